From an optimization exercise on the open Yosys and OpenROAD flow, aimed at small area; shortcuts taken in it are not production practice. RTL that was checked went through simulation tests only; none was proved equivalent to the original. Order is by start time. A run may have started before the one above it ended, and the first run may already hold edits. Some runs may be left out. An edit can pass the tests and still lose a function that they never use. Function not checked in runs 1 to 3: the RTL went through the layout flow alone.

<file path="design/flow/config.mk">
export PLATFORM = sky130hd
export DESIGN_NAME = top_module
export DESIGN_NICKNAME = top_module
export VERILOG_FILES = /design/flow/design.v
export SDC_FILE = /design/flow/constraint.sdc
export NUM_CORES = 4
export LEC_CHECK = 0
export CAP_MARGIN = 20
export CORE_MARGIN = 2
export CORE_UTILIZATION = 40
export SLEW_MARGIN = 20
</file>
<file path="design/flow/design.v">
module top_module(
    input clk,
    input load,
    input [255:0] data,
    output logic [255:0] q ); 
    logic [15:0][15:0] q_next, q_2d; 
    logic [255:0]q_1d;
    always @(posedge clk)begin
        if(load)begin
            q <= data;
        end
        else if(~load)begin
            q <= q_1d;
        end
    end
    always_comb begin  
    for(int k=0; k<16; k=k+1)begin
        for(int m=0; m<16; m=m+1)begin
            q_2d[k][m] = q[k*16 + m];
        end
    end
        for(int i=0; i<16; i=i+1)begin
            for(int j=0; j<16; j++)begin
                int j_left, j_right, i_down, i_up;
                int count;
                j_left = (j + 4'b1111) & 4'b1111;
                j_right = (j + 4'b0001) & 4'b1111;
                i_down = (i + 4'b0001) & 4'b1111;
                i_up = (i + 4'b1111) & 4'b1111;
                count = q_2d[i_up][j] + q_2d[i_up][j_right] + q_2d[i][j_right] + q_2d[i_down][j_right] +
                        q_2d[i_down][j] + q_2d[i_down][j_left] + q_2d[i][j_left] + q_2d[i_up][j_left];
                case(count)
                    0: q_next[i][j] = 0;
                    1: q_next[i][j] = 0;
                    2: q_next[i][j] = q_2d[i][j];
                    3: q_next[i][j] = 1;
                    default: q_next[i][j] = 0;
                endcase 
            end 
        end
        for(int i=0; i<16; i=i+1)begin
            for(int j=0; j<16; j=j+1)begin
                q_1d[i*16 + j] = q_next[i][j];
            end
        end
    end
endmodule
</file>
<file path="design/flow/run.sh">
#!/bin/bash
# synth_recipe.tcl (not shown) runs the flow's synth.tcl, then flattens the netlist and writes it again
# the make line also repeats each setting of config.mk as NAME=value (left out here)
make -C /OpenROAD-flow-scripts/flow DESIGN_CONFIG=/design/flow/config.mk WORK_HOME=/design/flow/orfs CLKGATE_MAP_FILE= SYNTH_SCRIPT=/design/flow/synth_recipe.tcl finish
</file>
<file path="design/flow/constraint.sdc">
create_clock -name core_clock -period 5.0 [get_ports {clk}]
set_input_delay 1.0000 -clock core_clock [delete_from_list [all_inputs] [get_ports {clk}]]
set_output_delay 1.0000 -clock core_clock [all_outputs]
set_load 0.01 [all_outputs]
</file>
==> impl_summary.txt, run 1 <==
----------------------------------------------------
[Clock network]
  Post-cts hold buffer count ... 0
  CTS tree ... built
  Worst-skew pair later-pin latency ... 620 ps
  Count of instances resized after the clock tree is built ... 0
  Worst-case clock buffer depth ... 3
  Maximum level of the CTS H-tree ... 2
  Post-CTS repair timing setup buffer count ... 0
  Clock tree sinks ... 256
  Clock root buffer master ... clkbuf_16
  TritonCTS Buffers ... 45
  Clk pin slew, worst setup/hold paths ... 60 ps

[Place]
  Number of input and output port buffers inserted ... 513
  Weighted congestion at the end of routability-driven global placement ... 0.862
  DPL Wire Length ... 134000 µm
  Pre-CTS worst setup slack ... 829 ps
  Total instance count after detailed placement ... 7706
  Placed Area ... 0.0620 mm²

[Detailed routing]
  Total via count after detailed routing ... 39725
  Routed length per instance ... 20.3 µm
  Drt first pass iters ... 5
  Average vias per placed instance ... 5.11
  DRC errors left ... 0
  Antenna Nets Post-Route ... 0
  WL final ... 158000 µm
  Initial DRC Count ... 2178

[Status]
  Run status ... complete, no violations

[STA]
  RSZ-0062 raised after global routing ... false
  Setup TNS Final ... 0 ps
  Upper clock frequency limit ... 243 MHz
  Final critical path time including I/O delays and setup ... 4110 ps
  Share of the clock period used by the worst path after layout ... 0.823
  Normalized max-slew margin ... 0.423
  Number of endpoints with negative hold slack in the final report ... 0
  Setup violation total in the final timing report ... 0
  Final count of pins violating max slew ... 0
  Final Worst Setup Slack ... 886 ps
  Clock skew after layout ... 10.9 ps
  Least-Margin Pin Slew ... 865 ps

[Floorplan]
  Y dimension of the die ... 375 µm
  Starting utilization of the core area ... 0.401
  Die width ... 375 µm
  Number of rows in the core area ... 136
  Area of the die ... 0.140 mm²
  Boundary Pins ... 514
  Total core area ... 0.137 mm²

[Logic synthesis]
  Cell type with the largest total area after synthesis ... fa_1
  Synthesized area divided by synthesized cell count ... 10.1 µm²
  Number of standard cells after synthesis ... 5457
  Flop and latch count out of synthesis ... 256
  Fraction of registers with async set or reset after synthesis ... 0
  Count of distinct cell types in the synthesized netlist ... 22
  Number of flops mapped to enable cells by yosys ... 256
  Most instantiated flip-flop cell in the synthesis netlist ... edfxtp_1
  Synthesized area ... 0.0550 mm²
  Synth warnings ... 1
  Leading cell type by number of instances after synthesis ... inv_1
  Ranking of synthesized cells by instance count ... inv_1 (1279), fa_1 (1023), ha_1 (768)
  Synth Net Count ... 7506
  Share of the synthesized area in the top cell type ... 0.373
  Ranking of synthesized cells by area ... fa_1 (37%), ha_1 (17%), edfxtp_1 (14%)
  Part of the Yosys area used for sequential elements ... 0.140

[GRT]
  Initial antenna violation count ... 1
  Largest net degree at the start of global routing ... 130
  Number of global-route vias before repair ... 41869
  Total grt overflow ... 0
  Total routing resource utilization after global routing ... 0.230
  Wire length of the first global-routing pass ... 245000 µm

[Critical path]
  Crit Path Class ... flip-flop to flip-flop
  Crit path required time ... 5340 ps
  Source of the worst register-to-register timing path ... q[65]$_DFFE_PP_
  Critical-path maximum fanout ... 8
  Crit path arrival time ... 4460 ps
  Launching element of the worst setup path ... q[65]$_DFFE_PP_
  R2R Setup Slk ... 890 ps
  Crit start category ... flip-flop
  Setup crit end kind ... flip-flop

[Final layout]
  Largest regs ... q: 256 flops
  Number of filler instances in the final layout ... 13029
  Max FFs per register ... 256
  Synth-to-layout area growth ... 15.0%
  Final net count ... 8008
  Non-filler instance count after layout ... 7781
  Proportion of layout cells with a drive suffix above 1 ... 0.0214
  Final design instance area without fill ... 0.0632 mm²
  Largest reg by FF count ... q

[Min path]
  Hold path startpoint ... q[212]$_DFFE_PP_
  Worst Hold Class ... flip-flop to flip-flop

[Job]
  Max-capacitance violation count ... 0

----------------------------------------------------
-- area by class of cell --
type | count | area [µm²] | area share
diodes | 1 | 2.50 | 0.0000396
clock buffers | 61 | 1190 | 0.0188
clock inverters | 13 | 51.3 | 0.000811
inverters | 1279 | 4800 | 0.0759
multi-input cells | 3837 | 41900 | 0.662
flip-flops and latches | 256 | 7690 | 0.122
well taps | 1794 | 2240 | 0.0355
repair buffers | 540 | 5380 | 0.0851
-- kinds of logic (layout without fill, tap and decap cells) --
| logic type | after synthesis | in the layout | share of synthesized area |
|---|---|---|---|
| fa+ha+maj | 1791 | 1791 | 0.547 |
| buf+inv | 1364 | 1893 | 0.0984 |
| simple gates | 1278 | 1278 | 0.128 |
| flops | 256 | 256 | 0.140 |
| other cells | 0 | 1 | 0 |
| compound gates | 768 | 768 | 0.0864 |
-- worst paths after layout --
kind / endpoint / cells past startpoint
worst max-delay path: q[66]$_DFFE_PP_ / 10
worst max register to register: q[66]$_DFFE_PP_ / 10
worst min-delay path: q[227]$_DFFE_PP_ / 2
worst min register to register: q[227]$_DFFE_PP_ / 2
-- layout by cell type (no fill, tap or decap), drive strengths merged, types with 4 or more instances in the layout --
| cell | netlist | routed |
|---|---|---|
| a21oi | 506 | 506 |
| nor2 | 254 | 254 |
| or4b | 253 | 253 |
| fa | 1023 | 1023 |
| clkdlybuf4s50 | 0 | 512 |
| edfxtp | 256 | 256 |
| o31ai | 252 | 252 |
| and2 | 253 | 253 |
| nand2 | 508 | 508 |
| inv | 1279 | 1279 |
| clkinv | 0 | 13 |
| clkbuf | 13 | 61 |
| o21ai | 4 | 4 |
| ha | 768 | 768 |
| buf | 72 | 28 |
-- critical path, cell delays in order (launching register included) --
cell and delay, ps:
edfxtp_1 460, inv_1 540, fa_1 550, fa_1 460, fa_1 510, inv_1 50
ha_1 200, fa_1 380, nor2_1 90, a21oi_1 60, or4b_1 530
-- through the flow --
stage          hold slack (ps)   util
6_report                   779  0.462
2_1_floorplan              776      -
3_3_place_gp               761  0.453
4_1_cts                    773  0.462
5_1_grt                    815  0.462
3_5_place_dp               756  0.453
-- per-layer routing --
metal | track usage | vias up | part of all wire
met5 | 0 | - | 0
met1 | 0.303 | 19966 | 0.43
met2 | 0.385 | 855 | 0.48
li1 | - | 18680 | -
met4 | 0.0769 | 0 | 0.037
met3 | 0.0372 | 224 | 0.053
Power of run 1 is not shown: default switching activity piles up to over one toggle a cycle in this logic, so the estimate is an artifact.
==> run 2, diff against run 1 <==
==> design/flow/design.v (replaced) <==
module fa3(input a, input b, input c, output s, output co);
    assign s = a ^ b ^ c;
    assign co = (a & b) | (a & c) | (b & c);
endmodule
module ha2(input a, input b, output s, output co);
    assign s = a ^ b;
    assign co = a & b;
endmodule
module pairsum(input x0, input x1, input y0, input y1, output a0, output a1, output a2);
    wire c;
    ha2 h(.a(x0), .b(y0), .s(a0), .co(c));
    fa3 f(.a(x1), .b(y1), .c(c), .s(a1), .co(a2));
endmodule
module life_rule(input a0, input a1, input a2, input v0, input v1,
                 input self, input load, input d, output nq);
    wire t0, c, u1, u2;
    ha2 h(.a(a0), .b(v0), .s(t0), .co(c));
    fa3 f(.a(a1), .b(v1), .c(c), .s(u1), .co(u2));
    wire alive = (t0 & u1 & ~u2 & ~a2) | (self & ~t0 & ~u1 & (u2 ^ a2));
    assign nq = load ? d : alive;
endmodule
module top_module(
    input clk,
    input load,
    input [255:0] data,
    output reg [255:0] q );
    wire [255:0] v0, v1, nxt;
    wire [127:0] a0, a1, a2;
    genvar i, j;
    generate
        for (i = 0; i < 16; i = i + 1) begin : row
            for (j = 0; j < 16; j = j + 1) begin : col
                fa3 vs(.a(q[((i+15)%16)*16 + j]), .b(q[i*16 + j]), .c(q[((i+1)%16)*16 + j]),
                       .s(v0[i*16+j]), .co(v1[i*16+j]));
            end
            for (j = 0; j < 16; j = j + 2) begin : pr
                pairsum ps(.x0(v0[i*16+j]), .x1(v1[i*16+j]), .y0(v0[i*16+j+1]), .y1(v1[i*16+j+1]),
                           .a0(a0[i*8+j/2]), .a1(a1[i*8+j/2]), .a2(a2[i*8+j/2]));
                life_rule re(.a0(a0[i*8+j/2]), .a1(a1[i*8+j/2]), .a2(a2[i*8+j/2]),
                             .v0(v0[i*16+(j+15)%16]), .v1(v1[i*16+(j+15)%16]),
                             .self(q[i*16+j]), .load(load), .d(data[i*16+j]), .nq(nxt[i*16+j]));
                life_rule ro(.a0(a0[i*8+j/2]), .a1(a1[i*8+j/2]), .a2(a2[i*8+j/2]),
                             .v0(v0[i*16+(j+2)%16]), .v1(v1[i*16+(j+2)%16]),
                             .self(q[i*16+j+1]), .load(load), .d(data[i*16+j+1]), .nq(nxt[i*16+j+1]));
            end
        end
    endgenerate
    always @(posedge clk)
        q <= nxt;
endmodule
--- a/design/flow/config.mk
+++ b/design/flow/config.mk
@@ -10,2 +10,3 @@
 export CORE_UTILIZATION = 40
 export SLEW_MARGIN = 20
+export SYNTH_HIERARCHICAL = 1
==> impl_summary.txt, run 2 <==
----------------------------------------------------
[Status]
  Run status ... complete, no violations (unchanged)

[GRT]
  Total grt overflow ... 0 (unchanged)
  Total routing resource utilization after global routing ... 0.248 (was 0.230)
  Initial antenna violation count ... 6 (was 1)
  Number of global-route vias before repair ... 26630 (was 41869)
  Wire length of the first global-routing pass ... 158000 µm (was 245000 µm)
  Largest net degree at the start of global routing ... 153 (was 130)

[Logic synthesis]
  Synth Net Count ... 4354 (was 7506)
  Ranking of synthesized cells by area ... fa_1 (39%), dfxtp_1 (16%), ha_1 (15%) (was fa_1 (37%), ha_1 (17%), edfxtp_1 (14%))
  Flop and latch count out of synthesis ... 256 (unchanged)
  Number of flops mapped to enable cells by yosys ... 0 (was 256)
  Leading cell type by number of instances after synthesis ... fa_1 (was inv_1)
  Number of standard cells after synthesis ... 3072 (was 5457)
  Part of the Yosys area used for sequential elements ... 0.157 (was 0.140)
  Synthesized area divided by synthesized cell count ... 10.6 µm² (was 10.1 µm²)
  Most instantiated flip-flop cell in the synthesis netlist ... dfxtp_1 (was edfxtp_1)
  Fraction of registers with async set or reset after synthesis ... 0 (unchanged)
  Cell type with the largest total area after synthesis ... fa_1 (unchanged)
  Ranking of synthesized cells by instance count ... fa_1 (640), nor2_1 (512), ha_1 (384) (was inv_1 (1279), fa_1 (1023), ha_1 (768))
  Share of the synthesized area in the top cell type ... 0.392 (was 0.373)
  Synthesized area ... 0.0327 mm² (was 0.0550 mm²)
  Count of distinct cell types in the synthesized netlist ... 9 (was 22)
  Synth warnings ... 7 (was 1)

[STA]
  Normalized max-slew margin ... 0.436 (was 0.423)
  Setup violation total in the final timing report ... 0 (unchanged)
  RSZ-0062 raised after global routing ... false (unchanged)
  Clock skew after layout ... 14.5 ps (was 10.9 ps)
  Setup TNS Final ... 0 ps (unchanged)
  Share of the clock period used by the worst path after layout ... 0.587 (was 0.823)
  Number of endpoints with negative hold slack in the final report ... 0 (unchanged)
  Final count of pins violating max slew ... 0 (unchanged)
  Least-Margin Pin Slew ... 846 ps (was 865 ps)
  Upper clock frequency limit ... 341 MHz (was 243 MHz)
  Final critical path time including I/O delays and setup ... 2940 ps (was 4110 ps)

[Floorplan]
  Die width ... 290 µm (was 375 µm)
  Number of rows in the core area ... 104 (was 136)
  Total core area ... 0.0807 mm² (was 0.137 mm²)
  Boundary Pins ... 514 (unchanged)
  Starting utilization of the core area ... 0.405 (was 0.401)
  Y dimension of the die ... 290 µm (was 375 µm)
  Area of the die ... 0.0840 mm² (was 0.140 mm²)

[Final layout]
  Final design instance area without fill ... 0.0405 mm² (was 0.0632 mm²)
  Final net count ... 4914 (was 8008)
  Largest reg by FF count ... q (unchanged)
  Proportion of layout cells with a drive suffix above 1 ... 0.0178 (was 0.0214)
  Leading cell type in the layout, fill and taps excluded ... fa_1 (was inv_1)
  Max FFs per register ... 256 (unchanged)
  Number of filler instances in the final layout ... 7327 (was 13029)
  Most frequent cells in the layout ... fa_1 (640), nor2_1 (512), clkdlybuf4s50_1 (512), ha_1 (384) (was inv_1 (1279), fa_1 (1023), ha_1 (768), clkdlybuf4s50_1 (512), nand2_1 (508))
  Non-filler instance count after layout ... 4722 (was 7781)
  Synth-to-layout area growth ... 24.0% (was 15.0%)
  Largest regs ... q: 256 flops (unchanged)

[Detailed routing]
  Drt first pass iters ... 5 (unchanged)
  Initial DRC Count ... 1448 (was 2178)
  Routed length per instance ... 21.8 µm (was 20.3 µm)
  WL final ... 103000 µm (was 158000 µm)
  WL met1 ... 44500 µm (was 67800 µm)
  Total via count after detailed routing ... 25456 (was 39725)
  Antenna Nets Post-Route ... 0 (unchanged)
  Met2 wire length ... 49000 µm (was 75700 µm)
  Highest routed layer ... met5 (was met4)
  Met3 routed wirelength ... 6330 µm (was 8360 µm)
  DRC errors left ... 0 (unchanged)
  Average vias per placed instance ... 5.39 (was 5.11)

[Place]
  Placed Area ... 0.0392 mm² (was 0.0620 mm²)
  Number of input and output port buffers inserted ... 513 (unchanged)
  DPL Wire Length ... 87900 µm (was 134000 µm)
  Weighted congestion at the end of routability-driven global placement ... 0.905 (was 0.862)
  Total instance count after detailed placement ... 4652 (was 7706)

[Min path]
  Hold-critical path endpoint ... q[18]$_DFF_P_ (was q[227]$_DFFE_PP_)
  Number of stages on the worst hold path ... 2 (unchanged)
  Hold path startpoint ... q[18]$_DFF_P_ (was q[212]$_DFFE_PP_)
  Worst Hold Class ... flip-flop to flip-flop (unchanged)

[Critical path]
  Crit start category ... flip-flop (unchanged)
  R2R Setup Slk ... 2060 ps (was 890 ps)
  Crit path arrival time ... 3420 ps (was 4460 ps)
  Number of cells on the worst reg-to-reg path ... 7 (was 10)
  Crit path required time ... 5490 ps (was 5340 ps)
  Reg2Reg Capture Point ... q[88]$_DFF_P_ (was q[66]$_DFFE_PP_)
  Source of the worst register-to-register timing path ... q[105]$_DFF_P_ (was q[65]$_DFFE_PP_)
  Setup crit end kind ... flip-flop (unchanged)
  Crit Path Class ... flip-flop to flip-flop (unchanged)
  Launching element of the worst setup path ... q[105]$_DFF_P_ (was q[65]$_DFFE_PP_)
  Critical-path maximum fanout ... 5 (was 8)

[Clock network]
  Post-cts hold buffer count ... 0 (unchanged)
  Maximum level of the CTS H-tree ... 2 (unchanged)
  Clock root buffer master ... clkbuf_16 (unchanged)
  TritonCTS Buffers ... 38 (was 45)
  Clock tree sinks ... 256 (unchanged)
  Post-CTS repair timing setup buffer count ... 0 (unchanged)
  CTS tree ... built (unchanged)
  Worst-skew pair later-pin latency ... 560 ps (was 620 ps)
  Clk pin slew, worst setup/hold paths ... 60 ps (about the same)
  Count of instances resized after the clock tree is built ... 0 (unchanged)
  Worst-case clock buffer depth ... 3 (unchanged)

[Job]
  Max-capacitance violation count ... 0 (unchanged)

----------------------------------------------------
## run 2: cell types whose count changed after synthesis, sizes merged, moves of 255 or more
cell,before,now
inv,1279,0
nand2,508,0
a31oi,0,256
nand3,1,256
nor2,254,512
xor2,0,256
ha,768,384
dfxtp,0,256
edfxtp,256,0
fa,1023,640
## run 2: metrics by stage
step                 util  hold WS (ps)  setup slack [ps]
finish              0.502           606              2060
global route        0.502           639              1910
CTS                 0.502           615              2080
detailed placement  0.486           604              2110
global placement    0.486           596              2110
floorplan               -           576              2460
## run 2: cells by family (layout without fill, tap and decap cells)
| group | after synthesis | count (layout) | share of synthesized area |
|---|---|---|---|
| simple gates | 1024 | 1024 | 0.147 |
| compound gates | 512 | 512 | 0.0882 |
| other cells | 0 | 4 | 0 |
| flops | 256 | 256 | 0.157 |
| buf+inv | 0 | 586 | 0 |
| xor+xnor | 256 | 256 | 0.0686 |
| fa+ha+maj | 1024 | 1024 | 0.539 |
## run 2: worst max-delay path by stage
stage | end | slack [ps] | depth (start not counted)
global placement | q[96]$_DFF_P_ | 2110 | 7
global route | q[88]$_DFF_P_ | 1910 | 7
floorplan | q[0]$_DFF_P_ | 2460 | 7
finish | q[88]$_DFF_P_ | 2060 | 7
CTS | q[88]$_DFF_P_ | 2080 | 7
detailed placement | q[88]$_DFF_P_ | 2110 | 7
## run 2: Yosys stat by module (local to each module, per instance), a selection
module	area [µm²]	times used	cells inside
top_module	5120	1	256
life_rule	38.8	256	7
fa3	20.0	640	1
ha2	12.5	384	1
## run 2: layer usage
| layer | up-vias | GRT usage |
|---|---|---|
| met4 | 4 | 0.0713 |
| met1 | 12650 | 0.333 |
| met2 | 721 | 0.410 |
| li1 | 11949 | - |
| met5 | - | 0 |
| met3 | 132 | 0.0464 |
## run 2: worst max-delay path, stage by stage (launching register included)
cell and delay [ps]:
dfxtp_1 650, fa_1 560, ha_1 220, fa_1 510
fa_1 530, nor2_1 120, nand3_1 80, a21oi_1 180
## run 2: layout make-up
cell class	count	area [µm²]	area share
multi-input combinational	2816	27500	0.680
timing repair buffer	520	5230	0.129
sequential	256	5120	0.127
tap	1060	1330	0.0328
clock buffer	60	1170	0.0290
clock inverter	6	83.8	0.00207
antenna	4	10.0	0.000247
Power of run 2 is left out for the same reason.
==> run 3, diff against run 2 <==
==> design/flow/flow/run.sh (new file) <==
#!/bin/bash
# Standard layout, but the port buffers use the smallest buffer cell.
export BUFFER_PORTS_ARGS="-buffer_cell sky130_fd_sc_hd__buf_1"
bash standard.sh > standard.log 2>&1
==> design/flow/standard.sh (new file) <==
#!/bin/bash
# synth_recipe.tcl (not shown) runs the flow's synth.tcl, then flattens the netlist and writes it again
# the make line also repeats each setting of config.mk as NAME=value (left out here)
make -C /OpenROAD-flow-scripts/flow DESIGN_CONFIG=/design/flow/config.mk WORK_HOME=/design/flow/orfs CLKGATE_MAP_FILE= SYNTH_SCRIPT=/design/flow/synth_recipe.tcl "${@:-finish}"
--- a/design/flow/config.mk
+++ b/design/flow/config.mk
@@ -9,4 +9,5 @@
 export CORE_MARGIN = 2
 export CORE_UTILIZATION = 40
+export CTS_BUF_LIST = sky130_fd_sc_hd__clkbuf_4
 export SLEW_MARGIN = 20
 export SYNTH_HIERARCHICAL = 1
removed: design/flow/run.sh
==> impl_summary.txt, run 3 <==
----------------------------------------------------
[Status]
  Run status ... complete, no violations (unchanged)

[Logic synthesis]
  Number of flops mapped to enable cells by yosys ... 0 (unchanged)
  Share of the synthesized area in the top cell type ... 0.392 (unchanged)
  Part of the Yosys area used for sequential elements ... 0.157 (unchanged)
  Ranking of synthesized cells by instance count ... fa_1 (640), nor2_1 (512), ha_1 (384) (unchanged)
  Flop and latch count out of synthesis ... 256 (unchanged)
  Post-Synth Adder-Cell Area ... 0.539 (unchanged)
  Cell type with the largest total area after synthesis ... fa_1 (unchanged)
  Count of distinct cell types in the synthesized netlist ... 9 (unchanged)
  Ranking of synthesized cells by area ... fa_1 (39%), dfxtp_1 (16%), ha_1 (15%) (unchanged)
  Number of standard cells after synthesis ... 3072 (unchanged)
  Leading cell type by number of instances after synthesis ... fa_1 (unchanged)
  Area fraction in compound gates after synthesis ... 0.0882 (unchanged)
  Most instantiated flip-flop cell in the synthesis netlist ... dfxtp_1 (unchanged)
  Synth Net Count ... 4354 (unchanged)
  Synthesized area divided by synthesized cell count ... 10.6 µm² (unchanged)
  Synthesized area ... 0.0327 mm² (unchanged)
  Main combinational cell family by area after synthesis ... adder cells (unchanged)
  Synth warnings ... 7 (unchanged)
  Multiplexer area fraction after synthesis ... 0 (unchanged)
  Simple-gate share of the synthesized area ... 0.147 (unchanged)
  Fraction of registers with async set or reset after synthesis ... 0 (unchanged)
  Post-synthesis xor/xnor area fraction ... 0.0686 (unchanged)

[Min path]
  Number of stages on the worst hold path ... 3 (was 2)
  Worst Hold Class ... primary input to flip-flop (was flip-flop to flip-flop)
  Hold-critical path endpoint ... q[195]$_DFF_P_ (was q[18]$_DFF_P_)
  Hold path startpoint ... data[195] (was q[18]$_DFF_P_)

[STA]
  Final critical path time including I/O delays and setup ... 2930 ps (was 2940 ps)
  Least-Margin Pin Slew ... 660 ps (was 846 ps)
  Normalized max-slew margin ... 0.560 (was 0.436)
  Worst hold-check slack ... 339 ps (was 606 ps)
  Setup violation total in the final timing report ... 0 (unchanged)
  RSZ-0062 raised after global routing ... false (unchanged)
  Share of the clock period used by the worst path after layout ... 0.587 (about the same)
  Upper clock frequency limit ... 341 MHz (about the same)
  Final count of pins violating max slew ... 0 (unchanged)
  Setup TNS Final ... 0 ps (unchanged)
  Final Worst Setup Slack ... 2070 ps (was 2060 ps)
  Number of endpoints with negative hold slack in the final report ... 0 (unchanged)
  Clock skew after layout ... 33.7 ps (was 14.5 ps)

[GRT]
  Wire length of the first global-routing pass ... 156000 µm (was 158000 µm)
  Most Used Layer, Global Route ... met2 (unchanged)
  Total routing resource utilization after global routing ... 0.245 (was 0.248)
  Number of global-route vias before repair ... 26871 (was 26630)
  Met2 track utilization from global routing ... 0.399 (was 0.410)
  Largest net degree at the start of global routing ... 106 (was 153)
  Total grt overflow ... 0 (unchanged)
  Initial antenna violation count ... 11 (was 6)
  Met1 track demand over resource ... 0.319 (was 0.333)
  Global-route track usage on met3 ... 0.0549 (was 0.0464)

[Floorplan]
  Total core area ... 0.0807 mm² (unchanged)
  Number of rows in the core area ... 104 (unchanged)
  Boundary Pins ... 514 (unchanged)
  Starting utilization of the core area ... 0.405 (unchanged)
  Die width ... 290 µm (unchanged)
  Area of the die ... 0.0840 mm² (unchanged)
  Y dimension of the die ... 290 µm (unchanged)

[Critical path]
  Number of cells on the worst reg-to-reg path ... 7 (unchanged)
  Crit path arrival time ... 3720 ps (was 3420 ps)
  Crit Path Class ... flip-flop to flip-flop (unchanged)
  Reg2Reg Capture Point ... q[97]$_DFF_P_ (was q[88]$_DFF_P_)
  R2R Setup Slk ... 2070 ps (was 2060 ps)
  Setup crit end kind ... flip-flop (unchanged)
  Crit path required time ... 5790 ps (was 5490 ps)
  Critical-path maximum fanout ... 5 (unchanged)
  Source of the worst register-to-register timing path ... q[112]$_DFF_P_ (was q[105]$_DFF_P_)
  Crit start category ... flip-flop (unchanged)

[Clock network]
  Worst-skew pair later-pin latency ... 890 ps (was 560 ps)
  Clock tree sinks ... 256 (unchanged)
  Post-CTS repair timing setup buffer count ... 0 (unchanged)
  Worst-case clock buffer depth ... 3 (unchanged)
  Post-cts hold buffer count ... 0 (unchanged)
  Clk pin slew, worst setup/hold paths ... 70 ps (was 60 ps)
  Count of instances resized after the clock tree is built ... 0 (unchanged)
  CTS tree ... built (unchanged)
  TritonCTS Buffers ... 90 (was 38)
  Clock root buffer master ... clkbuf_4 (was clkbuf_16)
  Maximum level of the CTS H-tree ... 3 (was 2)

[Final layout]
  Largest regs ... q: 256 flops (unchanged)
  Leading cell type in the layout, fill and taps excluded ... fa_1 (unchanged)
  Final net count ... 4972 (was 4914)
  Most frequent cells in the layout ... fa_1 (640), nor2_1 (512), buf_1 (512), ha_1 (384) (was fa_1 (640), nor2_1 (512), clkdlybuf4s50_1 (512), ha_1 (384))
  Final design instance area without fill ... 0.0372 mm² (was 0.0405 mm²)
  Largest reg by FF count ... q (unchanged)
  Proportion of layout cells with a drive suffix above 1 ... 0.0413 (was 0.0178)
  Number of filler instances in the final layout ... 7865 (was 7327)
  Synth-to-layout area growth ... 13.9% (was 24.0%)
  Max FFs per register ... 256 (unchanged)

[Detailed routing]
  Total via count after detailed routing ... 26224 (was 25456)
  DRC errors left ... 0 (unchanged)
  Initial DRC Count ... 1402 (was 1448)
  WL final ... 102000 µm (was 103000 µm)
  Average vias per placed instance ... 5.43 (was 5.39)
  Drt first pass iters ... 8 (was 5)
  Routed length per instance ... 21.2 µm (was 21.8 µm)
  Antenna Nets Post-Route ... 0 (unchanged)

[Place]
  Placed Area ... 0.0361 mm² (was 0.0392 mm²)
  Pre-CTS worst setup slack ... 2100 ps (was 2110 ps)
  Weighted congestion at the end of routability-driven global placement ... 0.911 (was 0.905)
  DPL Wire Length ... 87500 µm (was 87900 µm)
  Number of input and output port buffers inserted ... 513 (unchanged)

[Job]
  Max-capacitance violation count ... 0 (unchanged)

----------------------------------------------------
==> run 3: critical path, cell delays in order (launching register included) <==
cell and delay, ps:
dfxtp_1 640, fa_1 580, ha_1 240, fa_1 510, fa_1 540, nor2_1 120, nand3_1 80, a21oi_1 150
==> run 3: through the flow <==
stage	utilization	cells
6_report	0.461	4826
4_1_cts	0.461	4814
5_1_grt	0.461	4824
2_1_floorplan	-	3072
3_3_place_gp	0.447	4658
3_5_place_dp	0.447	4658
==> run 3: worst max-delay path by stage <==
stage	start	cells past startpoint	end
after floorplan	q[16]$_DFF_P_	7	q[0]$_DFF_P_
after global placement	q[104]$_DFF_P_	7	q[88]$_DFF_P_
final	q[112]$_DFF_P_	7	q[97]$_DFF_P_
after CTS	q[112]$_DFF_P_	7	q[97]$_DFF_P_
after global routing	q[112]$_DFF_P_	7	q[112]$_DFF_P_
after detailed placement	q[48]$_DFF_P_	7	q[49]$_DFF_P_
==> run 3: area by class of cell <==
class / count / area (µm²) / area share
Antenna cell: 12 / 30.0 / 0.000807
Clock buffer: 138 / 1040 / 0.0278
Clock inverter: 18 / 68.8 / 0.00185
Multi-Input combinational cell: 2816 / 27500 / 0.740
Sequential cell: 256 / 5120 / 0.138
Tap cell: 1060 / 1330 / 0.0356
Timing Repair Buffer: 526 / 2080 / 0.0558
==> run 3: cell families (layout without fill, tap and decap cells) <==
group	Yosys count	after routing
compound gates	512	512
xor+xnor	256	256
fa+ha+maj	1024	1024
buf+inv	0	682
flops	256	256
other cells	0	12
simple gates	1024	1024
==> run 3: modules after synthesis (local to each module, per instance), a selection <==
module / area, µm² / flops+latches
ha2: 12.5 / 0
top_module: 5120 / 256
life_rule: 38.8 / 0
fa3: 20.0 / 0
==> run 3: per-layer routing <==
metal / vias to the layer above / wire length, µm
li1: 12120 / -
met1: 13038 / 42500
met2: 877 / 48400
met3: 185 / 7760
met4: 4 / 3440
met5: - / 26
Power of run 3 is left out for the same reason.
==> run 4, diff against run 3 <==
==> design/flow/design.v (replaced) <==
module g_a211oi_1(input A1, input A2, input B1, input C1, output Y);
    assign Y = (~A1&~B1&~C1) | (~A2&~B1&~C1);
endmodule
module g_a21oi_1(input A1, input A2, input B1, output Y);
    assign Y = (~A1&~B1) | (~A2&~B1);
endmodule
module g_clkinv_1(input A, output Y);
    assign Y = (~A);
endmodule
module g_nand2_1(input A, input B, output Y);
    assign Y = (~A) | (~B);
endmodule
module g_nor2_1(input A, input B, output Y);
    assign Y = (~A&~B);
endmodule
module g_o211ai_1(input A1, input A2, input B1, input C1, output Y);
    assign Y = (~A1&~A2) | (~B1) | (~C1);
endmodule
module g_o21ai_0(input A1, input A2, input B1, output Y);
    assign Y = (~A1&~A2) | (~B1);
endmodule
module life_rule(input a0, input a1, input a2, input pL, input mL, input s0, input load, input d0, output nq0);
    wire new_n10, new_n11, new_n12, new_n13, new_n14, new_n15, new_n16, new_n17, new_n18;
    g_clkinv_1 g0(.A(d0), .Y(new_n10));
    g_a21oi_1 g1(.A1(a1), .A2(mL), .B1(a2), .Y(new_n11));
    g_o21ai_0 g2(.A1(a1), .A2(mL), .B1(a2), .Y(new_n12));
    g_nor2_1 g3(.A(a0), .B(pL), .Y(new_n13));
    g_nand2_1 g4(.A(new_n12), .B(new_n13), .Y(new_n14));
    g_o211ai_1 g5(.A1(a1), .A2(mL), .B1(new_n11), .C1(new_n14), .Y(new_n15));
    g_o21ai_0 g6(.A1(new_n11), .A2(new_n14), .B1(new_n15), .Y(new_n16));
    g_a21oi_1 g7(.A1(a0), .A2(pL), .B1(new_n15), .Y(new_n17));
    g_a211oi_1 g8(.A1(new_n16), .A2(s0), .B1(load), .C1(new_n17), .Y(new_n18));
    g_a21oi_1 g9(.A1(load), .A2(new_n10), .B1(new_n18), .Y(nq0));
endmodule
module fa3(input a, input b, input c, output s, output co);
    assign s = a ^ b ^ c;
    assign co = (a & b) | (a & c) | (b & c);
endmodule
module ha2(input a, input b, output s, output co);
    assign s = a ^ b;
    assign co = a & b;
endmodule
module pairsum(input x0, input x1, input y0, input y1, output a0, output a1, output a2);
    wire c;
    ha2 h(.a(x0), .b(y0), .s(a0), .co(c));
    fa3 f(.a(x1), .b(y1), .c(c), .s(a1), .co(a2));
endmodule
module top_module(
    input clk,
    input load,
    input [255:0] data,
    output reg [255:0] q );
    wire [255:0] vp, vm, nxt;
    wire [127:0] a0, a1, a2;
    genvar i, j;
    generate
        for (i = 0; i < 16; i = i + 1) begin : row
            for (j = 0; j < 16; j = j + 1) begin : col
                fa3 vs(.a(q[((i+15)%16)*16 + j]), .b(q[i*16 + j]), .c(q[((i+1)%16)*16 + j]),
                       .s(vp[i*16+j]), .co(vm[i*16+j]));
            end
            for (j = 0; j < 16; j = j + 2) begin : pr
                pairsum ps(.x0(vp[i*16+j]), .x1(vm[i*16+j]), .y0(vp[i*16+j+1]), .y1(vm[i*16+j+1]),
                           .a0(a0[i*8+j/2]), .a1(a1[i*8+j/2]), .a2(a2[i*8+j/2]));
                life_rule re(.a0(a0[i*8+j/2]), .a1(a1[i*8+j/2]), .a2(a2[i*8+j/2]),
                             .pL(vp[i*16+(j+15)%16]), .mL(vm[i*16+(j+15)%16]),
                             .s0(q[i*16+j]), .load(load), .d0(data[i*16+j]), .nq0(nxt[i*16+j]));
                life_rule ro(.a0(a0[i*8+j/2]), .a1(a1[i*8+j/2]), .a2(a2[i*8+j/2]),
                             .pL(vp[i*16+(j+2)%16]), .mL(vm[i*16+(j+2)%16]),
                             .s0(q[i*16+j+1]), .load(load), .d0(data[i*16+j+1]), .nq0(nxt[i*16+j+1]));
            end
        end
    endgenerate
    always @(posedge clk)
        q <= nxt;
endmodule
==> design/flow/flow/run.sh (replaced) <==
#!/bin/bash
# The standard layout (standard.sh) with two changes:
#  - after synthesis every logic cell is given the smallest drive strength of
#    its family (flow/downsize.tcl); the resizer upsizes later where needed;
#  - the port buffers that global placement inserts use buf_1.
# Each tool's output goes to the ORFS logs; make's output to standard.log.
set -e
export POST_SYNTH_TCL=$PWD/flow/downsize.tcl
export BUFFER_PORTS_ARGS="-buffer_cell sky130_fd_sc_hd__buf_1"
bash standard.sh > standard.log 2>&1
==> design/flow/flow/downsize.tcl (new file) <==
# After synthesis: give every logic cell the smallest drive strength of its
# family (same function, e.g. a21oi_2 -> a21oi_1).  Flip-flops are left alone.
# Later resizer steps still upsize wherever timing, slew or capacitance needs it.
set db [ord::get_db]
set block [[$db getChip] getBlock]
set swapped 0
foreach inst [$block getInsts] {
  set m [$inst getMaster]
  set name [$m getName]
  if {![regexp {^(sky130_fd_sc_hd__[a-z0-9]+)_([0-9]+)$} $name -> base size]} { continue }
  if {[regexp {__(df|sdf|edf|dl|conb|tap|fill|decap|clk)} $base]} { continue }
  set best $m
  set barea [expr {[$m getWidth] * [$m getHeight]}]
  foreach s {0 1 2} {
    set c [$db findMaster "${base}_$s"]
    if {$c eq "NULL" || $c eq ""} { continue }
    set a [expr {[$c getWidth] * [$c getHeight]}]
    if {$a < $barea} { set best $c; set barea $a }
  }
  if {$best ne $m} {
    $inst swapMaster $best
    incr swapped
  }
}
puts "downsize: swapped $swapped instances to smaller drive strengths"
--- a/design/flow/config.mk
+++ b/design/flow/config.mk
@@ -8,6 +8,8 @@
 export CAP_MARGIN = 20
 export CORE_MARGIN = 2
-export CORE_UTILIZATION = 40
-export CTS_BUF_LIST = sky130_fd_sc_hd__clkbuf_4
+export CORE_UTILIZATION = 60
+export CTS_BUF_LIST = sky130_fd_sc_hd__clkbuf_4 sky130_fd_sc_hd__clkbuf_8
+export CTS_CLUSTER_DIAMETER = 50
+export CTS_CLUSTER_SIZE = 10
 export SLEW_MARGIN = 20
 export SYNTH_HIERARCHICAL = 1
==> impl_summary.txt, run 4 <==
----------------------------------------------------
[Status]
  Run status ... complete, no violations (unchanged)

[Clock network]
  Worst-case clock buffer depth ... 3 (unchanged)
  Clock root buffer master ... clkbuf_8 (was clkbuf_4)
  Post-CTS repair timing setup buffer count ... 0 (unchanged)
  Clock tree sinks ... 256 (unchanged)
  TritonCTS Buffers ... 45 (was 90)
  Worst-skew pair later-pin latency ... 670 ps (was 890 ps)
  Maximum level of the CTS H-tree ... 2 (was 3)
  CTS tree ... built (unchanged)
  Post-cts hold buffer count ... 0 (unchanged)
  Count of instances resized after the clock tree is built ... 0 (unchanged)
  Clk pin slew, worst setup/hold paths ... 70 ps (about the same)

[STA]
  Final count of pins violating max slew ... 0 (unchanged)
  Clock skew after layout ... 34.1 ps (was 33.7 ps)
  Setup violation total in the final timing report ... 0 (unchanged)
  Worst hold-check slack ... 536 ps (was 339 ps)
  Normalized max-slew margin ... 0.437 (was 0.560)
  Share of the clock period used by the worst path after layout ... 0.608 (was 0.587)
  Number of endpoints with negative hold slack in the final report ... 0 (unchanged)
  Upper clock frequency limit ... 329 MHz (was 341 MHz)
  Setup TNS Final ... 0 ps (unchanged)
  Final Worst Setup Slack ... 1960 ps (was 2070 ps)
  RSZ-0062 raised after global routing ... false (unchanged)
  Least-Margin Pin Slew ... 844 ps (was 660 ps)
  Final critical path time including I/O delays and setup ... 3040 ps (was 2930 ps)

[Place]
  Weighted congestion at the end of routability-driven global placement ... 0.976 (was 0.911)
  Number of input and output port buffers inserted ... 513 (unchanged)
  Total instance count after detailed placement ... 4445 (was 4658)
  Pre-CTS worst setup slack ... 2060 ps (was 2100 ps)
  DPL Wire Length ... 78600 µm (was 87500 µm)

[Final layout]
  Leading cell type in the layout, fill and taps excluded ... a21oi_1 (was fa_1)
  Area used by multi-input combinational logic ... 0.0215 mm² (was 0.0275 mm²)
  Max FFs per register ... 256 (unchanged)
  Number of filler instances in the final layout ... 3830 (was 7865)
  Proportion of layout cells with a drive suffix above 1 ... 0.0209 (was 0.0413)
  Synth-to-layout area growth ... 13.9% (about the same)
  Non-filler instance count after layout ... 4532 (was 4826)
  Largest reg by FF count ... q (unchanged)
  Largest regs ... q: 256 flops (unchanged)
  Final net count ... 4662 (was 4972)
  Most frequent cells in the layout ... a21oi_1 (768), o21ai_1 (512), buf_1 (512), fa_1 (384) (was fa_1 (640), nor2_1 (512), buf_1 (512), ha_1 (384))
  Area taken by flip-flops and latches ... 0.00512 mm² (unchanged)

[Critical path]
  Crit path required time ... 5500 ps (was 5790 ps)
  Peak per-stage delay on the critical path ... 640 ps (about the same)
  Critical-path cell with the highest stage delay ... dfxtp_1 (unchanged)
  Crit Path Class ... flip-flop to flip-flop (unchanged)
  Critical path, cell by cell ... fa_1 -> ha_1 -> fa_1 -> o21ai_1 -> nand2_1 -> o211ai_1 -> o21ai_1 -> a211oi_1 -> a21oi_1 (was fa_1 -> ha_1 -> fa_1 -> fa_1 -> nor2_1 -> nand3_1 -> a21oi_1)
  Critical-path maximum fanout ... 6 (was 5)
  Crit start category ... flip-flop (unchanged)
  Crit path arrival time ... 3540 ps (was 3720 ps)
  Setup crit end kind ... flip-flop (unchanged)

[GRT]
  Total routing resource utilization after global routing ... 0.403 (was 0.245)
  Number of global-route vias before repair ... 28309 (was 26871)
  Total grt overflow ... 0 (unchanged)
  Wire length of the first global-routing pass ... 150000 µm (was 156000 µm)
  Initial antenna violation count ... 13 (was 11)
  Largest net degree at the start of global routing ... 150 (was 106)

[Detailed routing]
  Drt first pass iters ... 8 (unchanged)
  DRC errors left ... 0 (unchanged)
  Antenna Nets Post-Route ... 0 (unchanged)
  WL final ... 98600 µm (was 102000 µm)
  Total via count after detailed routing ... 29938 (was 26224)
  Initial DRC Count ... 3234 (was 1402)
  Average vias per placed instance ... 6.61 (was 5.43)
  Routed length per instance ... 21.8 µm (was 21.2 µm)

[Logic synthesis]
  Number of standard cells after synthesis ... 3328 (was 3072)
  Synthesized area divided by synthesized cell count ... 8.28 µm² (was 10.6 µm²)
  Synth warnings ... 7 (unchanged)
  Synth Net Count ... 4098 (was 4354)
  Synthesized area ... 0.0275 mm² (was 0.0327 mm²)

[Job]
  Max-capacitance violation count ... 0 (unchanged)

[Floorplan]
  Y dimension of the die ... 218 µm (was 290 µm)
  Area of the die ... 0.0476 mm² (was 0.0840 mm²)
  Total core area ... 0.0454 mm² (was 0.0807 mm²)
  Boundary Pins ... 514 (unchanged)
  Starting utilization of the core area ... 0.607 (was 0.405)
  Die width ... 218 µm (was 290 µm)
  Number of rows in the core area ... 78 (was 104)

[Min path]
  Worst Hold Class ... primary input to flip-flop (unchanged)

----------------------------------------------------
==> run 4: worst paths after layout <==
| check | startpoint | endpoint | slack (ps) | depth (start not counted) |
|---|---|---|---|---|
| hold / removal | data[238] | q[238]$_DFF_P_ | 540 | 3 |
| setup reg to reg | q[102]$_DFF_P_ | q[102]$_DFF_P_ | 1960 | 9 |
| setup / recovery | q[102]$_DFF_P_ | q[102]$_DFF_P_ | 1960 | 9 |
| hold reg to reg | q[214]$_DFF_P_ | q[214]$_DFF_P_ | 750 | 2 |
==> run 4: per-layer routing <==
layer	vias to the layer above	wire, µm	global-route usage
met5	-	41	0
met3	347	10400	0.0862
met1	14269	37900	0.516
met2	1739	44800	0.637
li1	13577	-	-
met4	6	5480	0.224
==> run 4: layout make-up <==
| cell class | count | share of cell area |
|---|---|---|
| Multi-Input combinational cell | 2816 | 0.684 |
| Inverter | 256 | 0.0306 |
| Timing Repair Buffer | 517 | 0.0641 |
| Clock inverter | 23 | 0.00977 |
| Tap cell | 600 | 0.0239 |
| Clock buffer | 54 | 0.0231 |
| Sequential cell | 256 | 0.163 |
| Antenna cell | 10 | 0.000798 |
==> run 4: critical path, delay by kind of cell (launching register included) <==
family,cells,cell delay [ps]
fa+ha+maj,3,1340
compound gates,5,840
flops,1,640
simple gates,1,80
==> run 4: stage by stage <==
step / utilization / instance area [µm²]
finish: 0.691 / 31400
global route: 0.691 / 31400
CTS: 0.691 / 31300
detailed placement: 0.668 / 30300
global placement: 0.668 / 30300
floorplan: - / 27500
Power of run 4 is left out for the same reason.
==> run 5, diff against run 4 <==
==> design/flow/config.mk (replaced) <==
export PLATFORM = sky130hd
export DESIGN_NAME = top_module
export DESIGN_NICKNAME = top_module
export VERILOG_FILES = /design/flow/design.v
export SDC_FILE = /design/flow/constraint.sdc
export NUM_CORES = 4
export LEC_CHECK = 0
export CAP_MARGIN = 20
export CORE_MARGIN = 2
export CORE_UTILIZATION = 40
export CTS_BUF_LIST = sky130_fd_sc_hd__clkbuf_8
export CTS_CLUSTER_DIAMETER = 60
export CTS_CLUSTER_SIZE = 12
export SLEW_MARGIN = 20
export SYNTH_HIERARCHICAL = 1
==> impl_summary.txt, run 5 <==
----------------------------------------------------
[Status]
  Run status ... complete, no violations (unchanged)

[Final layout]
  Proportion of layout cells with a drive suffix above 1 ... 0.0231 (was 0.0209)
  Most frequent cells in the layout ... a21oi_1 (768), o21ai_1 (512), buf_1 (512), fa_1 (384), inv_1 (258) (was a21oi_1 (768), o21ai_1 (512), buf_1 (512), fa_1 (384))
  Synth-to-layout area growth ... 15.5% (was 13.9%)
  Number of filler instances in the final layout ... 6978 (was 3830)
  Max FFs per register ... 256 (unchanged)
  Area taken by flip-flops and latches ... 0.00512 mm² (unchanged)
  Final net count ... 4666 (was 4662)
  Leading cell type in the layout, fill and taps excluded ... a21oi_1 (unchanged)
  Area used by multi-input combinational logic ... 0.0215 mm² (unchanged)
  Largest regs ... q: 256 flops (unchanged)
  Largest reg by FF count ... q (unchanged)

[STA]
  Worst hold-check slack ... 544 ps (was 536 ps)
  Clock skew after layout ... 21.6 ps (was 34.1 ps)
  RSZ-0062 raised after global routing ... false (unchanged)
  Least-Margin Pin Slew ... 1010 ps (was 844 ps)
  Final critical path time including I/O delays and setup ... 2910 ps (was 3040 ps)
  Share of the clock period used by the worst path after layout ... 0.582 (was 0.608)
  Normalized max-slew margin ... 0.325 (was 0.437)
  Setup TNS Final ... 0 ps (unchanged)
  Upper clock frequency limit ... 344 MHz (was 329 MHz)
  Number of endpoints with negative hold slack in the final report ... 0 (unchanged)
  Setup violation total in the final timing report ... 0 (unchanged)
  Final count of pins violating max slew ... 0 (unchanged)
  Final Worst Setup Slack ... 2090 ps (was 1960 ps)

[Clock network]
  Maximum level of the CTS H-tree ... 2 (unchanged)
  Worst-case clock buffer depth ... 3 (unchanged)
  CTS tree ... built (unchanged)
  TritonCTS Buffers ... 46 (was 45)
  Worst-skew pair later-pin latency ... 650 ps (was 670 ps)
  Clock tree sinks ... 256 (unchanged)
  Count of instances resized after the clock tree is built ... 0 (unchanged)
  Clk pin slew, worst setup/hold paths ... 80 ps (was 70 ps)
  Post-cts hold buffer count ... 0 (unchanged)
  Clock root buffer master ... clkbuf_8 (unchanged)
  Post-CTS repair timing setup buffer count ... 0 (unchanged)

[Detailed routing]
  WL final ... 98100 µm (was 98600 µm)
  Antenna Nets Post-Route ... 0 (unchanged)
  Initial DRC Count ... 2186 (was 3234)
  Routed length per instance ... 20.4 µm (was 21.8 µm)
  Drt first pass iters ... 6 (was 8)
  Average vias per placed instance ... 5.85 (was 6.61)
  DRC errors left ... 0 (unchanged)
  Total via count after detailed routing ... 28184 (was 29938)

[Critical path]
  Critical-path maximum fanout ... 6 (unchanged)
  Crit path arrival time ... 3410 ps (was 3540 ps)
  Crit path required time ... 5500 ps (about the same)
  Reg2Reg Capture Point ... q[196]$_DFF_P_ (was q[102]$_DFF_P_)
  Capture point of the critical path ... q[196]$_DFF_P_ (was q[102]$_DFF_P_)
  Setup crit end kind ... flip-flop (unchanged)
  Crit Path Class ... flip-flop to flip-flop (unchanged)
  R2R Setup Slk ... 2090 ps (was 1960 ps)
  Crit start category ... flip-flop (unchanged)
  Launching element of the worst setup path ... q[196]$_DFF_P_ (was q[102]$_DFF_P_)
  Number of cells on the worst reg-to-reg path ... 9 (unchanged)
  Source of the worst register-to-register timing path ... q[196]$_DFF_P_ (was q[102]$_DFF_P_)

[GRT]
  Global-route track usage on met3 ... 0.0568 (was 0.0862)
  Met1 track demand over resource ... 0.363 (was 0.516)
  Most Used Layer, Global Route ... met2 (unchanged)
  Largest net degree at the start of global routing ... 134 (was 150)
  Initial antenna violation count ... 6 (was 13)
  Met2 track utilization from global routing ... 0.439 (was 0.637)
  Number of global-route vias before repair ... 25556 (was 28309)
  Total grt overflow ... 0 (unchanged)
  Wire length of the first global-routing pass ... 148000 µm (was 150000 µm)
  Total routing resource utilization after global routing ... 0.271 (was 0.403)

[Floorplan]
  Area of the die ... 0.0710 mm² (was 0.0476 mm²)
  Number of rows in the core area ... 96 (was 78)
  Y dimension of the die ... 266 µm (was 218 µm)
  Boundary Pins ... 514 (unchanged)
  Die width ... 266 µm (was 218 µm)
  Starting utilization of the core area ... 0.403 (was 0.607)
  Total core area ... 0.0683 mm² (was 0.0454 mm²)

[Place]
  Pre-CTS worst setup slack ... 2140 ps (was 2060 ps)
  Weighted congestion at the end of routability-driven global placement ... 0.923 (was 0.976)
  DPL Wire Length ... 79900 µm (was 78600 µm)
  Number of input and output port buffers inserted ... 513 (unchanged)

[Logic synthesis]
  Synth Net Count ... 4098 (unchanged)
  Synth warnings ... 7 (unchanged)
  Number of standard cells after synthesis ... 3328 (unchanged)
  Synthesized area divided by synthesized cell count ... 8.28 µm² (unchanged)
  Synthesized area ... 0.0275 mm² (unchanged)

[Job]
  Max-capacitance violation count ... 0 (unchanged)

[Min path]
  Worst Hold Class ... primary input to flip-flop (unchanged)

----------------------------------------------------
[run 5: how the worst min path moves through the flow]
stage | startpoint | to | slack [ps] | cells after the start
after floorplan | q[0]$_DFF_P_ | q[0]$_DFF_P_ | 700 | 2
after global placement | q[70]$_DFF_P_ | q[70]$_DFF_P_ | 700 | 2
after detailed placement | q[70]$_DFF_P_ | q[70]$_DFF_P_ | 730 | 2
after CTS | data[79] | q[79]$_DFF_P_ | 480 | 3
after global routing | data[81] | q[81]$_DFF_P_ | 510 | 3
final | data[79] | q[79]$_DFF_P_ | 540 | 3
[run 5: critical path: stages, from the launching register on]
cell      delay [ps]
dfxtp_1          610
fa_1             540
ha_1             240
fa_1             530
o21ai_1          160
nand2_1           90
o211ai_1         120
o21ai_1          100
a211oi_1         310
a21oi_1           70
[run 5: routing by layer]
metal | vias up | part of all wire
met4 | 8 | 0.029
met3 | 161 | 0.082
met2 | 1000 | 0.46
met1 | 13431 | 0.43
met5 | - | 0.00047
li1 | 13584 | -
[run 5: metrics by stage]
step                      area [µm²]  std cells  utilization
after global routing           31800       4816        0.465
after detailed placement       30700       4730        0.449
final                          31800       4816        0.465
after global placement         30700       4730        0.449
after floorplan                27500       3328            -
after CTS                      31800       4815        0.465
[run 5: layout make-up]
class	count	share of cell area
Multi-Input combinational cell	2816	0.675
Sequential cell	256	0.161
Timing Repair Buffer	520	0.0639
Tap cell	882	0.0347
Inverter	256	0.0302
Clock buffer	53	0.0229
Clock inverter	32	0.0126
Antenna cell	1	0.0000787
Power of run 5 is left out for the same reason.
==> run 6, diff against run 5 <==
--- a/design/flow/design.v
+++ b/design/flow/design.v
@@ -1,10 +1,10 @@
-module g_a211oi_1(input A1, input A2, input B1, input C1, output Y);
-    assign Y = (~A1&~B1&~C1) | (~A2&~B1&~C1);
+module g_a2111oi_0(input A1, input A2, input B1, input C1, input D1, output Y);
+    assign Y = (~A1&~B1&~C1&~D1) | (~A2&~B1&~C1&~D1);
+endmodule
+module g_a21o_1(input A1, input A2, input B1, output X);
+    assign X = (A1&A2) | (B1);
 endmodule
 module g_a21oi_1(input A1, input A2, input B1, output Y);
     assign Y = (~A1&~B1) | (~A2&~B1);
-endmodule
-module g_clkinv_1(input A, output Y);
-    assign Y = (~A);
 endmodule
 module g_nand2_1(input A, input B, output Y);
@@ -14,22 +14,21 @@
     assign Y = (~A&~B);
 endmodule
-module g_o211ai_1(input A1, input A2, input B1, input C1, output Y);
-    assign Y = (~A1&~A2) | (~B1) | (~C1);
-endmodule
 module g_o21ai_0(input A1, input A2, input B1, output Y);
     assign Y = (~A1&~A2) | (~B1);
 endmodule
+module g_o22ai_1(input A1, input A2, input B1, input B2, output Y);
+    assign Y = (~B1&~B2) | (~A1&~A2);
+endmodule
 module life_rule(input a0, input a1, input a2, input pL, input mL, input s0, input load, input d0, output nq0);
-    wire new_n10, new_n11, new_n12, new_n13, new_n14, new_n15, new_n16, new_n17, new_n18;
-    g_clkinv_1 g0(.A(d0), .Y(new_n10));
-    g_a21oi_1 g1(.A1(a1), .A2(mL), .B1(a2), .Y(new_n11));
-    g_o21ai_0 g2(.A1(a1), .A2(mL), .B1(a2), .Y(new_n12));
-    g_nor2_1 g3(.A(a0), .B(pL), .Y(new_n13));
-    g_nand2_1 g4(.A(new_n12), .B(new_n13), .Y(new_n14));
-    g_o211ai_1 g5(.A1(a1), .A2(mL), .B1(new_n11), .C1(new_n14), .Y(new_n15));
-    g_o21ai_0 g6(.A1(new_n11), .A2(new_n14), .B1(new_n15), .Y(new_n16));
-    g_a21oi_1 g7(.A1(a0), .A2(pL), .B1(new_n15), .Y(new_n17));
-    g_a211oi_1 g8(.A1(new_n16), .A2(s0), .B1(load), .C1(new_n17), .Y(new_n18));
-    g_a21oi_1 g9(.A1(load), .A2(new_n10), .B1(new_n18), .Y(nq0));
+    wire new_n8, new_n9, new_n10, new_n11, new_n12, new_n13, new_n14, alive_nl;
+    g_a21oi_1 g0(.A1(a1), .A2(mL), .B1(a2), .Y(new_n8));
+    g_o22ai_1 g1(.A1(a0), .A2(pL), .B1(a1), .B2(mL), .Y(new_n9));
+    g_nand2_1 g2(.A(a0), .B(pL), .Y(new_n10));
+    g_o21ai_0 g3(.A1(a1), .A2(mL), .B1(a2), .Y(new_n11));
+    g_o21ai_0 g4(.A1(s0), .A2(new_n10), .B1(new_n11), .Y(new_n12));
+    g_nor2_1 g5(.A(a0), .B(pL), .Y(new_n13));
+    g_a21oi_1 g6(.A1(new_n13), .A2(s0), .B1(new_n8), .Y(new_n14));
+    g_a2111oi_0 g7(.A1(new_n8), .A2(new_n9), .B1(new_n12), .C1(new_n14), .D1(load), .Y(alive_nl));
+    g_a21o_1 g8(.A1(load), .A2(d0), .B1(alive_nl), .X(nq0));
 endmodule
 module fa3(input a, input b, input c, output s, output co);
--- a/design/flow/flow/run.sh
+++ b/design/flow/flow/run.sh
@@ -8,3 +8,4 @@
 export POST_SYNTH_TCL=$PWD/flow/downsize.tcl
 export BUFFER_PORTS_ARGS="-buffer_cell sky130_fd_sc_hd__buf_1"
+export CTS_ARGS="-sink_clustering_enable -repair_clock_nets -sink_clustering_size 20 -sink_clustering_max_diameter 60 -buf_list {sky130_fd_sc_hd__clkbuf_8 sky130_fd_sc_hd__clkbuf_16} -root_buf sky130_fd_sc_hd__clkbuf_16 -tree_buf sky130_fd_sc_hd__clkbuf_16 -sink_clustering_buffer sky130_fd_sc_hd__clkbuf_8"
 bash standard.sh > standard.log 2>&1
--- a/design/flow/config.mk
+++ b/design/flow/config.mk
@@ -8,8 +8,5 @@
 export CAP_MARGIN = 20
 export CORE_MARGIN = 2
-export CORE_UTILIZATION = 40
-export CTS_BUF_LIST = sky130_fd_sc_hd__clkbuf_8
-export CTS_CLUSTER_DIAMETER = 60
-export CTS_CLUSTER_SIZE = 12
+export CORE_UTILIZATION = 55
 export SLEW_MARGIN = 20
 export SYNTH_HIERARCHICAL = 1
==> impl_summary.txt, run 6 <==
----------------------------------------------------
[Detailed routing]
  Total via count after detailed routing ... 29666 (was 28184)
  Drt first pass iters ... 8 (was 6)
  Initial DRC Count ... 3233 (was 2186)
  WL final ... 101000 µm (was 98100 µm)
  Average vias per placed instance ... 6.84 (was 5.85)
  DRC errors left ... 0 (unchanged)
  Routed length per instance ... 23.4 µm (was 20.4 µm)
  Antenna Nets Post-Route ... 0 (unchanged)

[GRT]
  Total routing resource utilization after global routing ... 0.384 (was 0.271)
  Wire length of the first global-routing pass ... 152000 µm (was 148000 µm)
  Initial antenna violation count ... 27 (was 6)
  Largest net degree at the start of global routing ... 155 (was 134)
  Total grt overflow ... 0 (unchanged)
  Number of global-route vias before repair ... 27653 (was 25556)

[STA]
  Least-Margin Pin Slew ... 760 ps (was 1010 ps)
  Number of endpoints with negative hold slack in the final report ... 0 (unchanged)
  Clock skew after layout ... 20.7 ps (was 21.6 ps)
  RSZ-0062 raised after global routing ... false (unchanged)
  Final critical path time including I/O delays and setup ... 3110 ps (was 2910 ps)
  Setup violation total in the final timing report ... 0 (unchanged)
  Final count of pins violating max slew ... 0 (unchanged)
  Final Worst Setup Slack ... 1890 ps (was 2090 ps)
  Normalized max-slew margin ... 0.480 (was 0.325)
  Setup TNS Final ... 0 ps (unchanged)
  Share of the clock period used by the worst path after layout ... 0.622 (was 0.582)
  Upper clock frequency limit ... 321 MHz (was 344 MHz)

[Critical path]
  Crit start category ... flip-flop (unchanged)
  R2R Setup Slk ... 1890 ps (was 2090 ps)
  Setup crit end kind ... flip-flop (unchanged)
  Critical-path cell with the highest stage delay ... a2111oi_0 (was dfxtp_1)
  Kind of cell with the highest combined delay on the critical path ... adder cells (unchanged)
  Source of the worst register-to-register timing path ... q[56]$_DFF_P_ (was q[196]$_DFF_P_)
  Reg2Reg Capture Point ... q[56]$_DFF_P_ (was q[196]$_DFF_P_)
  Critical path, cell by cell ... fa_1 -> ha_1 -> fa_1 -> a21oi_1 -> a21oi_1 -> a2111oi_0 -> a21o_1 (was fa_1 -> ha_1 -> fa_1 -> o21ai_1 -> nand2_1 -> o211ai_1 -> o21ai_1 -> a211oi_1 -> a21oi_1)
  Crit path arrival time ... 3610 ps (was 3410 ps)
  Cell count along the critical path ... 7 (was 9)
  Crit Path Class ... flip-flop to flip-flop (unchanged)
  Crit path required time ... 5500 ps (about the same)
  Critical-path maximum fanout ... 6 (unchanged)
  Number of cells on the worst reg-to-reg path ... 7 (was 9)
  Capture point of the critical path ... q[56]$_DFF_P_ (was q[196]$_DFF_P_)
  Critical path buffers and inverters ... 0 (unchanged)
  Peak per-stage delay on the critical path ... 670 ps (was 610 ps)
  Launching element of the worst setup path ... q[56]$_DFF_P_ (was q[196]$_DFF_P_)

[Floorplan]
  Y dimension of the die ... 226 µm (was 266 µm)
  Number of rows in the core area ... 81 (was 96)
  Boundary Pins ... 514 (unchanged)
  Total core area ... 0.0490 mm² (was 0.0683 mm²)
  Starting utilization of the core area ... 0.556 (was 0.403)
  Die width ... 226 µm (was 266 µm)
  Area of the die ... 0.0513 mm² (was 0.0710 mm²)

[Clock network]
  CTS tree ... built (unchanged)
  Clock tree sinks ... 256 (unchanged)
  Worst-skew pair later-pin latency ... 550 ps (was 650 ps)
  Worst-case clock buffer depth ... 3 (unchanged)
  Clock root buffer master ... clkbuf_16 (was clkbuf_8)
  Count of instances resized after the clock tree is built ... 0 (unchanged)
  Post-CTS repair timing setup buffer count ... 0 (unchanged)
  Clk pin slew, worst setup/hold paths ... 80 ps (about the same)
  Post-cts hold buffer count ... 0 (unchanged)
  TritonCTS Buffers ... 38 (was 46)
  Maximum level of the CTS H-tree ... 2 (unchanged)

[Status]
  Run status ... complete, no violations (unchanged)

[Logic synthesis]
  Synth Net Count ... 3842 (was 4098)
  Number of standard cells after synthesis ... 3072 (was 3328)
  Synthesized area divided by synthesized cell count ... 8.86 µm² (was 8.28 µm²)
  Synthesized area ... 0.0272 mm² (was 0.0275 mm²)
  Synth warnings ... 7 (unchanged)

[Min path]
  Worst Hold Class ... primary input to flip-flop (unchanged)

[Final layout]
  Synth-to-layout area growth ... 14.0% (was 15.5%)
  Most frequent cells in the layout ... a21oi_1 (512), o21ai_1 (512), buf_1 (512), fa_1 (384) (was a21oi_1 (768), o21ai_1 (512), buf_1 (512), fa_1 (384), inv_1 (258))
  Proportion of layout cells with a drive suffix above 1 ... 0.0186 (was 0.0231)
  Largest regs ... q: 256 flops (unchanged)
  Max FFs per register ... 256 (unchanged)
  Largest reg by FF count ... q (unchanged)
  Final net count ... 4399 (was 4666)
  Number of filler instances in the final layout ... 4379 (was 6978)

[Job]
  Max-capacitance violation count ... 0 (unchanged)

[Place]
  Weighted congestion at the end of routability-driven global placement ... 0.957 (was 0.923)
  Pre-CTS worst setup slack ... 1970 ps (was 2140 ps)
  Number of input and output port buffers inserted ... 513 (unchanged)
  DPL Wire Length ... 80500 µm (was 79900 µm)

----------------------------------------------------
## run 6: worst min path at each step
stage                     slack (ps)        endpoint  cells past startpoint           from
after detailed placement         780   q[74]$_DFF_P_                      3  q[74]$_DFF_P_
after global placement           750   q[90]$_DFF_P_                      3  q[90]$_DFF_P_
after CTS                        610   q[35]$_DFF_P_                      2       data[35]
final                            630  q[187]$_DFF_P_                      2      data[187]
after global routing             620   q[76]$_DFF_P_                      2       data[76]
after floorplan                  760    q[0]$_DFF_P_                      3   q[0]$_DFF_P_
## run 6: area by class of cell
type	count	area, µm²	share of cell area
Multi-Input combinational cell	2816	22100	0.712
Tap cell	664	831	0.0268
Clock buffer	45	676	0.0218
Antenna cell	15	37.5	0.00121
Sequential cell	256	5120	0.165
Clock inverter	22	275	0.00887
Timing Repair Buffer	517	2000	0.0643
## run 6: layer usage
metal / routed length [µm] / GRT usage
met5: 133 / 0
met4: 5490 / 0.204
met2: 46000 / 0.598
met1: 38800 / 0.489
met3: 10900 / 0.102
## run 6: per-stage QoR
step	instances	hold WS, ps	util	instance area [µm²]
4_1_cts	4320	611	0.633	31000
5_1_grt	4330	622	0.634	31000
3_3_place_gp	4253	753	0.614	30100
3_5_place_dp	4253	785	0.614	30100
2_1_floorplan	3072	763	-	27200
6_report	4335	626	0.634	31000
Power of run 6 is left out for the same reason.
==> run 7, diff against run 6 <==
==> design/flow/flow/run.sh (replaced) <==
#!/bin/bash
# The standard layout (standard.sh) with two changes:
#  - after synthesis every logic cell is given the smallest drive strength of
#    its family (flow/downsize.tcl); the resizer upsizes later where needed;
#  - the port buffers that global placement inserts use buf_1.
# Each tool's output goes to the ORFS logs; make's output to standard.log.
set -e
export POST_SYNTH_TCL=$PWD/flow/downsize.tcl
export BUFFER_PORTS_ARGS="-buffer_cell sky130_fd_sc_hd__buf_1"
export CTS_ARGS="-sink_clustering_enable -repair_clock_nets -sink_clustering_size 40 -sink_clustering_max_diameter 80 -buf_list {sky130_fd_sc_hd__clkbuf_16} -root_buf sky130_fd_sc_hd__clkbuf_16 -tree_buf sky130_fd_sc_hd__clkbuf_16 -sink_clustering_buffer sky130_fd_sc_hd__clkbuf_16"
bash standard.sh > standard.log 2>&1
==> impl_summary.txt, run 7 <==
----------------------------------------------------
[Floorplan]
  Boundary Pins ... 514 (unchanged)
  Y dimension of the die ... 226 µm (unchanged)
  Starting utilization of the core area ... 0.556 (unchanged)
  Area of the die ... 0.0513 mm² (unchanged)
  Die width ... 226 µm (unchanged)
  Total core area ... 0.0490 mm² (unchanged)
  Number of rows in the core area ... 81 (unchanged)

[Final layout]
  Largest regs ... q: 256 flops (unchanged)
  Area used by multi-input combinational logic ... 0.0221 mm² (unchanged)
  Synth-to-layout area growth ... 14.3% (was 14.0%)
  Area taken by flip-flops and latches ... 0.00512 mm² (unchanged)
  Most frequent cells in the layout ... a21oi_1 (512), o21ai_1 (512), buf_1 (512), fa_1 (384) (unchanged)
  Proportion of layout cells with a drive suffix above 1 ... 0.0157 (was 0.0186)
  Final net count ... 4389 (was 4399)
  Largest reg by FF count ... q (unchanged)
  Number of filler instances in the final layout ... 4367 (was 4379)
  Max FFs per register ... 256 (unchanged)

[Detailed routing]
  WL final ... 101000 µm (about the same)
  Routed length per instance ... 23.4 µm (about the same)
  DRC errors left ... 0 (unchanged)
  Antenna Nets Post-Route ... 0 (unchanged)
  Average vias per placed instance ... 6.89 (was 6.84)
  Total via count after detailed routing ... 29755 (was 29666)
  Drt first pass iters ... 6 (was 8)
  Initial DRC Count ... 3121 (was 3233)

[GRT]
  Largest net degree at the start of global routing ... 155 (unchanged)
  Initial antenna violation count ... 24 (was 27)
  Total routing resource utilization after global routing ... 0.381 (was 0.384)
  Number of global-route vias before repair ... 27651 (was 27653)
  Wire length of the first global-routing pass ... 152000 µm (about the same)
  Total grt overflow ... 0 (unchanged)

[Critical path]
  Setup crit end kind ... flip-flop (unchanged)
  Crit path required time ... 5540 ps (was 5500 ps)
  Critical path buffers and inverters ... 0 (unchanged)
  Kind of cell with the highest combined delay on the critical path ... adder cells (unchanged)
  Crit path arrival time ... 3710 ps (was 3610 ps)
  Critical-path cell with the highest stage delay ... a2111oi_0 (unchanged)
  Critical-path maximum fanout ... 6 (unchanged)
  Crit start category ... flip-flop (unchanged)
  Crit Path Class ... flip-flop to flip-flop (unchanged)
  Peak per-stage delay on the critical path ... 690 ps (was 670 ps)
  Critical path, cell by cell ... fa_1 -> ha_1 -> fa_1 -> a21oi_1 -> a21oi_1 -> a2111oi_0 -> a21o_1 (unchanged)

[Clock network]
  Worst-case clock buffer depth ... 3 (unchanged)
  Worst-skew pair later-pin latency ... 600 ps (was 550 ps)
  Count of instances resized after the clock tree is built ... 0 (unchanged)
  Post-CTS repair timing setup buffer count ... 0 (unchanged)
  CTS tree ... built (unchanged)
  TritonCTS Buffers ... 28 (was 38)
  Clock root buffer master ... clkbuf_16 (unchanged)
  Clk pin slew, worst setup/hold paths ... 80 ps (about the same)
  Maximum level of the CTS H-tree ... 1 (was 2)
  Clock tree sinks ... 256 (unchanged)
  Post-cts hold buffer count ... 0 (unchanged)

[Place]
  Weighted congestion at the end of routability-driven global placement ... 0.957 (unchanged)
  Number of input and output port buffers inserted ... 513 (unchanged)
  DPL Wire Length ... 80500 µm (unchanged)

[STA]
  Final critical path time including I/O delays and setup ... 3170 ps (was 3110 ps)
  Clock skew after layout ... 19.4 ps (was 20.7 ps)
  Setup TNS Final ... 0 ps (unchanged)
  Final count of pins violating max slew ... 0 (unchanged)
  Setup violation total in the final timing report ... 0 (unchanged)
  Least-Margin Pin Slew ... 811 ps (was 760 ps)
  Share of the clock period used by the worst path after layout ... 0.634 (was 0.622)
  RSZ-0062 raised after global routing ... false (unchanged)
  Normalized max-slew margin ... 0.445 (was 0.480)
  Worst hold-check slack ... 581 ps (was 626 ps)
  Upper clock frequency limit ... 315 MHz (was 321 MHz)
  Number of endpoints with negative hold slack in the final report ... 0 (unchanged)

[Status]
  Run status ... complete, no violations (unchanged)

[Logic synthesis]
  Synth Net Count ... 3842 (unchanged)
  Synthesized area divided by synthesized cell count ... 8.86 µm² (unchanged)
  Synthesized area ... 0.0272 mm² (unchanged)
  Synth warnings ... 7 (unchanged)
  Number of standard cells after synthesis ... 3072 (unchanged)

[Min path]
  Worst Hold Class ... primary input to flip-flop (unchanged)

[Job]
  Max-capacitance violation count ... 0 (unchanged)

----------------------------------------------------
==> run 7: changes by cell type in the layout (fill, tap and decap cells not counted), sizes merged <==
cell	delta
bufinv	-2
clkbuf	-16
clkinv	-2
clkinvlp	+1
inv	+4
==> run 7: cell type report <==
| class | instances | share of cell area |
|---|---|---|
| Antenna cell | 15 | 0.00121 |
| Clock buffer | 29 | 0.0233 |
| Clock inverter | 23 | 0.00969 |
| Multi-Input combinational cell | 2816 | 0.710 |
| Sequential cell | 256 | 0.165 |
| Tap cell | 664 | 0.0267 |
| Timing Repair Buffer | 517 | 0.0642 |
==> run 7: metrics by stage <==
stage	util	setup slack (ps)	std cells	area, µm²
after floorplan	-	2520	3072	27200
after global placement	0.614	2000	4253	30100
after detailed placement	0.614	1970	4253	30100
after CTS	0.635	1940	4305	31100
after global routing	0.635	1710	4314	31100
final	0.636	1830	4320	31100
==> run 7: per-layer routing <==
layer,part of all wire,global-route usage,wire [µm],vias up
li1,-,-,-,13312
met1,0.38,0.489,38500,14389
met2,0.45,0.595,45500,1712
met3,0.11,0.0932,10800,322
met4,0.059,0.205,5940,20
met5,0.0012,0,125,-
==> run 7: final timing paths <==
check / slack, ps / startpoint / endpoint / cells after the start
worst max-delay path: 1830 / q[56]$_DFF_P_ / q[56]$_DFF_P_ / 7
worst min-delay path: 580 / data[119] / q[119]$_DFF_P_ / 2
worst max register to register: 1830 / q[56]$_DFF_P_ / q[56]$_DFF_P_ / 7
worst min register to register: 790 / q[21]$_DFF_P_ / q[21]$_DFF_P_ / 3
==> run 7: worst reg2reg max path, stage by stage (launching register included) <==
cell       delay (ps)
dfxtp_1           620
fa_1              570
ha_1              270
fa_1              550
a21oi_1           220
a21oi_1            60
a2111oi_0         690
a21o_1            130
Power of run 7 is left out for the same reason.
==> run 8, diff against run 7 <==
--- a/design/flow/flow/run.sh
+++ b/design/flow/flow/run.sh
@@ -8,4 +8,4 @@
 export POST_SYNTH_TCL=$PWD/flow/downsize.tcl
 export BUFFER_PORTS_ARGS="-buffer_cell sky130_fd_sc_hd__buf_1"
-export CTS_ARGS="-sink_clustering_enable -repair_clock_nets -sink_clustering_size 40 -sink_clustering_max_diameter 80 -buf_list {sky130_fd_sc_hd__clkbuf_16} -root_buf sky130_fd_sc_hd__clkbuf_16 -tree_buf sky130_fd_sc_hd__clkbuf_16 -sink_clustering_buffer sky130_fd_sc_hd__clkbuf_16"
+export CTS_ARGS="-sink_clustering_enable -repair_clock_nets -sink_clustering_size 20 -sink_clustering_max_diameter 100 -buf_list {sky130_fd_sc_hd__clkbuf_16} -root_buf sky130_fd_sc_hd__clkbuf_16 -tree_buf sky130_fd_sc_hd__clkbuf_16 -sink_clustering_buffer sky130_fd_sc_hd__clkbuf_16"
 bash standard.sh > standard.log 2>&1
==> impl_summary.txt, run 8 <==
----------------------------------------------------
[GRT]
  Most Used Layer, Global Route ... met2 (unchanged)
  Met2 track utilization from global routing ... 0.596 (was 0.595)
  Wire length of the first global-routing pass ... 151000 µm (was 152000 µm)
  Global-route track usage on met3 ... 0.0882 (was 0.0932)
  Number of global-route vias before repair ... 27429 (was 27651)
  Total routing resource utilization after global routing ... 0.380 (was 0.381)
  Largest net degree at the start of global routing ... 155 (unchanged)
  Initial antenna violation count ... 25 (was 24)
  Total grt overflow ... 0 (unchanged)
  Met1 track demand over resource ... 0.491 (was 0.489)

[Final layout]
  Number of filler instances in the final layout ... 4443 (was 4367)
  Largest reg by FF count ... q (unchanged)
  Most frequent cells in the layout ... a21oi_1 (512), o21ai_1 (512), buf_1 (512), fa_1 (384) (unchanged)
  Largest regs ... q: 256 flops (unchanged)
  Max FFs per register ... 256 (unchanged)
  Proportion of layout cells with a drive suffix above 1 ... 0.00939 (was 0.0157)
  Synth-to-layout area growth ... 12.7% (was 14.3%)
  Final net count ... 4380 (was 4389)

[Detailed routing]
  Routed length per instance ... 23.4 µm (about the same)
  Antenna Nets Post-Route ... 0 (unchanged)
  WL final ... 101000 µm (about the same)
  DRC errors left ... 0 (unchanged)
  Initial DRC Count ... 3254 (was 3121)
  Total via count after detailed routing ... 29393 (was 29755)
  Average vias per placed instance ... 6.84 (was 6.89)
  Drt first pass iters ... 8 (was 6)

[Logic synthesis]
  Number of standard cells after synthesis ... 3072 (unchanged)
  Synthesized area divided by synthesized cell count ... 8.86 µm² (unchanged)
  Synthesized area ... 0.0272 mm² (unchanged)
  Synth warnings ... 7 (unchanged)
  Synth Net Count ... 3842 (unchanged)

[Critical path]
  Launching element of the worst setup path ... q[161]$_DFF_P_ (was q[56]$_DFF_P_)
  Source of the worst register-to-register timing path ... q[161]$_DFF_P_ (was q[56]$_DFF_P_)
  Setup crit end kind ... flip-flop (unchanged)
  Crit start category ... flip-flop (unchanged)
  Peak per-stage delay on the critical path ... 730 ps (was 690 ps)
  Critical path, cell by cell ... fa_1 -> ha_1 -> fa_1 -> a21oi_1 -> a21oi_1 -> a2111oi_0 -> a21o_1 (unchanged)
  Number of cells on the worst reg-to-reg path ... 7 (unchanged)
  Critical-path cell with the highest stage delay ... a2111oi_0 (unchanged)
  Crit Path Class ... flip-flop to flip-flop (unchanged)
  R2R Setup Slk ... 1870 ps (was 1830 ps)
  Crit path arrival time ... 3630 ps (was 3710 ps)
  Reg2Reg Capture Point ... q[160]$_DFF_P_ (was q[56]$_DFF_P_)
  Capture point of the critical path ... q[160]$_DFF_P_ (was q[56]$_DFF_P_)
  Crit path required time ... 5510 ps (was 5540 ps)
  Critical-path maximum fanout ... 6 (unchanged)

[Floorplan]
  Y dimension of the die ... 226 µm (unchanged)
  Total core area ... 0.0490 mm² (unchanged)
  Starting utilization of the core area ... 0.556 (unchanged)
  Area of the die ... 0.0513 mm² (unchanged)
  Boundary Pins ... 514 (unchanged)
  Number of rows in the core area ... 81 (unchanged)
  Die width ... 226 µm (unchanged)

[Clock network]
  Post-cts hold buffer count ... 0 (unchanged)
  Worst-skew pair later-pin latency ... 570 ps (was 600 ps)
  TritonCTS Buffers ... 19 (was 28)
  Post-CTS repair timing setup buffer count ... 0 (unchanged)
  Count of instances resized after the clock tree is built ... 0 (unchanged)
  Clock root buffer master ... clkbuf_16 (unchanged)
  Clk pin slew, worst setup/hold paths ... 100 ps (was 80 ps)
  CTS tree ... built (unchanged)
  Worst-case clock buffer depth ... 3 (unchanged)
  Maximum level of the CTS H-tree ... 1 (unchanged)
  Clock tree sinks ... 256 (unchanged)

[STA]
  Least-Margin Pin Slew ... 796 ps (was 811 ps)
  Setup TNS Final ... 0 ps (unchanged)
  Clock skew after layout ... 19.8 ps (was 19.4 ps)
  Upper clock frequency limit ... 320 MHz (was 315 MHz)
  Normalized max-slew margin ... 0.455 (was 0.445)
  Final critical path time including I/O delays and setup ... 3130 ps (was 3170 ps)
  RSZ-0062 raised after global routing ... false (unchanged)
  Share of the clock period used by the worst path after layout ... 0.625 (was 0.634)
  Final count of pins violating max slew ... 0 (unchanged)
  Number of endpoints with negative hold slack in the final report ... 0 (unchanged)
  Setup violation total in the final timing report ... 0 (unchanged)

[Status]
  Run status ... complete, no violations (unchanged)

[Place]
  Number of input and output port buffers inserted ... 513 (unchanged)
  Weighted congestion at the end of routability-driven global placement ... 0.957 (unchanged)
  DPL Wire Length ... 80500 µm (unchanged)

[Min path]
  Worst Hold Class ... primary input to flip-flop (unchanged)

[Job]
  Max-capacitance violation count ... 0 (unchanged)

----------------------------------------------------
## run 8: cell type report
| class | instances | area, µm² | area share |
|---|---|---|---|
| Tap cell | 664 | 831 | 0.0271 |
| Multi-Input combinational cell | 2816 | 22100 | 0.720 |
| Clock inverter | 13 | 124 | 0.00404 |
| Sequential cell | 256 | 5120 | 0.167 |
| Timing Repair Buffer | 517 | 2000 | 0.0651 |
| Antenna cell | 15 | 37.5 | 0.00122 |
| Clock buffer | 19 | 475 | 0.0155 |
## run 8: worst max-delay path: cells and delay by family (launching register included)
family                     cells  cell delay, ps
AOI/OAI and AO/OA              4            1120
adders and majority gates      3            1340
DFF                            1             600
## run 8: metrics by stage
| step | hold WS (ps) | instances | util | setup WS, ps | cell area (µm²) |
|---|---|---|---|---|---|
| 2_1_floorplan | 763 | 3072 | - | 2520 | 27200 |
| 3_3_place_gp | 753 | 4253 | 0.614 | 2000 | 30100 |
| 3_5_place_dp | 785 | 4253 | 0.614 | 1970 | 30100 |
| 4_1_cts | 598 | 4285 | 0.626 | 1930 | 30700 |
| 5_1_grt | 613 | 4294 | 0.627 | 1720 | 30700 |
| 6_report | 613 | 4300 | 0.627 | 1870 | 30700 |
## run 8: routing by layer
metal	wire length, µm	part of all wire
met1	39100	0.39
met2	46100	0.46
met3	10300	0.10
met4	5190	0.052
met5	115	0.0011
## run 8: worst min-delay path by stage
stage | endpoint | from | slack [ps] | cells after the start
5_1_grt | q[25]$_DFF_P_ | data[25] | 610 | 2
4_1_cts | q[240]$_DFF_P_ | data[240] | 600 | 2
6_report | q[34]$_DFF_P_ | data[34] | 610 | 2
3_3_place_gp | q[90]$_DFF_P_ | q[90]$_DFF_P_ | 750 | 3
2_1_floorplan | q[0]$_DFF_P_ | q[0]$_DFF_P_ | 760 | 3
3_5_place_dp | q[74]$_DFF_P_ | q[74]$_DFF_P_ | 780 | 3
Power of run 8 is left out for the same reason.
==> run 9, diff against run 8 <==
--- a/design/flow/config.mk
+++ b/design/flow/config.mk
@@ -6,7 +6,7 @@
 export NUM_CORES = 4
 export LEC_CHECK = 0
-export CAP_MARGIN = 20
+export CAP_MARGIN = 0
 export CORE_MARGIN = 2
 export CORE_UTILIZATION = 55
-export SLEW_MARGIN = 20
+export SLEW_MARGIN = 0
 export SYNTH_HIERARCHICAL = 1
==> impl_summary.txt, run 9 <==
----------------------------------------------------
[STA]
  Number of endpoints with negative hold slack in the final report ... 0 (unchanged)
  Clock skew after layout ... 19.8 ps (unchanged)
  Share of the clock period used by the worst path after layout ... 0.625 (unchanged)
  Upper clock frequency limit ... 320 MHz (unchanged)
  Normalized max-slew margin ... 0.455 (unchanged)
  Final count of pins violating max slew ... 0 (unchanged)
  Worst hold-check slack ... 613 ps (unchanged)
  Least-Margin Pin Slew ... 796 ps (unchanged)
  Setup TNS Final ... 0 ps (unchanged)
  Final critical path time including I/O delays and setup ... 3130 ps (unchanged)
  Setup violation total in the final timing report ... 0 (unchanged)
  RSZ-0062 raised after global routing ... false (unchanged)

[Critical path]
  Crit Path Class ... flip-flop to flip-flop (unchanged)
  Peak per-stage delay on the critical path ... 730 ps (about the same)
  Kind of cell with the highest combined delay on the critical path ... adder cells (unchanged)
  Setup crit end kind ... flip-flop (unchanged)
  Launching element of the worst setup path ... q[161]$_DFF_P_ (unchanged)
  Crit start category ... flip-flop (unchanged)
  Reg2Reg Capture Point ... q[160]$_DFF_P_ (unchanged)
  Critical-path maximum fanout ... 6 (unchanged)
  Cell count along the critical path ... 7 (unchanged)
  Critical path, cell by cell ... fa_1 -> ha_1 -> fa_1 -> a21oi_1 -> a21oi_1 -> a2111oi_0 -> a21o_1 (unchanged)
  Critical-path cell with the highest stage delay ... a2111oi_0 (unchanged)
  Critical path buffers and inverters ... 0 (unchanged)
  Number of cells on the worst reg-to-reg path ... 7 (unchanged)
  Crit path arrival time ... 3630 ps (about the same)
  Source of the worst register-to-register timing path ... q[161]$_DFF_P_ (unchanged)
  Crit path required time ... 5510 ps (about the same)
  R2R Setup Slk ... 1870 ps (about the same)

[Logic synthesis]
  Number of standard cells after synthesis ... 3072 (unchanged)
  Synth warnings ... 7 (unchanged)
  Synthesized area divided by synthesized cell count ... 8.86 µm² (unchanged)
  Synthesized area ... 0.0272 mm² (unchanged)
  Synth Net Count ... 3842 (unchanged)

[Floorplan]
  Boundary Pins ... 514 (unchanged)
  Y dimension of the die ... 226 µm (unchanged)
  Starting utilization of the core area ... 0.556 (unchanged)
  Die width ... 226 µm (unchanged)
  Number of rows in the core area ... 81 (unchanged)
  Total core area ... 0.0490 mm² (unchanged)
  Area of the die ... 0.0513 mm² (unchanged)

[Clock network]
  Post-cts hold buffer count ... 0 (unchanged)
  TritonCTS Buffers ... 19 (unchanged)
  Clock root buffer master ... clkbuf_16 (unchanged)
  CTS tree ... built (unchanged)
  Clk pin slew, worst setup/hold paths ... 100 ps (about the same)
  Maximum level of the CTS H-tree ... 1 (unchanged)
  Post-CTS repair timing setup buffer count ... 0 (unchanged)
  Count of instances resized after the clock tree is built ... 0 (unchanged)
  Worst-skew pair later-pin latency ... 570 ps (about the same)
  Worst-case clock buffer depth ... 3 (unchanged)
  Clock tree sinks ... 256 (unchanged)

[Final layout]
  Synth-to-layout area growth ... 12.7% (unchanged)
  Final net count ... 4380 (unchanged)
  Largest reg by FF count ... q (unchanged)
  Max FFs per register ... 256 (unchanged)
  Largest regs ... q: 256 flops (unchanged)
  Number of filler instances in the final layout ... 4443 (unchanged)
  Most frequent cells in the layout ... a21oi_1 (512), o21ai_1 (512), buf_1 (512), fa_1 (384) (unchanged)
  Proportion of layout cells with a drive suffix above 1 ... 0.00939 (unchanged)

[GRT]
  Total grt overflow ... 0 (unchanged)
  Total routing resource utilization after global routing ... 0.380 (unchanged)
  Initial antenna violation count ... 25 (unchanged)
  Wire length of the first global-routing pass ... 151000 µm (unchanged)
  Number of global-route vias before repair ... 27429 (unchanged)
  Largest net degree at the start of global routing ... 155 (unchanged)

[Detailed routing]
  Initial DRC Count ... 3254 (unchanged)
  Average vias per placed instance ... 6.84 (unchanged)
  Routed length per instance ... 23.4 µm (unchanged)
  Drt first pass iters ... 8 (unchanged)
  Total via count after detailed routing ... 29393 (unchanged)
  WL final ... 101000 µm (unchanged)
  DRC errors left ... 0 (unchanged)
  Antenna Nets Post-Route ... 0 (unchanged)

[Min path]
  Worst Hold Class ... primary input to flip-flop (unchanged)
  Number of stages on the worst hold path ... 2 (unchanged)
  Hold-critical path endpoint ... q[34]$_DFF_P_ (unchanged)
  Hold path startpoint ... data[34] (unchanged)

[Job]
  Max-capacitance violation count ... 0 (unchanged)

[Place]
  Number of input and output port buffers inserted ... 513 (unchanged)
  DPL Wire Length ... 80500 µm (unchanged)
  Weighted congestion at the end of routability-driven global placement ... 0.957 (unchanged)

[Status]
  Run status ... complete, no violations (unchanged)

----------------------------------------------------
[run 9: cell counts in the layout (fill, tap and decap cells not counted)]
No cell type changed its count.
[run 9: metrics by stage]
step,util,setup WS [ps],cell area (µm²),instances
after floorplan,-,2520,27200,3072
after global placement,0.614,2000,30100,4253
after detailed placement,0.614,1970,30100,4253
after CTS,0.626,1930,30700,4285
after global routing,0.627,1720,30700,4294
final,0.627,1870,30700,4300
[run 9: per-layer routing]
metal / wire length (µm) / global-route usage / vias up
met5: 115 / 0 / -
met4: 5190 / 0.197 / 22
met3: 10300 / 0.0882 / 281
met2: 46100 / 0.596 / 1617
met1: 39100 / 0.491 / 14222
li1: - / - / 13251
[run 9: worst reg2reg max path: stages, from the launching register on]
cell       delay (ps)
dfxtp_1           600
fa_1              570
ha_1              230
fa_1              550
a21oi_1           210
a21oi_1            50
a2111oi_0         730
a21o_1            140
[run 9: how the worst max path moves through the flow]
stage                          end  slack (ps)
global placement     q[29]$_DFF_P_        2000
global route        q[126]$_DFF_P_        1720
CTS                  q[29]$_DFF_P_        1930
floorplan             q[0]$_DFF_P_        2520
finish              q[160]$_DFF_P_        1870
detailed placement    q[7]$_DFF_P_        1970
[run 9: layout make-up]
| cell class | count | area [µm²] | share of cell area |
|---|---|---|---|
| multi-input cells | 2816 | 22100 | 0.720 |
| flip-flops and latches | 256 | 5120 | 0.167 |
| clock buffers | 19 | 475 | 0.0155 |
| clock inverters | 13 | 124 | 0.00404 |
| well taps | 664 | 831 | 0.0271 |
| repair buffers | 517 | 2000 | 0.0651 |
| diodes | 15 | 37.5 | 0.00122 |
Power of run 9 is left out for the same reason.
==> run 10, diff against run 9 <==
--- a/design/flow/flow/run.sh
+++ b/design/flow/flow/run.sh
@@ -8,4 +8,4 @@
 export POST_SYNTH_TCL=$PWD/flow/downsize.tcl
 export BUFFER_PORTS_ARGS="-buffer_cell sky130_fd_sc_hd__buf_1"
-export CTS_ARGS="-sink_clustering_enable -repair_clock_nets -sink_clustering_size 20 -sink_clustering_max_diameter 100 -buf_list {sky130_fd_sc_hd__clkbuf_16} -root_buf sky130_fd_sc_hd__clkbuf_16 -tree_buf sky130_fd_sc_hd__clkbuf_16 -sink_clustering_buffer sky130_fd_sc_hd__clkbuf_16"
+export CTS_ARGS="-sink_clustering_enable -repair_clock_nets -sink_clustering_size 24 -sink_clustering_max_diameter 110 -buf_list {sky130_fd_sc_hd__clkbuf_16} -root_buf sky130_fd_sc_hd__clkbuf_16 -tree_buf sky130_fd_sc_hd__clkbuf_16 -sink_clustering_buffer sky130_fd_sc_hd__clkbuf_16"
 bash standard.sh > standard.log 2>&1
==> impl_summary.txt, run 10 <==
----------------------------------------------------
[Status]
  Run status ... complete, no violations (unchanged)

[STA]
  Worst hold-check slack ... 619 ps (was 613 ps)
  Upper clock frequency limit ... 316 MHz (was 320 MHz)
  Normalized max-slew margin ... 0.494 (was 0.455)
  Setup violation total in the final timing report ... 0 (unchanged)
  Final count of pins violating max slew ... 0 (unchanged)
  Share of the clock period used by the worst path after layout ... 0.633 (was 0.625)
  Number of endpoints with negative hold slack in the final report ... 0 (unchanged)
  Clock skew after layout ... 33.6 ps (was 19.8 ps)
  Setup TNS Final ... 0 ps (unchanged)
  Least-Margin Pin Slew ... 759 ps (was 796 ps)
  RSZ-0062 raised after global routing ... false (unchanged)
  Final critical path time including I/O delays and setup ... 3160 ps (was 3130 ps)
  Final Worst Setup Slack ... 1840 ps (was 1870 ps)

[Clock network]
  Post-cts hold buffer count ... 0 (unchanged)
  TritonCTS Buffers ... 16 (was 19)
  Count of instances resized after the clock tree is built ... 0 (unchanged)
  Maximum level of the CTS H-tree ... 1 (unchanged)
  Worst-case clock buffer depth ... 3 (unchanged)
  Clock tree sinks ... 256 (unchanged)
  CTS tree ... built (unchanged)
  Worst-skew pair later-pin latency ... 560 ps (was 570 ps)
  Clock root buffer master ... clkbuf_16 (unchanged)
  Post-CTS repair timing setup buffer count ... 0 (unchanged)
  Clk pin slew, worst setup/hold paths ... 120 ps (was 100 ps)

[Critical path]
  Number of cells on the worst reg-to-reg path ... 7 (unchanged)
  Source of the worst register-to-register timing path ... q[126]$_DFF_P_ (was q[161]$_DFF_P_)
  Critical-path maximum fanout ... 6 (unchanged)
  Reg2Reg Capture Point ... q[126]$_DFF_P_ (was q[160]$_DFF_P_)
  Critical path, cell by cell ... fa_1 -> ha_1 -> fa_1 -> a21oi_1 -> a21oi_1 -> a2111oi_0 -> a21o_1 (unchanged)
  Setup crit end kind ... flip-flop (unchanged)
  Crit start category ... flip-flop (unchanged)
  Crit path arrival time ... 3670 ps (was 3630 ps)
  Crit Path Class ... flip-flop to flip-flop (unchanged)
  Peak per-stage delay on the critical path ... 660 ps (was 730 ps)
  Crit path required time ... 5510 ps (about the same)
  R2R Setup Slk ... 1840 ps (was 1870 ps)
  Critical-path cell with the highest stage delay ... dfxtp_1 (was a2111oi_0)
  Launching element of the worst setup path ... q[126]$_DFF_P_ (was q[161]$_DFF_P_)

[Logic synthesis]
  Synth warnings ... 7 (unchanged)
  Synthesized area divided by synthesized cell count ... 8.86 µm² (unchanged)
  Synthesized area ... 0.0272 mm² (unchanged)
  Number of standard cells after synthesis ... 3072 (unchanged)
  Synth Net Count ... 3842 (unchanged)

[Final layout]
  Area used by multi-input combinational logic ... 0.0221 mm² (unchanged)
  Proportion of layout cells with a drive suffix above 1 ... 0.00830 (was 0.00939)
  Synth-to-layout area growth ... 12.4% (was 12.7%)
  Final net count ... 4377 (was 4380)
  Most frequent cells in the layout ... a21oi_1 (512), o21ai_1 (512), buf_1 (512), fa_1 (384) (unchanged)
  Largest regs ... q: 256 flops (unchanged)
  Area taken by flip-flops and latches ... 0.00512 mm² (unchanged)
  Number of filler instances in the final layout ... 4430 (was 4443)
  Largest reg by FF count ... q (unchanged)
  Max FFs per register ... 256 (unchanged)
  Non-filler instance count after layout ... 4294 (was 4300)

[Place]
  Number of input and output port buffers inserted ... 513 (unchanged)
  Weighted congestion at the end of routability-driven global placement ... 0.957 (unchanged)
  Total instance count after detailed placement ... 4253 (unchanged)
  Pre-CTS worst setup slack ... 1970 ps (unchanged)
  DPL Wire Length ... 80500 µm (unchanged)

[Floorplan]
  Area of the die ... 0.0513 mm² (unchanged)
  Number of rows in the core area ... 81 (unchanged)
  Starting utilization of the core area ... 0.556 (unchanged)
  Boundary Pins ... 514 (unchanged)
  Die width ... 226 µm (unchanged)
  Y dimension of the die ... 226 µm (unchanged)
  Total core area ... 0.0490 mm² (unchanged)

[Min path]
  Number of stages on the worst hold path ... 2 (unchanged)
  Hold path startpoint ... data[160] (was data[34])
  Worst Hold Class ... primary input to flip-flop (unchanged)
  Hold-critical path endpoint ... q[160]$_DFF_P_ (was q[34]$_DFF_P_)

[Detailed routing]
  Antenna Nets Post-Route ... 0 (unchanged)
  Average vias per placed instance ... 6.87 (was 6.84)
  Initial DRC Count ... 3310 (was 3254)
  WL final ... 101000 µm (about the same)
  Routed length per instance ... 23.4 µm (about the same)
  DRC errors left ... 0 (unchanged)
  Drt first pass iters ... 7 (was 8)
  Total via count after detailed routing ... 29498 (was 29393)

[GRT]
  Largest net degree at the start of global routing ... 155 (unchanged)
  Total grt overflow ... 0 (unchanged)
  Number of global-route vias before repair ... 27370 (was 27429)
  Total routing resource utilization after global routing ... 0.380 (about the same)
  Wire length of the first global-routing pass ... 151000 µm (about the same)
  Initial antenna violation count ... 24 (was 25)

[Job]
  Max-capacitance violation count ... 0 (unchanged)

----------------------------------------------------
run 10: stage by stage:
| step | util | instance area [µm²] |
|---|---|---|
| floorplan | - | 27200 |
| global placement | 0.614 | 30100 |
| detailed placement | 0.614 | 30100 |
| CTS | 0.625 | 30600 |
| global route | 0.625 | 30600 |
| finish | 0.625 | 30600 |
run 10: how the worst max path moves through the flow:
stage | end | slack [ps]
2_1_floorplan | q[0]$_DFF_P_ | 2520
3_3_place_gp | q[29]$_DFF_P_ | 2000
3_5_place_dp | q[7]$_DFF_P_ | 1970
4_1_cts | q[29]$_DFF_P_ | 1950
5_1_grt | q[126]$_DFF_P_ | 1730
6_report | q[126]$_DFF_P_ | 1840
run 10: critical path, delay by kind of cell, from the launching register on:
family	cells	cell delay, ps
adder cells (fa/ha/maj)	3	1350
flip-flops	1	660
AO/OA/AOI/OAI	4	1100
run 10: layer usage:
layer  track usage  up-vias  wire (µm)
li1              -    13228          -
met1         0.492    14261      39000
met2         0.602     1716      45800
met3        0.0853      273      10600
met4         0.186       20       5160
met5             0        -        112
run 10: final cells by class:
class | count | share of cell area
diodes | 15 | 0.00123
clock buffers | 17 | 0.0139
clock inverters | 9 | 0.00319
multi-input cells | 2816 | 0.722
flip-flops and latches | 256 | 0.167
well taps | 664 | 0.0271
repair buffers | 517 | 0.0652
Power of run 10 is left out for the same reason.
==> run 11, diff against run 10 <==
--- a/design/flow/design.v
+++ b/design/flow/design.v
@@ -17,18 +17,17 @@
     assign Y = (~A1&~A2) | (~B1);
 endmodule
-module g_o22ai_1(input A1, input A2, input B1, input B2, output Y);
-    assign Y = (~B1&~B2) | (~A1&~A2);
+module g_xor2_1(input A, input B, output X);
+    assign X = (A&~B) | (~A&B);
 endmodule
 module life_rule(input a0, input a1, input a2, input pL, input mL, input s0, input load, input d0, output nq0);
-    wire new_n8, new_n9, new_n10, new_n11, new_n12, new_n13, new_n14, alive_nl;
-    g_a21oi_1 g0(.A1(a1), .A2(mL), .B1(a2), .Y(new_n8));
-    g_o22ai_1 g1(.A1(a0), .A2(pL), .B1(a1), .B2(mL), .Y(new_n9));
-    g_nand2_1 g2(.A(a0), .B(pL), .Y(new_n10));
-    g_o21ai_0 g3(.A1(a1), .A2(mL), .B1(a2), .Y(new_n11));
-    g_o21ai_0 g4(.A1(s0), .A2(new_n10), .B1(new_n11), .Y(new_n12));
-    g_nor2_1 g5(.A(a0), .B(pL), .Y(new_n13));
-    g_a21oi_1 g6(.A1(new_n13), .A2(s0), .B1(new_n8), .Y(new_n14));
-    g_a2111oi_0 g7(.A1(new_n8), .A2(new_n9), .B1(new_n12), .C1(new_n14), .D1(load), .Y(alive_nl));
-    g_a21o_1 g8(.A1(load), .A2(d0), .B1(alive_nl), .X(nq0));
+    wire x1, lz, l2n, h3n, t12, t14, alive_nl;
+    g_xor2_1 g0(.A(a1), .B(mL), .X(x1));
+    g_nor2_1 g1(.A(a0), .B(pL), .Y(lz));
+    g_nand2_1 g2(.A(a0), .B(pL), .Y(l2n));
+    g_o21ai_0 g3(.A1(a1), .A2(mL), .B1(a2), .Y(h3n));
+    g_o21ai_0 g4(.A1(s0), .A2(l2n), .B1(h3n), .Y(t12));
+    g_a21oi_1 g5(.A1(lz), .A2(s0), .B1(x1), .Y(t14));
+    g_a2111oi_0 g6(.A1(x1), .A2(lz), .B1(t12), .C1(t14), .D1(load), .Y(alive_nl));
+    g_a21o_1 g7(.A1(load), .A2(d0), .B1(alive_nl), .X(nq0));
 endmodule
 module fa3(input a, input b, input c, output s, output co);
==> impl_summary.txt, run 11 <==
----------------------------------------------------
[Status]
  Run status ... complete, no violations (unchanged)

[STA]
  Share of the clock period used by the worst path after layout ... 0.648 (was 0.633)
  Setup TNS Final ... 0 ps (unchanged)
  Final count of pins violating max slew ... 0 (unchanged)
  Upper clock frequency limit ... 309 MHz (was 316 MHz)
  Normalized max-slew margin ... 0.388 (was 0.494)
  RSZ-0062 raised after global routing ... false (unchanged)
  Setup violation total in the final timing report ... 0 (unchanged)
  Number of endpoints with negative hold slack in the final report ... 0 (unchanged)
  Least-Margin Pin Slew ... 918 ps (was 759 ps)
  Final critical path time including I/O delays and setup ... 3240 ps (was 3160 ps)
  Clock skew after layout ... 14.5 ps (was 33.6 ps)

[Final layout]
  Largest regs ... q: 256 flops (unchanged)
  Final net count ... 4125 (was 4377)
  Proportion of layout cells with a drive suffix above 1 ... 0.0101 (was 0.00830)
  Most frequent cells in the layout ... o21ai_1 (512), buf_1 (512), fa_1 (384) (was a21oi_1 (512), o21ai_1 (512), buf_1 (512), fa_1 (384))
  Largest reg by FF count ... q (unchanged)
  Final core occ ... 0.628 (was 0.625)
  Number of filler instances in the final layout ... 4178 (was 4430)
  Synth-to-layout area growth ... 12.7% (was 12.4%)
  Max FFs per register ... 256 (unchanged)
  Non-filler instance count after layout ... 3991 (was 4294)

[Detailed routing]
  Antenna Nets Post-Route ... 0 (unchanged)
  Drt first pass iters ... 7 (unchanged)
  Met2 wire length ... 44200 µm (was 45800 µm)
  Initial DRC Count ... 2496 (was 3310)
  WL met1 ... 38400 µm (was 39000 µm)
  Routed length per instance ... 23.4 µm (about the same)
  Met3 routed wirelength ... 7780 µm (was 10600 µm)
  Total via count after detailed routing ... 25553 (was 29498)
  DRC errors left ... 0 (unchanged)
  Highest routed layer ... met5 (unchanged)
  WL final ... 93600 µm (was 101000 µm)
  Average vias per placed instance ... 6.40 (was 6.87)

[Critical path]
  Crit path required time ... 5500 ps (was 5510 ps)
  Crit path arrival time ... 3740 ps (was 3670 ps)
  Crit start category ... flip-flop (unchanged)
  Kind of cell with the highest combined delay on the critical path ... adder cells (unchanged)
  Critical-path cell with the highest stage delay ... a2111oi_0 (was dfxtp_1)
  Critical-path maximum fanout ... 6 (unchanged)
  Crit Path Class ... flip-flop to flip-flop (unchanged)
  Worst path most repeated cell ... fa_1
  Peak per-stage delay on the critical path ... 760 ps (was 660 ps)
  Critical path buffers and inverters ... 0 (unchanged)
  Setup crit end kind ... flip-flop (unchanged)
  Critical path, cell by cell ... fa_1 -> ha_1 -> fa_1 -> xor2_1 -> a21oi_1 -> a2111oi_0 -> a21o_1 (was fa_1 -> ha_1 -> fa_1 -> a21oi_1 -> a21oi_1 -> a2111oi_0 -> a21o_1)

[Clock network]
  TritonCTS Buffers ... 16 (unchanged)
  Clock tree sinks ... 256 (unchanged)
  CTS tree ... built (unchanged)
  Worst-skew pair later-pin latency ... 550 ps (was 560 ps)
  Post-cts hold buffer count ... 0 (unchanged)
  Clock root buffer master ... clkbuf_16 (unchanged)
  Worst-case clock buffer depth ... 3 (unchanged)
  Maximum level of the CTS H-tree ... 1 (unchanged)
  Count of instances resized after the clock tree is built ... 0 (unchanged)
  Clk pin slew, worst setup/hold paths ... 110 ps (was 120 ps)
  Post-CTS repair timing setup buffer count ... 0 (unchanged)

[Floorplan]
  Number of rows in the core area ... 80 (was 81)
  Boundary Pins ... 514 (unchanged)
  Y dimension of the die ... 224 µm (was 226 µm)
  Total core area ... 0.0477 mm² (was 0.0490 mm²)
  Area of the die ... 0.0501 mm² (was 0.0513 mm²)
  Starting utilization of the core area ... 0.557 (was 0.556)
  Die width ... 224 µm (was 226 µm)

[Min path]
  Worst Hold Class ... primary input to flip-flop (unchanged)

[GRT]
  Total grt overflow ... 0 (unchanged)
  Initial antenna violation count ... 20 (was 24)
  Wire length of the first global-routing pass ... 142000 µm (was 151000 µm)
  Largest net degree at the start of global routing ... 140 (was 155)
  Total routing resource utilization after global routing ... 0.367 (was 0.380)
  Number of global-route vias before repair ... 24724 (was 27370)

[Job]
  Max-capacitance violation count ... 0 (unchanged)

[Place]
  DPL Wire Length ... 77400 µm (was 80500 µm)
  Number of input and output port buffers inserted ... 513 (unchanged)
  Weighted congestion at the end of routability-driven global placement ... 0.942 (was 0.957)
  Total instance count after detailed placement ... 3952 (was 4253)

[Logic synthesis]
  Number of standard cells after synthesis ... 2816 (was 3072)
  Synthesized area divided by synthesized cell count ... 9.44 µm² (was 8.86 µm²)
  Synth warnings ... 7 (unchanged)
  Synthesized area ... 0.0266 mm² (was 0.0272 mm²)
  Synth Net Count ... 3586 (was 3842)

----------------------------------------------------
==> run 11: worst paths after layout <==
path	start	cells past startpoint	to	slack, ps
min	data[131]	2	q[131]$_DFF_P_	630
max reg2reg	q[12]$_DFF_P_	7	q[12]$_DFF_P_	1760
min reg2reg	q[137]$_DFF_P_	3	q[137]$_DFF_P_	800
max	q[12]$_DFF_P_	7	q[12]$_DFF_P_	1760
==> run 11: worst reg2reg max path: cells and delay by family, from the launching register on <==
kind | cells | cell delay, ps
fa+ha+maj | 3 | 1390
xor+xnor | 1 | 200
compound gates | 3 | 950
flops | 1 | 650
==> run 11: layout make-up <==
type	instances	area, µm²	share of cell area
antenna	12	30.0	0.00100
timing repair buffer	521	2040	0.0680
clock buffer	17	425	0.0142
tap	615	769	0.0257
sequential	256	5120	0.171
multi-input combinational	2560	21500	0.716
clock inverter	10	123	0.00409
==> run 11: routing by layer <==
metal  vias up  track usage
met5         -            0
met4        18        0.122
met3       167       0.0745
met2      1057        0.605
met1     12611        0.485
li1      11700            -
==> run 11: metrics by stage <==
stage	area (µm²)	setup WS, ps	hold slack [ps]
detailed placement	29400	1870	784
floorplan	26600	2480	763
finish	30000	1760	633
global placement	29400	1890	754
global route	30000	1690	621
CTS	29900	1840	609
Power of run 11 is left out for the same reason.
==> run 12, diff against run 11 <==
--- a/design/flow/flow/run.sh
+++ b/design/flow/flow/run.sh
@@ -8,4 +8,4 @@
 export POST_SYNTH_TCL=$PWD/flow/downsize.tcl
 export BUFFER_PORTS_ARGS="-buffer_cell sky130_fd_sc_hd__buf_1"
-export CTS_ARGS="-sink_clustering_enable -repair_clock_nets -sink_clustering_size 24 -sink_clustering_max_diameter 110 -buf_list {sky130_fd_sc_hd__clkbuf_16} -root_buf sky130_fd_sc_hd__clkbuf_16 -tree_buf sky130_fd_sc_hd__clkbuf_16 -sink_clustering_buffer sky130_fd_sc_hd__clkbuf_16"
+export CTS_ARGS="-sink_clustering_enable -repair_clock_nets -sink_clustering_size 28 -sink_clustering_max_diameter 120 -buf_list {sky130_fd_sc_hd__clkbuf_16} -root_buf sky130_fd_sc_hd__clkbuf_16 -tree_buf sky130_fd_sc_hd__clkbuf_16 -sink_clustering_buffer sky130_fd_sc_hd__clkbuf_16"
 bash standard.sh > standard.log 2>&1
==> impl_summary.txt, run 12 <==
----------------------------------------------------
[Status]
  Run status ... complete, no violations (unchanged)

[Critical path]
  Peak per-stage delay on the critical path ... 880 ps (was 760 ps)
  Worst path most repeated cell ... fa_1 (unchanged)
  Critical path buffers and inverters ... 0 (unchanged)
  Crit path required time ... 5470 ps (was 5500 ps)
  Crit start category ... flip-flop (unchanged)
  Crit Path Class ... flip-flop to flip-flop (unchanged)
  Critical-path maximum fanout ... 6 (unchanged)
  Critical path, cell by cell ... fa_1 -> ha_1 -> fa_1 -> xor2_1 -> a21oi_1 -> a2111oi_0 -> a21o_1 (unchanged)
  Setup crit end kind ... flip-flop (unchanged)
  Crit path arrival time ... 3830 ps (was 3740 ps)
  Kind of cell with the highest combined delay on the critical path ... adder cells (unchanged)
  Critical-path cell with the highest stage delay ... a2111oi_0 (unchanged)

[GRT]
  Largest net degree at the start of global routing ... 140 (unchanged)
  Wire length of the first global-routing pass ... 141000 µm (was 142000 µm)
  Number of global-route vias before repair ... 24734 (was 24724)
  Total routing resource utilization after global routing ... 0.366 (was 0.367)
  Total grt overflow ... 0 (unchanged)
  Initial antenna violation count ... 22 (was 20)

[STA]
  RSZ-0062 raised after global routing ... false (unchanged)
  Worst hold-check slack ... 637 ps (was 633 ps)
  Final Worst Setup Slack ... 1640 ps (was 1760 ps)
  Least-Margin Pin Slew ... 985 ps (was 918 ps)
  Upper clock frequency limit ... 298 MHz (was 309 MHz)
  Setup TNS Final ... 0 ps (unchanged)
  Clock skew after layout ... 20.6 ps (was 14.5 ps)
  Final count of pins violating max slew ... 0 (unchanged)
  Number of endpoints with negative hold slack in the final report ... 0 (unchanged)
  Share of the clock period used by the worst path after layout ... 0.672 (was 0.648)
  Setup violation total in the final timing report ... 0 (unchanged)
  Normalized max-slew margin ... 0.327 (was 0.388)
  Final critical path time including I/O delays and setup ... 3360 ps (was 3240 ps)

[Clock network]
  Count of instances resized after the clock tree is built ... 0 (unchanged)
  Clock root buffer master ... clkbuf_16 (unchanged)
  Post-CTS repair timing setup buffer count ... 0 (unchanged)
  TritonCTS Buffers ... 15 (was 16)
  Post-cts hold buffer count ... 0 (unchanged)
  Worst-case clock buffer depth ... 3 (unchanged)
  Maximum level of the CTS H-tree ... 1 (unchanged)
  Clk pin slew, worst setup/hold paths ... 120 ps (was 110 ps)
  Worst-skew pair later-pin latency ... 540 ps (was 550 ps)
  CTS tree ... built (unchanged)
  Clock tree sinks ... 256 (unchanged)

[Detailed routing]
  Highest routed layer ... met5 (unchanged)
  Drt first pass iters ... 6 (was 7)
  DRC errors left ... 0 (unchanged)
  Routed length per instance ... 23.4 µm (about the same)
  WL final ... 93300 µm (was 93600 µm)
  Initial DRC Count ... 2347 (was 2496)
  Antenna Nets Post-Route ... 0 (unchanged)
  Met2 wire length ... 44000 µm (was 44200 µm)
  WL met1 ... 38200 µm (was 38400 µm)
  Met3 routed wirelength ... 7750 µm (was 7780 µm)
  Total via count after detailed routing ... 25516 (was 25553)
  Average vias per placed instance ... 6.40 (about the same)

[Floorplan]
  Y dimension of the die ... 224 µm (unchanged)
  Boundary Pins ... 514 (unchanged)
  Total core area ... 0.0477 mm² (unchanged)
  Area of the die ... 0.0501 mm² (unchanged)
  Number of rows in the core area ... 80 (unchanged)
  Die width ... 224 µm (unchanged)
  Starting utilization of the core area ... 0.557 (unchanged)

[Final layout]
  Most frequent cells in the layout ... o21ai_1 (512), buf_1 (512), fa_1 (384) (unchanged)
  Largest regs ... q: 256 flops (unchanged)
  Non-filler instance count after layout ... 3989 (was 3991)
  Synth-to-layout area growth ... 12.5% (was 12.7%)
  Proportion of layout cells with a drive suffix above 1 ... 0.00922 (was 0.0101)
  Area taken by flip-flops and latches ... 0.00512 mm² (unchanged)
  Max FFs per register ... 256 (unchanged)
  Area used by multi-input combinational logic ... 0.0215 mm² (unchanged)
  Final net count ... 4124 (was 4125)
  Largest reg by FF count ... q (unchanged)
  Number of filler instances in the final layout ... 4190 (was 4178)

[Logic synthesis]
  Synth warnings ... 7 (unchanged)
  Synthesized area divided by synthesized cell count ... 9.44 µm² (unchanged)
  Number of standard cells after synthesis ... 2816 (unchanged)
  Synthesized area ... 0.0266 mm² (unchanged)
  Synth Net Count ... 3586 (unchanged)

[Job]
  Max-capacitance violation count ... 0 (unchanged)

[Place]
  Number of input and output port buffers inserted ... 513 (unchanged)
  DPL Wire Length ... 77400 µm (unchanged)
  Total instance count after detailed placement ... 3952 (unchanged)
  Pre-CTS worst setup slack ... 1870 ps (unchanged)
  Weighted congestion at the end of routability-driven global placement ... 0.942 (unchanged)

[Min path]
  Worst Hold Class ... primary input to flip-flop (unchanged)

----------------------------------------------------
==> run 12: metal layers <==
layer	global-route usage	up-vias
met2	0.602	1064
met1	0.484	12575
met5	0	-
li1	-	11688
met4	0.120	18
met3	0.0761	171
==> run 12: worst paths after layout <==
kind                        end  depth (start not counted)  slack [ps]          start
setup reg to reg  q[12]$_DFF_P_                          7        1640  q[12]$_DFF_P_
hold / removal    q[59]$_DFF_P_                          2         640       data[59]
setup / recovery  q[12]$_DFF_P_                          7        1640  q[12]$_DFF_P_
hold reg to reg   q[53]$_DFF_P_                          3         800  q[53]$_DFF_P_
==> run 12: per-stage QoR <==
stage                     cell area [µm²]   util
final                               29900  0.626
after global routing                29900  0.626
after CTS                           29900  0.626
after detailed placement            29400  0.616
after global placement              29400  0.616
after floorplan                     26600      -
==> run 12: area by class of cell <==
cell class / count / share of cell area
multi-input cells: 2560 / 0.718
repair buffers: 521 / 0.0682
clock inverters: 9 / 0.00335
flip-flops and latches: 256 / 0.171
diodes: 13 / 0.00109
clock buffers: 15 / 0.0126
well taps: 615 / 0.0257
==> run 12: worst register-to-register path: stages, from the launching register on <==
cell and delay [ps]:
dfxtp_1 650, fa_1 570, ha_1 240, fa_1 580, xor2_1 200, a21oi_1 50, a2111oi_0 880, a21o_1 140
Power of run 12 is left out for the same reason.
==> run 13, diff against run 12 <==
--- a/design/flow/flow/run.sh
+++ b/design/flow/flow/run.sh
@@ -8,4 +8,4 @@
 export POST_SYNTH_TCL=$PWD/flow/downsize.tcl
 export BUFFER_PORTS_ARGS="-buffer_cell sky130_fd_sc_hd__buf_1"
-export CTS_ARGS="-sink_clustering_enable -repair_clock_nets -sink_clustering_size 28 -sink_clustering_max_diameter 120 -buf_list {sky130_fd_sc_hd__clkbuf_16} -root_buf sky130_fd_sc_hd__clkbuf_16 -tree_buf sky130_fd_sc_hd__clkbuf_16 -sink_clustering_buffer sky130_fd_sc_hd__clkbuf_16"
+export CTS_ARGS="-sink_clustering_enable -repair_clock_nets -dont_use_dummy_load -sink_clustering_size 24 -sink_clustering_max_diameter 110 -buf_list {sky130_fd_sc_hd__clkbuf_16} -root_buf sky130_fd_sc_hd__clkbuf_16 -tree_buf sky130_fd_sc_hd__clkbuf_16 -sink_clustering_buffer sky130_fd_sc_hd__clkbuf_16"
 bash standard.sh > standard.log 2>&1
==> impl_summary.txt, run 13 <==
----------------------------------------------------
[Status]
  Run status ... complete, no violations (unchanged)

[Clock network]
  Post-CTS repair timing setup buffer count ... 0 (unchanged)
  Maximum level of the CTS H-tree ... 1 (unchanged)
  Post-cts hold buffer count ... 0 (unchanged)
  Worst-case clock buffer depth ... 3 (unchanged)
  Clock root buffer master ... clkbuf_16 (unchanged)
  CTS tree ... built (unchanged)
  Clock tree sinks ... 256 (unchanged)
  TritonCTS Buffers ... 16 (was 15)
  Clk pin slew, worst setup/hold paths ... 110 ps (was 120 ps)
  Worst-skew pair later-pin latency ... 550 ps (was 540 ps)
  Count of instances resized after the clock tree is built ... 0 (unchanged)

[GRT]
  Number of global-route vias before repair ... 24651 (was 24734)
  Total routing resource utilization after global routing ... 0.366 (about the same)
  Wire length of the first global-routing pass ... 141000 µm (about the same)
  Initial antenna violation count ... 21 (was 22)
  Total grt overflow ... 0 (unchanged)
  Largest net degree at the start of global routing ... 140 (unchanged)

[Min path]
  Hold path startpoint ... data[123] (was data[59])
  Worst Hold Class ... primary input to flip-flop (unchanged)
  Hold-critical path endpoint ... q[123]$_DFF_P_ (was q[59]$_DFF_P_)
  Number of stages on the worst hold path ... 2 (unchanged)

[Critical path]
  Reg2Reg Capture Point ... q[12]$_DFF_P_ (unchanged)
  Setup crit end kind ... flip-flop (unchanged)
  Critical path, cell by cell ... fa_1 -> ha_1 -> fa_1 -> xor2_1 -> a21oi_1 -> a2111oi_0 -> a21o_1 (unchanged)
  Number of cells on the worst reg-to-reg path ... 7 (unchanged)
  Source of the worst register-to-register timing path ... q[12]$_DFF_P_ (unchanged)
  Critical-path cell with the highest stage delay ... a2111oi_0 (unchanged)
  R2R Setup Slk ... 1680 ps (was 1640 ps)
  Worst path most repeated cell ... fa_1 (unchanged)
  Crit Path Class ... flip-flop to flip-flop (unchanged)
  Crit start category ... flip-flop (unchanged)
  Crit path required time ... 5480 ps (was 5470 ps)
  Peak per-stage delay on the critical path ... 840 ps (was 880 ps)
  Critical-path maximum fanout ... 6 (unchanged)
  Crit path arrival time ... 3800 ps (was 3830 ps)

[STA]
  Clock skew after layout ... 42.4 ps (was 20.6 ps)
  Setup TNS Final ... 0 ps (unchanged)
  Normalized max-slew margin ... 0.357 (was 0.327)
  RSZ-0062 raised after global routing ... false (unchanged)
  Final count of pins violating max slew ... 0 (unchanged)
  Share of the clock period used by the worst path after layout ... 0.665 (was 0.672)
  Number of endpoints with negative hold slack in the final report ... 0 (unchanged)
  Least-Margin Pin Slew ... 940 ps (was 985 ps)
  Final critical path time including I/O delays and setup ... 3320 ps (was 3360 ps)
  Upper clock frequency limit ... 301 MHz (was 298 MHz)
  Setup violation total in the final timing report ... 0 (unchanged)

[Final layout]
  Most frequent cells in the layout ... o21ai_1 (512), buf_1 (512), fa_1 (384) (unchanged)
  Proportion of layout cells with a drive suffix above 1 ... 0.00746 (was 0.00922)
  Max FFs per register ... 256 (unchanged)
  Final net count ... 4125 (was 4124)
  Synth-to-layout area growth ... 12.2% (was 12.5%)
  Largest regs ... q: 256 flops (unchanged)
  Largest reg by FF count ... q (unchanged)
  Number of filler instances in the final layout ... 4196 (was 4190)

[Detailed routing]
  Routed length per instance ... 23.5 µm (was 23.4 µm)
  Total via count after detailed routing ... 25535 (was 25516)
  Average vias per placed instance ... 6.41 (was 6.40)
  Antenna Nets Post-Route ... 0 (unchanged)
  Drt first pass iters ... 6 (unchanged)
  WL final ... 93500 µm (was 93300 µm)
  DRC errors left ... 0 (unchanged)
  Initial DRC Count ... 2340 (was 2347)

[Floorplan]
  Area of the die ... 0.0501 mm² (unchanged)
  Total core area ... 0.0477 mm² (unchanged)
  Y dimension of the die ... 224 µm (unchanged)
  Die width ... 224 µm (unchanged)
  Number of rows in the core area ... 80 (unchanged)
  Starting utilization of the core area ... 0.557 (unchanged)
  Boundary Pins ... 514 (unchanged)

[Job]
  Max-capacitance violation count ... 0 (unchanged)

[Place]
  Weighted congestion at the end of routability-driven global placement ... 0.942 (unchanged)
  DPL Wire Length ... 77400 µm (unchanged)
  Number of input and output port buffers inserted ... 513 (unchanged)

[Logic synthesis]
  Number of standard cells after synthesis ... 2816 (unchanged)
  Synthesized area ... 0.0266 mm² (unchanged)
  Synthesized area divided by synthesized cell count ... 9.44 µm² (unchanged)
  Synth Net Count ... 3586 (unchanged)
  Synth warnings ... 7 (unchanged)

----------------------------------------------------
==> run 13: area by class of cell <==
class,count,area [µm²],area share
clock buffers,16,400,0.0134
diodes,13,32.5,0.00109
multi-input cells,2560,21500,0.719
flip-flops and latches,256,5120,0.172
well taps,615,769,0.0258
repair buffers,521,2040,0.0684
==> run 13: stage by stage <==
step / utilization / worst slack [ps] / area, µm² / cells / hold WS [ps]
finish: 0.625 / 1680 / 29800 / 3981 / 633
global route: 0.625 / 1690 / 29800 / 3978 / 628
CTS: 0.624 / 1840 / 29800 / 3968 / 610
detailed placement: 0.616 / 1870 / 29400 / 3952 / 784
global placement: 0.616 / 1890 / 29400 / 3952 / 754
floorplan: - / 2480 / 26600 / 2816 / 763
==> run 13: critical path, delay by kind of cell, from the launching register on <==
kind                       cells  cell delay [ps]
AOI/OAI and AO/OA              3             1030
adders and majority gates      3             1390
xor gates and xnor gates       1              200
DFF                            1              650
==> run 13: worst max-delay path by stage <==
| stage | from | end | slack [ps] | depth (start not counted) |
|---|---|---|---|---|
| finish | q[12]$_DFF_P_ | q[12]$_DFF_P_ | 1680 | 7 |
| global route | q[14]$_DFF_P_ | q[14]$_DFF_P_ | 1690 | 7 |
| CTS | q[70]$_DFF_P_ | q[55]$_DFF_P_ | 1840 | 7 |
| detailed placement | q[70]$_DFF_P_ | q[55]$_DFF_P_ | 1870 | 7 |
| global placement | q[14]$_DFF_P_ | q[14]$_DFF_P_ | 1890 | 7 |
| floorplan | q[16]$_DFF_P_ | q[0]$_DFF_P_ | 2480 | 7 |
==> run 13: per-layer routing <==
metal / wire (µm) / track usage
met4: 3250 / 0.126
met1: 38000 / 0.486
met3: 8030 / 0.0707
met5: 111 / 0
met2: 44000 / 0.601
Power of run 13 is left out for the same reason.
==> run 14, diff against run 13 <==
--- a/design/flow/flow/run.sh
+++ b/design/flow/flow/run.sh
@@ -1,7 +1,9 @@
 #!/bin/bash
-# The standard layout (standard.sh) with two changes:
+# The standard layout (standard.sh) with three changes:
 #  - after synthesis every logic cell is given the smallest drive strength of
 #    its family (flow/downsize.tcl); the resizer upsizes later where needed;
-#  - the port buffers that global placement inserts use buf_1.
+#  - the port buffers that global placement inserts use buf_1;
+#  - clock tree: clkbuf_16 throughout, sink clusters of up to 24 flip-flops
+#    within 110 um, and no dummy load cells on the clock leaves.
 # Each tool's output goes to the ORFS logs; make's output to standard.log.
 set -e
==> impl_summary.txt, run 14 <==
----------------------------------------------------
[Clock network]
  CTS tree ... built (unchanged)
  Count of instances resized after the clock tree is built ... 0 (unchanged)
  Worst-skew pair later-pin latency ... 550 ps (about the same)
  Clock tree sinks ... 256 (unchanged)
  Clock root buffer master ... clkbuf_16 (unchanged)
  Maximum level of the CTS H-tree ... 1 (unchanged)
  Clk pin slew, worst setup/hold paths ... 110 ps (about the same)
  Post-cts hold buffer count ... 0 (unchanged)
  TritonCTS Buffers ... 16 (unchanged)
  Worst-case clock buffer depth ... 3 (unchanged)
  Post-CTS repair timing setup buffer count ... 0 (unchanged)

[Min path]
  Number of stages on the worst hold path ... 2 (unchanged)
  Worst Hold Class ... primary input to flip-flop (unchanged)
  Hold path startpoint ... data[123] (unchanged)
  Hold-critical path endpoint ... q[123]$_DFF_P_ (unchanged)

[Final layout]
  Max FFs per register ... 256 (unchanged)
  Most frequent cells in the layout ... o21ai_1 (512), buf_1 (512), fa_1 (384) (unchanged)
  Largest regs ... q: 256 flops (unchanged)
  Synth-to-layout area growth ... 12.2% (unchanged)
  Final net count ... 4125 (unchanged)
  Final design instance area without fill ... 0.0298 mm² (unchanged)
  Largest reg by FF count ... q (unchanged)
  Final core occ ... 0.625 (unchanged)
  Proportion of layout cells with a drive suffix above 1 ... 0.00746 (unchanged)

[Detailed routing]
  Antenna Nets Post-Route ... 0 (unchanged)
  WL final ... 93500 µm (unchanged)
  Drt first pass iters ... 6 (unchanged)
  DRC errors left ... 0 (unchanged)
  Total via count after detailed routing ... 25535 (unchanged)
  Initial DRC Count ... 2340 (unchanged)
  Average vias per placed instance ... 6.41 (unchanged)
  Routed length per instance ... 23.5 µm (unchanged)

[Logic synthesis]
  Synthesized area ... 0.0266 mm² (unchanged)
  Synth warnings ... 7 (unchanged)
  Synth Net Count ... 3586 (unchanged)
  Number of standard cells after synthesis ... 2816 (unchanged)
  Synthesized area divided by synthesized cell count ... 9.44 µm² (unchanged)

[STA]
  Final count of pins violating max slew ... 0 (unchanged)
  Clock skew after layout ... 42.4 ps (unchanged)
  Setup TNS Final ... 0 ps (unchanged)
  Setup violation total in the final timing report ... 0 (unchanged)
  Least-Margin Pin Slew ... 940 ps (unchanged)
  Normalized max-slew margin ... 0.357 (unchanged)
  Share of the clock period used by the worst path after layout ... 0.665 (unchanged)
  Final critical path time including I/O delays and setup ... 3320 ps (unchanged)
  RSZ-0062 raised after global routing ... false (unchanged)
  Number of endpoints with negative hold slack in the final report ... 0 (unchanged)
  Upper clock frequency limit ... 301 MHz (unchanged)

[Critical path]
  Worst path most repeated cell ... fa_1 (unchanged)
  Critical-path cell with the highest stage delay ... a2111oi_0 (unchanged)
  Source of the worst register-to-register timing path ... q[12]$_DFF_P_ (unchanged)
  Critical-path maximum fanout ... 6 (unchanged)
  Crit path required time ... 5480 ps (about the same)
  Crit start category ... flip-flop (unchanged)
  Reg2Reg Capture Point ... q[12]$_DFF_P_ (unchanged)
  Number of cells on the worst reg-to-reg path ... 7 (unchanged)
  Setup crit end kind ... flip-flop (unchanged)
  Peak per-stage delay on the critical path ... 840 ps (about the same)
  R2R Setup Slk ... 1680 ps (about the same)
  Crit path arrival time ... 3800 ps (about the same)
  Critical path, cell by cell ... fa_1 -> ha_1 -> fa_1 -> xor2_1 -> a21oi_1 -> a2111oi_0 -> a21o_1 (unchanged)
  Crit Path Class ... flip-flop to flip-flop (unchanged)

[GRT]
  Wire length of the first global-routing pass ... 141000 µm (unchanged)
  Number of global-route vias before repair ... 24651 (unchanged)
  Initial antenna violation count ... 21 (unchanged)
  Largest net degree at the start of global routing ... 140 (unchanged)
  Total grt overflow ... 0 (unchanged)
  Total routing resource utilization after global routing ... 0.366 (unchanged)

[Floorplan]
  Boundary Pins ... 514 (unchanged)
  Die width ... 224 µm (unchanged)
  Total core area ... 0.0477 mm² (unchanged)
  Starting utilization of the core area ... 0.557 (unchanged)
  Area of the die ... 0.0501 mm² (unchanged)
  Y dimension of the die ... 224 µm (unchanged)
  Number of rows in the core area ... 80 (unchanged)

[Place]
  Number of input and output port buffers inserted ... 513 (unchanged)
  DPL Wire Length ... 77400 µm (unchanged)
  Weighted congestion at the end of routability-driven global placement ... 0.942 (unchanged)
  Placed Area ... 0.0294 mm² (unchanged)

[Status]
  Run status ... complete, no violations (unchanged)

[Job]
  Max-capacitance violation count ... 0 (unchanged)

----------------------------------------------------
[run 14: layout make-up]
class	instances	area [µm²]
tap	615	769
antenna	13	32.5
multi-input combinational	2560	21500
clock buffer	16	400
fill	4196	17900
sequential	256	5120
timing repair buffer	521	2040
[run 14: metrics by stage]
step                worst slack, ps  hold WS [ps]  instances
floorplan                      2480           763       2816
global placement               1890           754       3952
detailed placement             1870           784       3952
CTS                            1840           610       3968
global route                   1690           628       3978
finish                         1680           633       3981
[run 14: routing by layer]
metal  track usage  share of wire
met5             0         0.0012
met4         0.126          0.035
met3        0.0707          0.086
met2         0.601           0.47
met1         0.486           0.41
[run 14: worst max-delay path by stage]
stage	from	slack [ps]	end	depth (start not counted)
finish	q[12]$_DFF_P_	1680	q[12]$_DFF_P_	7
CTS	q[70]$_DFF_P_	1840	q[55]$_DFF_P_	7
global route	q[14]$_DFF_P_	1690	q[14]$_DFF_P_	7
detailed placement	q[70]$_DFF_P_	1870	q[55]$_DFF_P_	7
floorplan	q[16]$_DFF_P_	2480	q[0]$_DFF_P_	7
global placement	q[14]$_DFF_P_	1890	q[14]$_DFF_P_	7
[run 14: worst max-delay path, delay by kind of cell (launching register included)]
family,cells,cell delay (ps)
compound gates,3,1030
xor+xnor,1,200
fa+ha+maj,3,1390
flops,1,650
Power of run 14 is left out for the same reason.

afterwards: timing with drivers on the ports:
Ports are ideal in the flow. The routed layouts listed here were re-timed in OpenROAD.
Step 1 (the two cells are an assumption about what drives the block):
set clk [get_ports {clk}]
set_driving_cell -lib_cell sky130_fd_sc_hd__clkbuf_16 $clk
set_driving_cell -lib_cell sky130_fd_sc_hd__buf_2 [delete_from_list [all_inputs] $clk]
Step 2 also shifts input and output timing later by t, the mid clock arrival at the registers, as if the neighbouring blocks saw the same clock.
Slacks: ideal / step 1 / step 2; pairs: ideal / step 1.
run	shift t [ns]	slack for setup (ns)	worst hold slack (ns)
run 1	0.688	0.886 / 0.886 / 0.886	0.779 / 0.779 / 0.779
run 2	0.616	2.065 / 2.065 / 2.065	0.606 / 0.606 / 0.606
run 3	0.923	2.066 / 2.066 / 2.066	0.339 / 0.304 / 0.601
run 4	0.707	1.960 / 1.960 / 1.960	0.536 / 0.497 / 0.745
run 5	0.699	2.090 / 2.090 / 2.090	0.544 / 0.508 / 0.728
run 6	0.609	1.888 / 1.888 / 1.888	0.626 / 0.593 / 0.796
run 7	0.656	1.829 / 1.829 / 1.829	0.581 / 0.545 / 0.792
run 8	0.623	1.875 / 1.875 / 1.875	0.613 / 0.576 / 0.794
run 9	0.623	1.875 / 1.875 / 1.875	0.613 / 0.576 / 0.794
run 10	0.610	1.836 / 1.836 / 1.836	0.619 / 0.578 / 0.798
run 11	0.607	1.761 / 1.761 / 1.761	0.633 / 0.596 / 0.800
run 12	0.591	1.642 / 1.642 / 1.642	0.637 / 0.599 / 0.797
run 13	0.594	1.675 / 1.675 / 1.675	0.633 / 0.597 / 0.794
run 14	0.594	1.675 / 1.675 / 1.675	0.633 / 0.597 / 0.794
After both steps setup and hold are still met in every run listed.
